Background: an optimization exercise with open tools, aiming at small area and a short achievable clock period. Do not read the settings as production practice. Where RTL was checked, it was by simulation tests only, not by an equivalence proof against the original. Order is by start time. A run may have started before the one above it ended, and the first run may already hold edits. Some runs may be left out. An edit can pass the tests and still lose a function that they never use. Only the layout flow was run in runs 4 and 6 to 9; the RTL was not checked for function there. No activity file was given, so power comes from the tool's default toggle rates.

$ cat flow/config.mk
export PLATFORM = sky130hd
export DESIGN_NAME = ALU
export DESIGN_NICKNAME = ALU
export VERILOG_FILES = /design/flow/design.v
export SDC_FILE = /design/flow/constraint.sdc
export NUM_CORES = 4
export LEC_CHECK = 0
export CAP_MARGIN = 20
export CORE_MARGIN = 2
export CORE_UTILIZATION = 40
export SLEW_MARGIN = 20
$ cat flow/constraint.sdc
create_clock -name core_clock -period 5.5 [get_ports {clk}]
set_input_delay 1.1000 -clock core_clock [delete_from_list [all_inputs] [get_ports {clk}]]
set_output_delay 1.1000 -clock core_clock [all_outputs]
set_load 0.01 [all_outputs]
$ cat flow/design.v
`timescale 1ns / 1ps
module ALU(
    input clk,
    input reset,
    input [31:0] A, 
    input [31:0] B, 
    input [3:0] ALU_control, 
    output reg [31:0] result,
    output reg Z, 
    output reg N, 
    output reg C,
    output reg V
    );
    wire Cout;
    wire Z_wire, C_wire, V_wire, N_wire;
    wire [31:0] sum, mux1;
    reg [31:0] result_wire;
    assign mux1 = ALU_control[0] ? ~B : B;
    assign {Cout, sum} = A + mux1 + ALU_control[0];
    always @(*) begin
        case(ALU_control)
            4'b0000:  result_wire = sum;                                 
            4'b0001:  result_wire = sum;                                 
            4'b0010:  result_wire = A | B;                               
            4'b0011:  result_wire = A & B;                               
            4'b0100:  result_wire = A ^ B;                               
            4'b0101:  result_wire = A << B[4:0];                         
            4'b0110:  result_wire = A >> B[4:0];                         
            4'b0111:  result_wire = {31'b0, $signed(A) < $signed(B)};    
            4'b1000:  result_wire = {31'b0, A < B};                      
            default:  result_wire = 32'b0;
        endcase
    end 
    assign Z_wire = (result_wire == 32'b0);
    assign N_wire = result_wire[31]; 
    assign C_wire = (ALU_control[3:1] == 3'b000) & Cout;
    assign V_wire = (ALU_control[3:1] == 3'b000) & (A[31] == mux1[31]) & (result_wire[31] != A[31]);
    always @(posedge clk or posedge reset) begin
        if(reset) begin
            result <= 32'b0;
            Z <= 0;
            N <= 0;
            V <= 0;
            C <= 0;
        end
        else begin
            result <= result_wire;
            Z <= Z_wire;
            N <= N_wire;
            V <= V_wire;
            C <= C_wire;
        end
    end
endmodule
$ cat flow/run.sh
#!/bin/bash
# synth_recipe.tcl (not shown) runs the flow's synth.tcl, then flattens the netlist and writes it again
# the make line also repeats each setting of config.mk as NAME=value (left out here)
make -C /OpenROAD-flow-scripts/flow DESIGN_CONFIG=/design/flow/config.mk WORK_HOME=/design/flow/orfs CLKGATE_MAP_FILE= SYNTH_SCRIPT=/design/flow/synth_recipe.tcl finish
==> out/results.ini, run 1 <==
[status]
status = no timing/DRC/antenna violations

[routing]
vias = 11223
drtIter0Drc = 1411
wire_per_inst_um = 28.25
dr.pass1.iters = 6
wl_um = 48840
vias_per_cell = 6.491
drc = 0
drt.antenna.violating_nets = 0

[sta]
whs_ns = 1.217
worst_slew_pin_slew_ns = 0.9197
post-route-period-util = 0.9230
hold_viol_final = 0
period_needed_ns = 5.077
rsz0062_at_grt = false
report.final.setup_viol = 0
max_freq_ghz = 0.1970
finalSetupTns_ns = 0
slew_headroom = 0.3816
maxSlewViolCount = 0

[finish]
seqCellArea_um2 = 875.8
drive_gt1_frac = 0.1851
finalInstanceArea_mm2 = 0.01218
fill_cells = 2364
antenna_cells = 0
syn_to_final_growth_pct = 24.57
nets = 1608
multi_input_area_mm2 = 0.008208

[setup_path]
endpoint_kind = flip-flop
cp-start-kind = primary input
arrival_ns = 5.25
criticalPathCategory = in -> reg
crit_fanout = 4
critPathRequiredTime_ns = 5.68

[synth]
synth_top_family_by_area = compound AO/OA/AOI/OAI gates
synth_top_area_cell = ha_1
ys_warn_count = 1
synth-simple-area-share = 0.1708
ys_async_sr_fraction = 1.000
ys.flop_type = dfrtp_1
synth_xor_area_frac = 0.04478
yosysUniqueCellTypes = 83
synth_most_common_cell = ha_1
syn_nets = 1434
synth_fa_ha_area_frac = 0.1709
muxShareOfSynthArea = 0.1937
synth_cells = 1231
synth_compound_area_frac = 0.2550
synth_area_leaders = ha_1 17%, dfrtp_1 9.0%, mux4_2 8.3%
yosys_register_bits = 35
ys_top_cells_by_count = 132 x ha_1, 97 x nand2_1, 92 x nor2_1
synth_top_area_share = 0.1689
yosysSeqAreaShare = 0.08956
synth_edf_count = 0
syn_area_per_cell_um2 = 7.944
synth_area_mm2 = 0.009779

[global_routing]
grt_start_max_net_pins = 63
grt_pass1_vias = 10731
antenna_found_initial = 0
globalRouteOverflowTotal = 0
grt_pass1_wl_um = 71160
grt_usage = 0.3717

[die]
io_pins = 106
die-area_mm2 = 0.02572
dieHeight_um = 160.4
rows = 57
initial_utilization = 0.4045
core_area_mm2 = 0.02418
fp.dieW_um = 160.4

[place]
dpl_cell_area_mm2 = 0.01204
hpwl_um = 40550
port_buffers = 105
routabilityCongestion = 1.042

[cts]
cts_setup_buffers = 0
clock_path_buffers = 2
root_buffer = clkbuf_16
cts_hold_buf = 0
cts.clk_slew.worst_paths_ns = 0.05
cts.repair.resized = 0
cts_htree_levels = 2
cts_tree = built
clock_sinks = 35
cts_buffers = 5

[run]
max-cap-violations = 0

[power_and_ir_drop]
ir_worst_vdd_v = 0.0001499
p_leak_uw = 0.005440
power.density_mw_per_mm2 = 152.2

[hold_path]
hold_class = in -> async

## cell type report
| class | instances | area share |
|---|---|---|
| multi-input combinational | 1020 | 0.6738 |
| timing repair buffer | 252 | 0.1812 |
| sequential | 35 | 0.07190 |
| tap | 324 | 0.03328 |
| inverter | 91 | 0.02804 |
| clock buffer | 6 | 0.01140 |
| clock inverter | 1 | 0.0004108 |
## registers in the layout, indices dropped and copies added (netlist names)
name / cells
result: 31
C: 1
N: 1
V: 1
Z: 1
## worst max-delay path: stages
cell and delay, ns:
clkdlybuf4s50_1 0.49, mux2i_1 0.15, fa_1 0.44, nand3b_1 0.22, nand2_1 0.15, a31oi_1 0.17
o41ai_2 0.67, xor2_1 0.15, a2111o_1 0.49, or4_1 0.51, nor4_1 0.31, buf_4 0.16
nand4b_1 0.10, nor4_2 0.14
## how the worst max path moves through the flow
stage / from / end / slack, ns / cells after the start
floorplan: B[1] / Z$_DFF_PP0_ / 0.006 / 20
global placement: B[5] / Z$_DFF_PP0_ / 0.23 / 15
detailed placement: A[0] / Z$_DFF_PP0_ / 0.20 / 14
CTS: A[0] / Z$_DFF_PP0_ / 0.46 / 14
global route: B[5] / Z$_DFF_PP0_ / 0.28 / 15
finish: A[0] / Z$_DFF_PP0_ / 0.42 / 14
## stage by stage
stage | setup WS [ns] | std cells | utilization | total power (uW)
3_3_place_gp | 0.2284 | 1722 | 0.4979 | 1553
5_1_grt | 0.2772 | 1729 | 0.5039 | 1955
6_report | 0.4233 | 1729 | 0.5039 | 1854
3_5_place_dp | 0.1959 | 1722 | 0.4979 | 1554
2_1_floorplan | 0.006074 | 1231 | - | 1003
4_1_cts | 0.4582 | 1729 | 0.5039 | 1824
## cell families after synthesis
kind of cell,after synthesis
simple gates,341
mux,135
fa+ha+maj,133
buf+inv,176
compound gates,361
xor+xnor,50
flops,35
## layout by cell type, fill, tap and decap left out, types with 20 or more instances in the layout
cell and count:
nor2_1 92, clkdlybuf4s50_1 100, a21oi_1 74, nand3_1 23, buf_4 142, a211oi_1 20
ha_1 132, mux2i_1 50, a22oi_1 23, nand2_1 97, nor3_1 21, o21ai_0 70
mux4_2 36, xor2_1 42, inv_1 89, dfrtp_1 35, mux2_2 43
## routing by layer
layer / vias to the layer above / global-route usage / routed length [um]
li1: 4982 / - / -
met3: 97 / 0.07800 / 5452
met1: 5440 / 0.5156 / 20360
met2: 704 / 0.5740 / 21180
met5: - / 0 / 0
met4: 0 / 0.1274 / 1859
## report_power, final
| part | total [uW] | internal [uW] | switching (uW) |
|---|---|---|---|
| clock network | 262 | 176 | 86.8 |
| registers | 293 | 286 | 6.33 |
| logic | 1300 | 530 | 769 |
==> inputs of run 2 (changes only) <==
==> flow/design.v (replaced) <==
`timescale 1ns / 1ps
module ALU(
    input clk,
    input reset,
    input [31:0] A,
    input [31:0] B,
    input [3:0] ALU_control,
    output reg [31:0] result,
    output reg Z,
    output reg N,
    output reg C,
    output reg V
    );
    wire [3:0] op = ALU_control;
    wire op_add  = (op == 4'b0000);
    wire op_sub  = (op == 4'b0001);
    wire op_or   = (op == 4'b0010);
    wire op_and  = (op == 4'b0011);
    wire op_xor  = (op == 4'b0100);
    wire op_sll  = (op == 4'b0101);
    wire op_srl  = (op == 4'b0110);
    wire op_slt  = (op == 4'b0111);
    wire op_sltu = (op == 4'b1000);
    wire op_arith = (op[3:1] == 3'b000);
    wire inv = op[3] | (op[0] & ~(op[1] & ~op[2]));
    wire [31:0] bx = B ^ {32{inv}};
    wire [31:0] p = A ^ bx;
    wire [31:0] g = A & bx;
    wire [32:0] s = {1'b0, A} + {1'b0, bx} + {32'b0, inv};
    wire [31:0] sum = s[31:0];
    wire cout = s[32];
    wire ltu = ~cout;
    wire lts = (A[31] ^ B[31]) ? A[31] : ~cout;
    function [31:0] rev(input [31:0] x);
        integer k;
        for (k = 0; k < 32; k = k + 1) rev[k] = x[31 - k];
    endfunction
    wire [31:0] sh_in = op_sll ? rev(A) : A;
    wire [31:0] sh_out = sh_in >> B[4:0];
    wire [31:0] sh_rev = rev(sh_out);
    wire [31:0] r =
          ({32{op_add | op_sub}} & sum)
        | ({32{op_xor | op_or}} & p)
        | ({32{op_and | op_or}} & g)
        | ({32{op_srl}} & sh_out)
        | ({32{op_sll}} & sh_rev)
        | {31'b0, (op_slt & lts) | (op_sltu & ltu)};
    wire z_w = ~|r;
    wire c_w = op_arith & cout;
    wire v_w = op_arith & (A[31] == bx[31]) & (sum[31] != A[31]);
    always @(posedge clk or posedge reset) begin
        if (reset) begin
            result <= 32'b0;
            Z <= 1'b0;
            N <= 1'b0;
            C <= 1'b0;
            V <= 1'b0;
        end else begin
            result <= r;
            Z <= z_w;
            N <= r[31];
            C <= c_w;
            V <= v_w;
        end
    end
endmodule
==> out/results.ini, run 2 <==
[setup_path]
critPathRequiredTime_ns = 5.68
critical_path.top_delay_family = simple AND/OR/NAND/NOR gates
crit_fanout = 8
cp-start-kind = primary input
criticalPathCategory = in -> reg
critPathMaxStageDelay_ns = 0.60
critical_path.cell_chain = clkdlybuf4s50_1 -> nand2b_1 -> nor2_2 -> nor2_4 -> buf_6 -> buf_4 -> xor2_1 -> ha_1 -> nand4_1 -> or2_2 -> o221ai_2 -> o211ai_1 -> a41o_1 -> a211o_1 -> or4_1 -> nor4_1 -> nand2_1 -> nor4_2
endpoint_kind = flip-flop
path_buf_inv = 3
slowest_stage = or4_1
arrival_ns = 5.42

[routing]
drtIter0Drc = 1086
wl_um = 31230
drc = 0
dr.pass1.iters = 6
wire_per_inst_um = 25.43
drt.antenna.violating_nets = 0
vias_per_cell = 6.559
vias = 8054

[power_and_ir_drop]
ir_worst_vdd_v = 0.0001572
power.density_mw_per_mm2 = 204.9
p_total_uw = 1767
p_leak_uw = 0.003666

[synth]
yosysUniqueCellTypes = 75
syn_nets = 957
synth_area_leaders = dfrtp_1 13%, ha_1 7.7%, mux4_2 7.6%
synth_cells = 846
yosysSeqAreaShare = 0.1345
ys.flop_type = dfrtp_1
synth_edf_count = 0
ys_warn_count = 1
ys_async_sr_fraction = 1.000
synth_area_mm2 = 0.006510
ys_top_cells_by_count = 99 x nand2_1, 81 x a21oi_1, 56 x o21ai_0
synth_most_common_cell = nand2_1
yosys_register_bits = 35
synth_top_area_share = 0.1345
synth_top_area_cell = dfrtp_1
syn_area_per_cell_um2 = 7.695

[cts]
clock_sinks = 35
cts_buffers = 5
cts_htree_levels = 2
clock_path_buffers = 2
cts_setup_buffers = 0
root_buffer = clkbuf_16
cts.clk_slew.worst_paths_ns = 0.05
cts_tree = built

[global_routing]
grt-busiest-layer = met2
grt_pass1_wl_um = 47960
antenna_found_initial = 0
globalRouteOverflowTotal = 0
grt_usage = 0.3581
met1_usage = 0.4945
grt_start_max_net_pins = 55
use_met2 = 0.5259
grt_pass1_vias = 7627
use_met3 = 0.07677

[place]
hpwl_um = 25840
port_buffers = 105
preCtsSetupSlack_ns = -0.1816
place_inst = 1220
routabilityCongestion = 1.010

[die]
dieHeight_um = 131.6
core_area_mm2 = 0.01589
rows = 46
io_pins = 106
initial_utilization = 0.4098
die-area_mm2 = 0.01731
fp.dieW_um = 131.6

[sta]
worst_slew_pin_slew_ns = 1.116
finalWorstSetupSlack_ns = 0.2589
hold_viol_final = 0
maxSlewViolCount = 0
slew_headroom = 0.2534
period_needed_ns = 5.241
whs_ns = 1.219
report.final.setup_viol = 0
max_freq_ghz = 0.1908
post-route-period-util = 0.9529

[finish]
layout_common_cells = 106 x buf_4, 104 x clkdlybuf4s50_1, 99 x nand2_1, 81 x a21oi_1, 55 x o21ai_0
largest_reg_flops = 31
drive_gt1_frac = 0.1621
stdcell_count = 1228
final_common_cell = buf_4
utilization = 0.5431
regMostFlops = result
nets = 1122
syn_to_final_growth_pct = 32.52
antenna_cells = 0

[run]
max-cap-violations = 0

[hold_path]
hold_class = in -> async

[status]
status = no timing/DRC/antenna violations

run 2: cell count changes after synthesis, sizes merged, moves of 16 or more:
cell    change
nor2       -37
mux2       -44
ha         -92
inv        -72
mux2i      -26
nand2b     +18
buf        -16
run 2: final cells by class:
cell class,count,area (um2)
Inverter,18,67.56
Timing Repair Buffer,214,1893
Sequential cell,35,875.8
Tap cell,216,270.3
Multi-Input combinational cell,737,5364
Clock buffer,8,156.4
Fill cell,1546,7258
run 2: repair_timing:
item / CTS / global route
gates resized for setup: 0 / 10
setup endpoints to repair: 0 / 3
hold buffers: 0 / 0
run 2: report_power, final:
part / internal [uW] / switching (uW) / leakage (uW)
Sequential: 293 / 9.26 / 0.000462
Combinational: 519 / 663 / 0.00313
Clock: 192 / 90.7 / 0.0000772
run 2: cell families (layout without fill, tap and decap cells):
group / Yosys count / in the layout / synth area share
buffers and inverters: 74 / 240 / 0.05074
muxes: 50 / 50 / 0.1195
AOI/OAI and AO/OA: 325 / 325 / 0.3415
DFF: 35 / 35 / 0.1345
and+or+nand+nor: 266 / 266 / 0.1997
xor gates and xnor gates: 55 / 55 / 0.07400
adders and majority gates: 41 / 41 / 0.07995
run 2: worst max path at each step:
stage	startpoint	end	slack, ns	cells after the start
2_1_floorplan	ALU_control[2]	Z$_DFF_PP0_	0.02	19
3_3_place_gp	ALU_control[3]	Z$_DFF_PP0_	0.05	18
3_5_place_dp	ALU_control[3]	Z$_DFF_PP0_	-0.18	19
4_1_cts	ALU_control[3]	Z$_DFF_PP0_	0.11	19
5_1_grt	ALU_control[3]	Z$_DFF_PP0_	-0.005	20
6_report	ALU_control[3]	Z$_DFF_PP0_	0.26	18
run 2: tightest hold or removal path, cell delays in order:
cell	delay, ns
clkdlybuf4s50_1	0.40
inv_1	0.05
buf_4	0.36
run 2: per-stage QoR:
stage | setup TNS, ns | area [um2]
after floorplan | 0 | 6515
after global placement | 0 | 8427
after detailed placement | -0.1921 | 8427
after CTS | 0 | 8583
after global routing | -0.005301 | 8627
final | 0 | 8627
run 2: per-layer routing:
metal  up-vias  wire (um)  part of all wire
li1       3611          -                 -
met1      3853      13040              0.42
met2       504      13110              0.42
met3        86       3279              0.10
met4         0       1813             0.058
met5         -          0                 0
==> inputs of run 3 (changes only) <==
--- a/flow/config.mk
+++ b/flow/config.mk
@@ -10,2 +10,3 @@
 export CORE_UTILIZATION = 40
+export GPL_TIMING_DRIVEN = 0
 export SLEW_MARGIN = 20
==> out/results.ini, run 3 <==
[die]
dieHeight_um = 131.6
core_area_mm2 = 0.01589
io_pins = 106
initial_utilization = 0.4098
rows = 46
fp.dieW_um = 131.6
die-area_mm2 = 0.01731

[setup_path]
critPathRequiredTime_ns = 5.68
crit_fanout = 10
cp-start-kind = primary input
arrival_ns = 5.53
endpoint_kind = flip-flop
criticalPathCategory = in -> reg

[synth]
synth_edf_count = 0
synth_top_area_cell = dfrtp_1
ys.flop_type = dfrtp_1
synth_cells = 846
syn_nets = 957
syn_area_per_cell_um2 = 7.695
yosysSeqAreaShare = 0.1345
ys_warn_count = 1
ys_top_cells_by_count = 99 x nand2_1, 81 x a21oi_1, 56 x o21ai_0
ys_async_sr_fraction = 1.000
synth_top_area_share = 0.1345
synth_most_common_cell = nand2_1
yosys_register_bits = 35
synth_area_mm2 = 0.006510
yosysUniqueCellTypes = 75
synth_area_leaders = dfrtp_1 13%, ha_1 7.7%, mux4_2 7.6%

[global_routing]
grt_start_max_net_pins = 36
grt_usage = 0.3554
grt_pass1_wl_um = 47200
grt_pass1_vias = 7446
antenna_found_initial = 0
globalRouteOverflowTotal = 0

[run]
max-cap-violations = 0

[place]
dpl_cell_area_mm2 = 0.007816
routabilityCongestion = 1.029
port_buffers = 103
preCtsSetupSlack_ns = -2.121
hpwl_um = 25810

[sta]
slew_headroom = 0.2901
finalWorstSetupSlack_ns = 0.1485
report.final.setup_viol = 0
finalSetupTns_ns = 0
maxSlewViolCount = 0
hold_viol_final = 0
period_needed_ns = 5.351
post-route-period-util = 0.9730
worst_slew_pin_slew_ns = 1.065
max_freq_ghz = 0.1869

[finish]
antenna_cells = 0
utilization = 0.5195
finalInstanceArea_mm2 = 0.008252
final_common_cell = clkdlybuf4s50_1
drive_gt1_frac = 0.09613
syn_to_final_growth_pct = 26.75
layout_common_cells = 100 x clkdlybuf4s50_1, 99 x nand2_1, 78 x a21oi_1, 56 x o21ai_0, 50 x nor2_1
fill_cells = 1655
regMostFlops = result
nets = 1067
largest_reg_flops = 31

[hold_path]
hold_class = in -> async

[cts]
clock_sinks = 35
cts_hold_buf = 0
cts.clk_slew.worst_paths_ns = 0.05
cts_buffers = 5
cts_htree_levels = 2
cts_tree = built
root_buffer = clkbuf_16
clock_path_buffers = 2

[routing]
dr.pass1.iters = 8
vias = 8071
drc = 0
drt.antenna.violating_nets = 0
wl_um = 31570
wire_per_inst_um = 26.92
drtIter0Drc = 1211
vias_per_cell = 6.881

[power_and_ir_drop]
ir_worst_vdd_v = 0.0001604
p_leak_uw = 0.003340
p_total_uw = 1730
power.density_mw_per_mm2 = 209.6

[status]
status = no timing/DRC/antenna violations

==> run 3: cell counts after synthesis <==
No cell type changed its count.
==> run 3: timing repair <==
| action | 4_1_cts | 5_1_grt |
|---|---|---|
| buffers inserted | 8 | 0 |
| endpoints found under the setup margin | 28 | 2 |
| resized for setup | 35 | 20 |
| pin swaps | 6 | 6 |
==> run 3: logic make-up after synthesis <==
group           share of synthesized area
compound gates                     0.3415
xor+xnor                          0.07400
fa+ha+maj                         0.07995
buf+inv                           0.05074
flops                              0.1345
mux                                0.1195
simple gates                       0.1997
==> run 3: per-layer routing <==
layer	share of wire	track usage	up-vias
met5	0	0	-
met4	0.052	0.1534	0
met3	0.12	0.07253	94
met2	0.41	0.5218	659
met1	0.41	0.5027	3824
li1	-	-	3494
==> run 3: layout make-up <==
type                            instances  area, um2  area share
Multi-Input combinational cell        737       5433      0.6584
Timing Repair Buffer                  111       1112      0.1348
Sequential cell                        35      875.8      0.1061
Buffer                                 48      321.6     0.03897
Tap cell                              216      270.3     0.03275
Clock buffer                            5      125.1     0.01516
Inverter                               18      70.07    0.008491
Clock inverter                          3      43.79    0.005307
==> run 3: worst paths after layout <==
kind / from / cells after the start / to
min: reset / 2 / N$_DFF_PP0_
max in group asynchronous: reset / 2 / result[8]$_DFF_PP0_
min in group core_clock: ALU_control[1] / 3 / result[4]$_DFF_PP0_
max: ALU_control[2] / 20 / Z$_DFF_PP0_
==> run 3: critical path, stage by stage <==
cell           delay, ns
dlygate4sd2_1       0.29
clkbuf_8            0.19
nor2_4              0.16
clkbuf_8            0.16
nor2_4              0.06
buf_12              0.14
clkbuf_16           0.16
xor2_1              0.16
ha_1                0.26
a21o_1              0.23
o21bai_1            0.18
a311oi_2            0.38
o221ai_4            0.17
o211ai_1            0.34
nand2_1             0.18
a211o_1             0.34
or4_1               0.53
nor4_1              0.23
nand2_1             0.12
nor4_2              0.14
==> run 3: report_power, final <==
group | internal (uW) | switching, uW | total (uW) | leakage (uW)
sequential | 293 | 9.13 | 302 | 0.000462
combinational | 442 | 673 | 1110 | 0.00279
clock | 213 | 99.6 | 313 | 0.0000838
==> run 3: per-stage QoR <==
stage	hold WS, ns	cells
after floorplan	1.254	846
after global placement	1.667	1165
after detailed placement	1.557	1165
after CTS	1.266	1175
after global routing	1.319	1173
final	1.244	1173
==> inputs of run 4 (changes only) <==
--- a/flow/design.v
+++ b/flow/design.v
@@ -33,9 +33,8 @@
     wire lts = (A[31] ^ B[31]) ? A[31] : ~cout;
-    function [31:0] rev(input [31:0] x);
-        integer k;
-        for (k = 0; k < 32; k = k + 1) rev[k] = x[31 - k];
-    endfunction
-    wire [31:0] sh_in = op_sll ? rev(A) : A;
-    wire [31:0] sh_out = sh_in >> B[4:0];
-    wire [31:0] sh_rev = rev(sh_out);
+    wire [31:0] sh_out, sh_rev;
+    alu_shr u_shr (.a(A), .s(B[4:0]), .left(op_sll), .y(sh_out));
+    genvar k;
+    generate for (k = 0; k < 32; k = k + 1) begin : g_rev
+        assign sh_rev[k] = sh_out[31 - k];
+    end endgenerate
     wire [31:0] r =
@@ -66 +65,32 @@
 endmodule
+module alu_shr(
+    input [31:0] a,
+    input [4:0] s,
+    input left,
+    output [31:0] y
+    );
+    wire nleft = ~left;
+    wire [4:0] ns = ~s;
+    wire [31:0] t [0:5];
+    genvar i, k;
+    generate
+        for (i = 0; i < 32; i = i + 1) begin : g_in
+            alu_aoi22 u (.a(left), .b(a[31 - i]), .c(nleft), .d(a[i]), .y(t[0][i]));
+        end
+        for (k = 0; k < 5; k = k + 1) begin : g_st
+            for (i = 0; i < 32; i = i + 1) begin : g_b
+                if (i + (1 << k) < 32) begin : g_m
+                    alu_aoi22 u (.a(s[k]), .b(t[k][i + (1 << k)]), .c(ns[k]), .d(t[k][i]), .y(t[k + 1][i]));
+                end else if (k % 2 == 0) begin : g_f0
+                    assign t[k + 1][i] = ~(s[k] | t[k][i]);
+                end else begin : g_f1
+                    assign t[k + 1][i] = ~(ns[k] & t[k][i]);
+                end
+            end
+        end
+    endgenerate
+    assign y = t[5];
+endmodule
+module alu_aoi22(input a, input b, input c, input d, output y);
+    assign y = ~((a & b) | (c & d));
+endmodule
--- a/flow/config.mk
+++ b/flow/config.mk
@@ -12 +12,3 @@
 export SLEW_MARGIN = 20
+export SYNTH_HIERARCHICAL = 1
+export SYNTH_MINIMUM_KEEP_SIZE = 0
==> out/results.ini, run 4 <==
[sta]
hold_viol_final = 0
worst_slew_pin_slew_ns = 1.089
slew_headroom = 0.2714
finalWorstSetupSlack_ns = -0.1795
post-route-period-util = 1.033
maxSlewViolCount = 0
report.final.setup_viol = 1
max_freq_ghz = 0.1761
period_needed_ns = 5.680
rsz0062_at_grt = true

[synth]
synth_area_leaders = a22oi_2 30%, dfrtp_1 13%, ha_1 7.3%
syn_nets = 893
synth_area_mm2 = 0.006818
ys_async_sr_fraction = 1.000
ys.flop_type = dfrtp_1
ys_warn_count = 8
syn_area_per_cell_um2 = 8.718
synth_most_common_cell = a22oi_2
yosysSeqAreaShare = 0.1285
ys_top_cells_by_count = 161 x a22oi_2, 58 x nand2_1, 50 x a21oi_1
synth_edf_count = 0
yosysUniqueCellTypes = 79
synth_top_area_cell = a22oi_2
yosys_register_bits = 35
synth_top_area_share = 0.2955
synth_cells = 782

[status]
check-failures = negative setup slack
status = failed layout checks

[setup_path]
arrival_ns = 5.86
path_buf_inv = 7
critical_path.cell_chain = buf_8 -> buf_4 -> buf_4 -> nor3b_4 -> clkbuf_8 -> buf_6 -> nor2_4 -> clkbuf_8 -> xor2_1 -> ha_1 -> buf_4 -> nand4_1 -> or4_1 -> o21ba_4 -> or4b_4 -> a21oi_1 -> nand3b_1 -> or4_1 -> nor4_4 -> nand4b_1 -> nor4_2
criticalPathCategory = in -> reg
critPathRequiredTime_ns = 5.68
critPathMaxStageDelay_ns = 0.59
cp-start-kind = primary input
critical_path.top_delay_family = simple AND/OR/NAND/NOR gates
endpoint_kind = flip-flop
crit_top_cell = buf_4
slowest_stage = or4_1
crit_fanout = 10

[cts]
cts.clk_slew.worst_paths_ns = 0.05
cts_buffers = 5
clock_sinks = 35
cts_tree = built
cts_hold_buf = 0
clock_path_buffers = 2
root_buffer = clkbuf_16
cts_htree_levels = 2

[routing]
drt.antenna.violating_nets = 0
vias_per_cell = 6.411
wl_um = 27590
dr.pass1.iters = 5
wire_per_inst_um = 23.74
drc = 0
drtIter0Drc = 788
vias = 7450

[finish]
antenna_cells = 0
fill_cells = 1553
syn_to_final_growth_pct = 32.43
finalInstanceArea_mm2 = 0.009029
regMostFlops = result
utilization = 0.5425
seqCellArea_um2 = 875.8
final_common_cell = a22oi_2
multi_input_area_mm2 = 0.005743
nets = 1053
largest_reg_flops = 31
drive_gt1_frac = 0.3163
layout_common_cells = 161 x a22oi_2, 97 x clkdlybuf4s50_1, 58 x nand2_1, 47 x a21oi_1, 42 x nor2_1

[die]
dieHeight_um = 134.6
initial_utilization = 0.4097
core_area_mm2 = 0.01664
die-area_mm2 = 0.01811
fp.dieW_um = 134.6
rows = 47
io_pins = 106

[run]
max-cap-violations = 0

[global_routing]
grt_pass1_vias = 7063
grt_start_max_net_pins = 36
globalRouteOverflowTotal = 0
antenna_found_initial = 0
grt_pass1_wl_um = 42480
grt_usage = 0.3037

[power_and_ir_drop]
p_leak_uw = 0.003503
power.density_mw_per_mm2 = 191.9
ir_worst_vdd_v = 0.0001690

[place]
hpwl_um = 21350
routabilityCongestion = 1.004
port_buffers = 103
dpl_cell_area_mm2 = 0.008262

[hold_path]
hold_class = in -> async

-- run 4: path summary, 6_finish.rpt --
check | start | to | cells past startpoint
max | ALU_control[3] | Z$_DFF_PP0_ | 21
min | reset | result[1]$_DFF_PP0_ | 2
max in group asynchronous | reset | result[12]$_DFF_PP0_ | 2
min in group core_clock | ALU_control[3] | result[2]$_DFF_PP0_ | 4
-- run 4: repair_timing --
action                                  4_1_cts  5_1_grt
setup buffers                                39        9
pin swaps                                    28       29
gates resized for setup                      48       21
endpoints found under the setup margin       33        6
cloned                                        4        0
-- run 4: cells by family (layout without fill, tap and decap cells) --
kind of cell	count (synthesis)	after routing	share of synthesized area
AOI/OAI and AO/OA	375	375	0.5197
muxes	5	5	0.008441
and+or+nand+nor	210	210	0.1606
adders and majority gates	41	41	0.07634
xor gates and xnor gates	45	45	0.05891
buffers and inverters	71	231	0.04753
DFF	35	35	0.1285
-- run 4: final cells by class --
cell class	count	share of cell area
Buffer	40	0.03201
Clock buffer	6	0.01538
Clock inverter	1	0.0005543
Inverter	30	0.01289
Multi-Input combinational cell	676	0.6361
Sequential cell	35	0.09701
Tap cell	220	0.03049
Timing Repair Buffer	153	0.1748
Timing Repair inverter	1	0.0008315
-- run 4: where the power goes --
part | internal [uW] | switching [uW] | total, uW
Combinational | 495 | 668 | 1160
Sequential | 293 | 7.79 | 301
Clock | 176 | 92.9 | 269
Total | 964 | 769 | 1730
-- run 4: modules after synthesis, one instance, submodules excluded --
module     flops+latches  copies in the design  area [um2]  cells inside
alu_aoi22              0                   161       12.51             1
alu_shr                0                     1       197.7            41
ALU                   35                     1        4606           580
-- run 4: layer usage --
layer / vias to the layer above / routed length, um / GRT usage / share of wire
li1: 3475 / - / - / -
met1: 3598 / 12180 / 0.4228 / 0.44
met2: 323 / 12940 / 0.5054 / 0.47
met3: 54 / 1642 / 0.02440 / 0.060
met4: 0 / 824 / 0.08421 / 0.030
met5: - / 0 / 0 / 0
-- run 4: per-stage QoR --
step	worst slack, ns	cells	setup TNS [ns]	hold slack, ns	total power [uW]
3_3_place_gp	-2.538	1105	-43.57	1.588	1356
5_1_grt	-0.3483	1162	-0.3483	1.311	1850
6_report	-0.1795	1162	-0.1795	1.249	1733
3_5_place_dp	-2.457	1109	-39.89	1.562	1361
4_1_cts	-0.1856	1157	-0.1856	1.273	1702
2_1_floorplan	-0.4123	782	-0.4123	1.254	990.0
==> inputs of run 5 (changes only) <==
--- a/flow/design.v
+++ b/flow/design.v
@@ -33,8 +33,9 @@
     wire lts = (A[31] ^ B[31]) ? A[31] : ~cout;
-    wire [31:0] sh_out, sh_rev;
-    alu_shr u_shr (.a(A), .s(B[4:0]), .left(op_sll), .y(sh_out));
-    genvar k;
-    generate for (k = 0; k < 32; k = k + 1) begin : g_rev
-        assign sh_rev[k] = sh_out[31 - k];
-    end endgenerate
+    function [31:0] rev(input [31:0] x);
+        integer k;
+        for (k = 0; k < 32; k = k + 1) rev[k] = x[31 - k];
+    endfunction
+    wire [31:0] sh_in = op_sll ? rev(A) : A;
+    wire [31:0] sh_out = sh_in >> B[4:0];
+    wire [31:0] sh_rev = rev(sh_out);
     wire [31:0] r =
@@ -65,32 +66 @@
 endmodule
-module alu_shr(
-    input [31:0] a,
-    input [4:0] s,
-    input left,
-    output [31:0] y
-    );
-    wire nleft = ~left;
-    wire [4:0] ns = ~s;
-    wire [31:0] t [0:5];
-    genvar i, k;
-    generate
-        for (i = 0; i < 32; i = i + 1) begin : g_in
-            alu_aoi22 u (.a(left), .b(a[31 - i]), .c(nleft), .d(a[i]), .y(t[0][i]));
-        end
-        for (k = 0; k < 5; k = k + 1) begin : g_st
-            for (i = 0; i < 32; i = i + 1) begin : g_b
-                if (i + (1 << k) < 32) begin : g_m
-                    alu_aoi22 u (.a(s[k]), .b(t[k][i + (1 << k)]), .c(ns[k]), .d(t[k][i]), .y(t[k + 1][i]));
-                end else if (k % 2 == 0) begin : g_f0
-                    assign t[k + 1][i] = ~(s[k] | t[k][i]);
-                end else begin : g_f1
-                    assign t[k + 1][i] = ~(ns[k] & t[k][i]);
-                end
-            end
-        end
-    endgenerate
-    assign y = t[5];
-endmodule
-module alu_aoi22(input a, input b, input c, input d, output y);
-    assign y = ~((a & b) | (c & d));
-endmodule
==> flow/flow/run.sh (new file) <==
#!/bin/bash
# The standard ORFS layout, with three changes: port buffers use the
# smallest buffer, and after global routing gates that are not timing
# critical are sized down (ORFS's power recovery).
set -euo pipefail
bash standard.sh \
  "BUFFER_PORTS_ARGS=-buffer_cell sky130_fd_sc_hd__buf_1" \
  RECOVER_POWER=100 \
  finish > flow_make.log 2>&1
==> flow/standard.sh (new file) <==
#!/bin/bash
# synth_recipe.tcl (not shown) runs the flow's synth.tcl, then flattens the netlist and writes it again
# the make line also repeats each setting of config.mk as NAME=value (left out here)
make -C /OpenROAD-flow-scripts/flow DESIGN_CONFIG=/design/flow/config.mk WORK_HOME=/design/flow/orfs CLKGATE_MAP_FILE= SYNTH_SCRIPT=/design/flow/synth_recipe.tcl "${@:-finish}"
--- a/flow/config.mk
+++ b/flow/config.mk
@@ -12,3 +12 @@
 export SLEW_MARGIN = 20
-export SYNTH_HIERARCHICAL = 1
-export SYNTH_MINIMUM_KEEP_SIZE = 0
removed: flow/run.sh
==> out/results.ini, run 5 <==
[sta]
period_needed_ns = 5.364
slew_headroom = 0.2082
maxSlewViolCount = 0
hold_viol_final = 0
worst_slew_pin_slew_ns = 1.186
post-route-period-util = 0.9752
max_freq_ghz = 0.1864
finalSetupTns_ns = 0
report.final.setup_viol = 0
whs_ns = 1.118

[setup_path]
arrival_ns = 5.54
endpoint_kind = flip-flop
criticalPathCategory = in -> reg
critPathRequiredTime_ns = 5.68
crit_fanout = 10
cp-start-kind = primary input
critPathLaunch = ALU_control[3]

[die]
io_pins = 106
die-area_mm2 = 0.01731
initial_utilization = 0.4098
core_area_mm2 = 0.01589
dieHeight_um = 131.6
fp.dieW_um = 131.6
rows = 46

[synth]
yosys_register_bits = 35
synth_edf_count = 0
ys_warn_count = 1
synth_top_area_share = 0.1345
synth_top_family_by_area = compound AO/OA/AOI/OAI gates
syn_area_per_cell_um2 = 7.695
synth_area_mm2 = 0.006510
ys_top_cells_by_count = 99 x nand2_1, 81 x a21oi_1, 56 x o21ai_0
synth_xor_area_frac = 0.07400
yosysSeqAreaShare = 0.1345
synth_compound_area_frac = 0.3415
yosysUniqueCellTypes = 75
synth_most_common_cell = nand2_1
synth_cells = 846
synth_area_leaders = dfrtp_1 13%, ha_1 7.7%, mux4_2 7.6%
synth_fa_ha_area_frac = 0.07995
synth_top_area_cell = dfrtp_1
ys_async_sr_fraction = 1.000
synth-simple-area-share = 0.1997
muxShareOfSynthArea = 0.1195
syn_nets = 957
ys.flop_type = dfrtp_1

[routing]
dr.pass1.iters = 7
vias_per_cell = 6.801
drtIter0Drc = 1174
drc = 0
wire_per_inst_um = 26.30
vias = 7978
wl_um = 30850
drt.antenna.violating_nets = 0

[finish]
regMostFlops = result
fill_cells = 1691
drive_gt1_frac = 0.09195
syn_to_final_growth_pct = 15.68
final_common_cell = buf_1
largest_reg_flops = 31
nets = 1067
utilization = 0.4741
antenna_cells = 0
finalInstanceArea_mm2 = 0.007531
layout_common_cells = 104 x buf_1, 98 x nand2_1, 79 x a21oi_1, 56 x o21ai_0, 51 x nor2_1

[place]
dpl_cell_area_mm2 = 0.007177
hpwl_um = 25290
routabilityCongestion = 1.077
port_buffers = 103

[cts]
cts.clk_slew.worst_paths_ns = 0.05
cts_hold_buf = 0
root_buffer = clkbuf_16
clock_sinks = 35
cts_htree_levels = 2
cts_buffers = 5
cts_tree = built
clock_path_buffers = 2

[status]
status = no timing/DRC/antenna violations

[power_and_ir_drop]
power.density_mw_per_mm2 = 210.3
ir_worst_vdd_v = 0.0001923
p_leak_uw = 0.003022

[global_routing]
grt_usage = 0.3490
antenna_found_initial = 0
globalRouteOverflowTotal = 0
grt_pass1_vias = 7333
grt_pass1_wl_um = 46470
grt_start_max_net_pins = 36

[hold_path]
hold_class = in -> async

[run]
max-cap-violations = 0

run 5: cell types whose count changed after synthesis, sizes merged, moves of 13 or more:
cell / change
mux2i: +24
inv: -13
o21ai: +19
clkbuf: +14
a22oi: -134
nand2b: +15
nand2: +41
a21oi: +25
mux4: +22
run 5: per-layer routing:
layer  vias to the layer above  routed length [um]  global-route usage
met4                         0                1969              0.1624
met3                        95                3674             0.05671
li1                       3509                   -                   -
met2                       585               12570              0.5160
met5                         -                   0                   0
met1                      3789               12640              0.4948
run 5: what timing repair did:
item / 4_1_cts / 5_1_grt
buffers inserted: 1 / 5
gates cloned: 0 / 0
pin swaps: 2 / 5
gates resized for setup: 29 / 22
setup endpoints to repair: 19 / 3
run 5: final cells by class:
type                       instances  area, um2  share of cell area
inverter                          18      67.56            0.008972
timing repair buffer             110      441.7             0.05865
clock buffer                       7      132.6             0.01761
multi-input combinational        737       5429              0.7209
buffer                            49      309.0             0.04104
tap                              216      270.3             0.03589
sequential                        35      875.8              0.1163
clock inverter                     1      5.005           0.0006646
run 5: cell families (layout without fill, tap and decap cells):
kind of cell / Yosys count / after routing
AND/OR/NAND/NOR: 266 / 266
XOR/XNOR: 55 / 55
buffers and inverters: 74 / 185
AO/OA/AOI/OAI: 325 / 325
adder cells (fa/ha/maj): 41 / 41
flip-flops: 35 / 35
multiplexers: 50 / 50
run 5: critical path: stages:
cell	delay, ns
clkbuf_4	0.17
nand2b_4	0.17
nor2_4	0.15
buf_8	0.16
buf_6	0.17
nor2_4	0.09
clkbuf_16	0.19
xor2_1	0.16
ha_2	0.42
a21o_1	0.18
o21bai_1	0.14
a311oi_2	0.11
buf_4	0.17
o221ai_4	0.22
o211ai_1	0.19
buf_4	0.17
a41o_1	0.25
a211o_1	0.33
or4_1	0.53
nor4_1	0.23
nand2_1	0.11
nor4_2	0.12
run 5: final timing paths:
| path | to | slack [ns] | depth (start not counted) |
|---|---|---|---|
| hold / removal | Z$_DFF_PP0_ | 1.12 | 2 |
| max in group asynchronous | result[7]$_DFF_PP0_ | 3.67 | 2 |
| min in group core_clock | result[4]$_DFF_PP0_ | 1.42 | 3 |
| setup / recovery | Z$_DFF_PP0_ | 0.14 | 22 |
run 5: report_power, final:
part,total (uW),internal [uW],switching (uW)
sequential,302,294,8.92
combinational,1030,360,668
clock,253,166,87.0
run 5: metrics by stage:
stage / worst slack, ns / std cells / power (uW)
5_1_grt: -0.03288 / 1173 / 1673
6_report: 0.1363 / 1173 / 1584
2_1_floorplan: 0.01645 / 846 / 931.4
3_5_place_dp: -1.679 / 1166 / 1253
3_3_place_gp: -1.755 / 1165 / 1258
4_1_cts: 0.003209 / 1173 / 1533
==> inputs of run 6 (changes only) <==
--- a/flow/design.v
+++ b/flow/design.v
@@ -8,3 +8,3 @@
     output reg [31:0] result,
-    output reg Z,
+    output Z,
     output reg N,
@@ -33,9 +33,8 @@
     wire lts = (A[31] ^ B[31]) ? A[31] : ~cout;
-    function [31:0] rev(input [31:0] x);
-        integer k;
-        for (k = 0; k < 32; k = k + 1) rev[k] = x[31 - k];
-    endfunction
-    wire [31:0] sh_in = op_sll ? rev(A) : A;
-    wire [31:0] sh_out = sh_in >> B[4:0];
-    wire [31:0] sh_rev = rev(sh_out);
+    wire [31:0] sh_out, sh_rev;
+    alu_shr u_shr (.a(A), .s(B[4:0]), .left(op_sll), .y(sh_out));
+    genvar k;
+    generate for (k = 0; k < 32; k = k + 1) begin : g_rev
+        assign sh_rev[k] = sh_out[31 - k];
+    end endgenerate
     wire [31:0] r =
@@ -47,5 +46,6 @@
         | {31'b0, (op_slt & lts) | (op_sltu & ltu)};
-    wire z_w = ~|r;
     wire c_w = op_arith & cout;
     wire v_w = op_arith & (A[31] == bx[31]) & (sum[31] != A[31]);
+    reg zero_ok;
+    assign Z = zero_ok & ~|result;
     always @(posedge clk or posedge reset) begin
@@ -53,3 +53,3 @@
             result <= 32'b0;
-            Z <= 1'b0;
+            zero_ok <= 1'b0;
             N <= 1'b0;
@@ -59,3 +59,3 @@
             result <= r;
-            Z <= z_w;
+            zero_ok <= 1'b1;
             N <= r[31];
@@ -66 +66,32 @@
 endmodule
+module alu_shr(
+    input [31:0] a,
+    input [4:0] s,
+    input left,
+    output [31:0] y
+    );
+    wire nleft = ~left;
+    wire [4:0] ns = ~s;
+    wire [31:0] t [0:5];
+    genvar i, k;
+    generate
+        for (i = 0; i < 32; i = i + 1) begin : g_in
+            alu_aoi22 u (.a(left), .b(a[31 - i]), .c(nleft), .d(a[i]), .y(t[0][i]));
+        end
+        for (k = 0; k < 5; k = k + 1) begin : g_st
+            for (i = 0; i < 32; i = i + 1) begin : g_b
+                if (i + (1 << k) < 32) begin : g_m
+                    alu_aoi22 u (.a(s[k]), .b(t[k][i + (1 << k)]), .c(ns[k]), .d(t[k][i]), .y(t[k + 1][i]));
+                end else if (k % 2 == 0) begin : g_f0
+                    assign t[k + 1][i] = ~(s[k] | t[k][i]);
+                end else begin : g_f1
+                    assign t[k + 1][i] = ~(ns[k] & t[k][i]);
+                end
+            end
+        end
+    endgenerate
+    assign y = t[5];
+endmodule
+module alu_aoi22(input a, input b, input c, input d, output y);
+    assign y = ~((a & b) | (c & d));
+endmodule
==> flow/flow/run.sh (replaced) <==
#!/bin/bash
# The standard ORFS layout, with these changes: before the floorplan repair
# every gate gets its smallest size (flow/pre_fp.tcl), and port buffers use
# the smallest buffer.
set -euo pipefail
bash standard.sh \
  "PRE_FLOORPLAN_TCL=$PWD/flow/pre_fp.tcl" \
  "BUFFER_PORTS_ARGS=-buffer_cell sky130_fd_sc_hd__buf_1" \
  finish > flow_make.log 2>&1
==> flow/flow/pre_fp.tcl (new file) <==
# Run before ORFS's floorplan repair: remove the synthesis buffers and give
# every cell the smallest drive strength of its kind; the repair steps that
# follow size up only what timing needs.
remove_buffers
set n 0
foreach inst [get_cells *] {
  set cell [get_property $inst ref_name]
  if {![regexp {^(sky130_fd_sc_hd__[a-z0-9]+)_([0-9]+)$} $cell -> base drive]} { continue }
  if {[string match "*dfr*" $base] || [string match "*df*" $base]} { continue }
  set best $cell
  set best_area [get_property [get_lib_cells */$cell] area]
  foreach lc [get_lib_cells */${base}_*] {
    set name [get_property $lc name]
    if {![regexp "^${base}_\[0-9\]+\$" $name]} { continue }
    if {[get_property $lc dont_use]} { continue }
    set a [get_property $lc area]
    if {$a < $best_area} { set best $name; set best_area $a }
  }
  if {$best ne $cell} {
    replace_cell $inst $best
    incr n
  }
}
puts "pre_fp: downsized $n cells"
--- a/flow/config.mk
+++ b/flow/config.mk
@@ -12 +12,3 @@
 export SLEW_MARGIN = 20
+export SYNTH_HIERARCHICAL = 1
+export SYNTH_MINIMUM_KEEP_SIZE = 0
==> out/results.ini, run 6 <==
[die]
initial_utilization = 0.4053
fp.dieW_um = 119.4
dieHeight_um = 119.4
die-area_mm2 = 0.01425
rows = 42
core_area_mm2 = 0.01314
io_pins = 106

[routing]
drc = 0
vias = 6770
vias_per_cell = 6.951
wire_per_inst_um = 22.82
drt.antenna.violating_nets = 0
wl_um = 22220
dr.pass1.iters = 10
drtIter0Drc = 1136

[cts]
cts_buffers = 5
clock_sinks = 35
cts_tree = built
root_buffer = clkbuf_16
cts_hold_buf = 0
cts.repair.resized = 0
cts_htree_levels = 2
cts.clk_slew.worst_paths_ns = 0.05
clock_path_buffers = 2
cts_setup_buffers = 0

[power_and_ir_drop]
ir_worst_vdd_v = 0.0001128
power.density_mw_per_mm2 = 223.3
p_leak_uw = 0.002649

[setup_path]
endpoint_kind = flip-flop
critPathRequiredTime_ns = 5.65
crit_fanout = 18
cp-start-kind = primary input
arrival_ns = 5.48
critPathLaunch = ALU_control[3]
criticalPathCategory = in -> reg

[sta]
hold_viol_final = 0
maxSlewViolCount = 0
worst_slew_pin_slew_ns = 0.9082
max_freq_ghz = 0.1876
period_needed_ns = 5.329
post-route-period-util = 0.9690
finalSetupTns_ns = 0
report.final.setup_viol = 0
whs_ns = 0.8996
finalWorstSetupSlack_ns = 0.1707
slew_headroom = 0.3938
rsz0062_at_grt = true

[global_routing]
grt_pass1_vias = 6172
globalRouteOverflowTotal = 0
grt_usage = 0.3000
grt_pass1_wl_um = 33610
antenna_found_initial = 0
grt_start_max_net_pins = 66

[finish]
fill_cells = 1349
syn_to_final_growth_pct = 17.18
antenna_cells = 0
seqCellArea_um2 = 875.8
largest_reg_flops = 31
layout_common_cells = 167 x a22oi_1, 100 x buf_1, 49 x nand2_1, 46 x a21oi_1, 41 x nor2_1
final_common_cell = a22oi_1
stdcell_count = 974
multi_input_area_mm2 = 0.004409
regMostFlops = result
drive_gt1_frac = 0.03885
nets = 909

[place]
routabilityCongestion = 0.9690
port_buffers = 105
hpwl_um = 17030
place_inst = 965
preCtsSetupSlack_ns = -0.2863

[synth]
syn_area_per_cell_um2 = 7.866
syn_nets = 788
synth_cells = 677
synth_area_mm2 = 0.005325
ys_warn_count = 8

[status]
status = no timing/DRC/antenna violations

[run]
max-cap-violations = 0

[hold_path]
hold_class = in -> async

run 6: worst max-delay path, stage by stage:
cell and delay, ns:
buf_1 0.50, nor2_1 0.20, nor2_4 0.63, buf_16 0.24
xor2_1 0.19, ha_1 0.34, a21o_1 0.20, a211oi_1 0.24
a21oi_1 0.11, a31oi_1 0.64, o21ai_0 0.34, a21oi_1 0.33
xor2_1 0.11, o211ai_1 0.31
run 6: final timing paths:
check	endpoint	slack, ns
worst max-delay path	result[15]$_DFF_PP0_	0.17
worst min-delay path	N$_DFF_PP0_	0.90
max in group asynchronous	result[15]$_DFF_PP0_	4.15
min in group core_clock	V$_DFF_PP0_	1.27
run 6: final cells by class:
type                       count  area share
clock buffer                   6     0.02226
clock inverter                 1   0.0008021
inverter                      23     0.01384
multi-input combinational    620      0.7066
sequential                    35      0.1404
tap                          176     0.03529
timing repair buffer         113     0.08081
run 6: where the power goes:
group	switching [uW]	leakage (uW)	internal [uW]
clock	98.8	0.0000727	176
combinational	518	0.00212	280
sequential	20.9	0.000453	299
run 6: metrics by stage:
| stage | util | power (uW) | cell area, um2 |
|---|---|---|---|
| 5_1_grt | 0.4750 | 1487 | 6240 |
| 3_5_place_dp | 0.4624 | 1097 | 6075 |
| 3_3_place_gp | 0.4527 | 1080 | 5947 |
| 6_report | 0.4750 | 1393 | 6240 |
| 2_1_floorplan | - | 830.3 | 5333 |
| 4_1_cts | 0.4733 | 1375 | 6218 |
run 6: per-layer routing:
metal | vias to the layer above | wire length, um | GRT usage
met5 | - | 0 | 0
met4 | 0 | 501 | 0.08676
met3 | 38 | 2328 | 0.05220
met2 | 396 | 10170 | 0.4756
met1 | 3259 | 9222 | 0.4183
li1 | 3077 | - | -
==> inputs of run 7 (changes only) <==
--- a/flow/config.mk
+++ b/flow/config.mk
@@ -11,2 +11,3 @@
 export GPL_TIMING_DRIVEN = 0
+export SETUP_SLACK_MARGIN = 2
 export SLEW_MARGIN = 20
==> out/results.ini, run 7 <==
[die]
core_area_mm2 = 0.01314
die-area_mm2 = 0.01425
rows = 42
io_pins = 106
initial_utilization = 0.4053
dieHeight_um = 119.4
fp.dieW_um = 119.4

[sta]
maxSlewViolCount = 0
period_needed_ns = 4.089
worst_slew_pin_slew_ns = 0.9739
post-route-period-util = 0.7435
slew_headroom = 0.3500
hold_viol_final = 0
report.final.setup_viol = 0
finalWorstSetupSlack_ns = 1.411
max_freq_ghz = 0.2445
rsz0062_at_grt = true
finalSetupTns_ns = 0

[finish]
drive_gt1_frac = 0.2345
final_common_cell = a22oi_1
regMostFlops = result
syn_to_final_growth_pct = 38.53
nets = 967
finalInstanceArea_mm2 = 0.007377
stdcell_count = 1033
antenna_cells = 0
fill_cells = 1249
largest_reg_flops = 31
layout_common_cells = 110 x a22oi_1, 96 x buf_1, 57 x a22oi_2, 53 x buf_4, 47 x nand2_1

[power_and_ir_drop]
switchingPower_uw = 710.1
pwr-share-comb = 0.626
p_clk_frac = 0.169
ir_worst_vdd_v = 0.0001069
swShare = 0.4534
power_frac_seq = 0.204
power.density_mw_per_mm2 = 212.3
p_int_uw = 856.0
p_leak_uw = 0.003021

[routing]
drc = 0
dr.pass1.iters = 9
wl_um = 24220
drtIter0Drc = 953
vias_per_cell = 6.911
vias = 7139
drt.antenna.violating_nets = 0
wire_per_inst_um = 23.44

[place]
port_buffers = 105
dpl_cell_area_mm2 = 0.006188
hpwl_um = 17280
routabilityCongestion = 0.9262
preCtsSetupSlack_ns = -0.2700
place_inst = 967

[global_routing]
antenna_found_initial = 1
grt_pass1_vias = 6468
globalRouteOverflowTotal = 0
grt_usage = 0.3315
grt_pass1_wl_um = 37000
grt_start_max_net_pins = 42

[status]
status = no timing/DRC/antenna violations

[synth]
ys_warn_count = 8
synth_cells = 677
syn_nets = 788
syn_area_per_cell_um2 = 7.866
synth_area_mm2 = 0.005325

[setup_path]
cp-start-kind = primary input
critPathMaxStageDelay_ns = 0.55
crit_top_cell = a22oi_2
slowest_stage = a222oi_1
critical_path.cell_chain = buf_12 -> and4bb_4 -> clkinvlp_4 -> buf_6 -> a22oi_2 -> a22oi_2 -> buf_4 -> a22oi_2 -> a22oi_1 -> a22oi_2 -> a22oi_1 -> a222oi_1 -> a21boi_1 -> a21bo_1
criticalPathCategory = in -> reg
critPathRequiredTime_ns = 5.67
arrival_ns = 4.26
crit_fanout = 8
endpoint_kind = flip-flop

[cts]
clock_sinks = 35
cts.clk_slew.worst_paths_ns = 0.05
cts_htree_levels = 2
root_buffer = clkbuf_16
cts_buffers = 5
cts_tree = built
clock_path_buffers = 2
cts_hold_buf = 0

[run]
max-cap-violations = 0

[hold_path]
hold_class = in -> async

run 7: what timing repair did:
action / 4_1_cts / 5_1_grt
endpoints found under the setup margin: 34 / 33
buffers inserted: 44 / 7
cloned: 7 / 0
resized for setup: 123 / 14
endpoints found under the hold margin: 0 / 0
pin swaps: 55 / 26
run 7: path summary, 6_finish.rpt:
kind	startpoint	endpoint	depth (start not counted)
max in group asynchronous	reset	result[20]$_DFF_PP0_	2
max	ALU_control[1]	N$_DFF_PP0_	14
min in group core_clock	ALU_control[2]	result[3]$_DFF_PP0_	4
min	reset	result[28]$_DFF_PP0_	2
run 7: power groups by stage:
stage / logic, uW / registers (uW) / clock network [uW]
6_report: 981 / 320 / 265
5_1_grt: 1050 / 325 / 280
4_1_cts: 937 / 321 / 271
3_5_place_dp: 797 / 325 / 0
3_3_place_gp: 781 / 323 / 0
2_1_floorplan: 509 / 343 / 0
run 7: final cells by class:
class	count	area [um2]	share of cell area
Clock inverter	1	5.005	0.0006784
Multi-Input combinational cell	621	4952	0.6713
Inverter	23	97.59	0.01323
Timing Repair inverter	3	22.52	0.003053
Clock buffer	7	132.6	0.01798
Timing Repair Buffer	167	1071	0.1452
Tap cell	176	220.2	0.02985
Sequential cell	35	875.8	0.1187
run 7: per-stage QoR:
step	hold slack, ns	util	power (uW)
after floorplan	1.254	-	852.5
after global placement	1.471	0.4595	1104
after detailed placement	1.232	0.4710	1123
after CTS	0.9304	0.5534	1528
after global routing	0.9838	0.5615	1656
final	0.9028	0.5615	1566
run 7: worst max-delay path: cells and delay by family:
family | cells | cell delay (ns)
AND/OR/NAND/NOR | 1 | 0.44
buffers and inverters | 4 | 0.61
AO/OA/AOI/OAI | 9 | 2.10
run 7: per-layer routing:
metal	vias to the layer above	GRT usage	routed length (um)
li1	3194	-	-
met1	3481	0.4639	10400
met2	409	0.5417	11130
met3	55	0.02730	1924
met4	0	0.1059	767
met5	-	0	0
==> inputs of run 8 (changes only) <==
--- a/flow/config.mk
+++ b/flow/config.mk
@@ -11,3 +11,3 @@
 export GPL_TIMING_DRIVEN = 0
-export SETUP_SLACK_MARGIN = 2
+export SETUP_SLACK_MARGIN = 1
 export SLEW_MARGIN = 20
==> out/results.ini, run 8 <==
[routing]
drt.antenna.violating_nets = 0
wl_um = 23230
drtIter0Drc = 1191
vias = 6982
wire_per_inst_um = 23.41
dr.pass1.iters = 10
vias_per_cell = 7.038
drc = 0

[sta]
period_needed_ns = 4.387
finalSetupTns_ns = 0
finalWorstSetupSlack_ns = 1.113
slew_headroom = 0.3777
post-route-period-util = 0.7977
maxSlewViolCount = 0
hold_viol_final = 0
max_freq_ghz = 0.2279
rsz0062_at_grt = true
worst_slew_pin_slew_ns = 0.9324
report.final.setup_viol = 0

[power_and_ir_drop]
ir_worst_vdd_v = 0.0001053
p_total_uw = 1438
p_leak_uw = 0.002737
power.density_mw_per_mm2 = 221.9

[finish]
nets = 925
drive_gt1_frac = 0.07485
final_common_cell = a22oi_1
layout_common_cells = 162 x a22oi_1, 96 x buf_1, 49 x nand2_1, 46 x a21oi_1, 41 x nor2_1
largest_reg_flops = 31
regMostFlops = result
stdcell_count = 992
syn_to_final_growth_pct = 21.66

[die]
die-area_mm2 = 0.01425
core_area_mm2 = 0.01314
rows = 42
io_pins = 106
initial_utilization = 0.4053
fp.dieW_um = 119.4
dieHeight_um = 119.4

[cts]
root_buffer = clkbuf_16
clock_path_buffers = 2
cts_tree = built
cts_buffers = 5
cts_htree_levels = 2
cts.clk_slew.worst_paths_ns = 0.05
clock_sinks = 35

[global_routing]
globalRouteOverflowTotal = 0
grt_pass1_vias = 6089
grt_usage = 0.3136
grt_pass1_wl_um = 35210
grt_start_max_net_pins = 39
antenna_found_initial = 1

[place]
port_buffers = 105
preCtsSetupSlack_ns = -0.2213
hpwl_um = 17070
routabilityCongestion = 0.9689
place_inst = 966

[status]
status = no timing/DRC/antenna violations

[setup_path]
cp-start-kind = primary input
critPathRequiredTime_ns = 5.64
arrival_ns = 4.53
criticalPathCategory = in -> reg
endpoint_kind = flip-flop
critPathLaunch = ALU_control[1]
crit_fanout = 12

[synth]
synth_cells = 677
syn_area_per_cell_um2 = 7.866
synth_area_mm2 = 0.005325
ys_warn_count = 8
syn_nets = 788

[hold_path]
hold_class = in -> async

[run]
max-cap-violations = 0

## run 8: routing by layer
metal | vias up | global-route usage | routed length (um)
met5 | - | 0 | 8
met1 | 3304 | 0.4549 | 9688
met2 | 500 | 0.4878 | 10320
met4 | 2 | 0.08162 | 650
met3 | 49 | 0.04406 | 2555
li1 | 3127 | - | -
## run 8: how the worst max path moves through the flow
| stage | endpoint | slack (ns) |
|---|---|---|
| floorplan | result[15]$_DFF_PP0_ | 1.03 |
| global placement | result[15]$_DFF_PP0_ | -0.55 |
| detailed placement | result[29]$_DFF_PP0_ | -0.22 |
| CTS | result[29]$_DFF_PP0_ | 1.01 |
| global route | result[29]$_DFF_PP0_ | 0.92 |
| finish | result[29]$_DFF_PP0_ | 1.11 |
## run 8: what timing repair did
| action | in CTS | in global routing |
|---|---|---|
| resized for setup | 8 | 12 |
| endpoints found under the setup margin | 34 | 8 |
| hold buffers | 0 | 0 |
| gates cloned | 4 | 2 |
| setup buffers | 6 | 5 |
| pin swaps | 2 | 1 |
## run 8: worst max-delay path, stage by stage
cell and delay (ns):
buf_2 0.19, and4bb_4 0.51, clkinvlp_4 0.23, buf_4 0.19, a22oi_1 0.22, a22oi_1 0.16, a22oi_1 0.26, a22oi_1 0.15
a22oi_1 0.27, a22oi_2 0.14, a22o_1 0.22, a21oi_1 0.22, nand3_1 0.11, a31oi_1 0.19, nand4b_1 0.14, o31a_1 0.14
o21ai_0 0.10
## run 8: stage by stage
step                      utilization  hold WS [ns]  cell area, um2
after floorplan                     -         1.254            5348
after global placement         0.4538         1.462            5962
after detailed placement       0.4630         1.227            6082
after CTS                      0.4838        0.9339            6356
after global routing           0.4930        0.9855            6476
final                          0.4931        0.9099            6479
## run 8: area by class of cell
cell class                      instances  area (um2)
Antenna cell                            1       2.502
Clock buffer                            8       156.4
Fill cell                            1338        6659
Inverter                               23       93.84
Multi-Input combinational cell        622        4488
Sequential cell                        35       875.8
Tap cell                              176       220.2
Timing Repair Buffer                  124       621.8
Timing Repair inverter                  3       20.02
## run 8: where the power goes
part,switching (uW),internal (uW),total [uW]
registers,22.5,299,321
logic,535,293,828
clock network,96.3,192,289
==> inputs of run 9 (changes only) <==
--- a/flow/design.v
+++ b/flow/design.v
@@ -14,4 +14,3 @@
     wire [3:0] op = ALU_control;
-    wire op_add  = (op == 4'b0000);
-    wire op_sub  = (op == 4'b0001);
+    wire op_addsub = (op[3:1] == 3'b000);
     wire op_or   = (op == 4'b0010);
@@ -23,27 +22,35 @@
     wire op_sltu = (op == 4'b1000);
-    wire op_arith = (op[3:1] == 3'b000);
     wire inv = op[3] | (op[0] & ~(op[1] & ~op[2]));
     wire [31:0] bx = B ^ {32{inv}};
-    wire [31:0] p = A ^ bx;
-    wire [31:0] g = A & bx;
-    wire [32:0] s = {1'b0, A} + {1'b0, bx} + {32'b0, inv};
-    wire [31:0] sum = s[31:0];
-    wire cout = s[32];
+    wire [31:0] p, gn, tn;
+    genvar k;
+    generate for (k = 0; k < 32; k = k + 1) begin : g_pg
+        alu_pg u (.a(A[k]), .b(bx[k]), .p(p[k]), .gn(gn[k]), .tn(tn[k]));
+    end endgenerate
+    wire [31:0] sum;
+    wire cout;
+    alu_add u_add (.p(p), .gn(gn), .tn(tn), .cin(inv), .sum(sum), .cout(cout));
     wire ltu = ~cout;
     wire lts = (A[31] ^ B[31]) ? A[31] : ~cout;
-    wire [31:0] sh_out, sh_rev;
-    alu_shr u_shr (.a(A), .s(B[4:0]), .left(op_sll), .y(sh_out));
-    genvar k;
-    generate for (k = 0; k < 32; k = k + 1) begin : g_rev
-        assign sh_rev[k] = sh_out[31 - k];
+    wire lt = (op_slt & lts) | (op_sltu & ltu);
+    wire [31:0] y;
+    alu_shr u_shr (.a(A), .s(B[4:0]), .left(op[0]), .y(y));
+    wire sel_s = op_addsub;
+    wire sel_p = op_xor | op_or;
+    wire nsel_g = ~(op_and | op_or);
+    wire [31:0] r;
+    generate for (k = 0; k < 32; k = k + 1) begin : g_r
+        wire n1, n2, n3, n4;
+        alu_a2bb2oi u1 (.an(gn[k]), .bn(nsel_g), .c(sel_p), .d(p[k]), .y(n1));
+        alu_aoi22 u2 (.a(sel_s), .b(sum[k]), .c(op_srl), .d(y[k]), .y(n2));
+        alu_nand2 u3 (.a(op_sll), .b(y[31 - k]), .y(n3));
+        if (k == 0) begin : g_b0
+            alu_and2b u4 (.a(n1), .bn(lt), .y(n4));
+            alu_nand3 u5 (.a(n4), .b(n2), .c(n3), .y(r[k]));
+        end else begin : g_bn
+            alu_nand3 u5 (.a(n1), .b(n2), .c(n3), .y(r[k]));
+        end
     end endgenerate
-    wire [31:0] r =
-          ({32{op_add | op_sub}} & sum)
-        | ({32{op_xor | op_or}} & p)
-        | ({32{op_and | op_or}} & g)
-        | ({32{op_srl}} & sh_out)
-        | ({32{op_sll}} & sh_rev)
-        | {31'b0, (op_slt & lts) | (op_sltu & ltu)};
-    wire c_w = op_arith & cout;
-    wire v_w = op_arith & (A[31] == bx[31]) & (sum[31] != A[31]);
+    wire c_w = op_addsub & cout;
+    wire v_w = op_addsub & (A[31] == bx[31]) & (sum[31] != A[31]);
     reg zero_ok;
@@ -66,2 +73,103 @@
 endmodule
+module alu_pg(input a, input b, output p, output gn, output tn);
+    alu_nand2 u1 (.a(a), .b(b), .y(gn));
+    alu_nor2 u2 (.a(a), .b(b), .y(tn));
+    alu_and2b u3 (.a(gn), .bn(tn), .y(p));
+endmodule
+module alu_add(
+    input [31:0] p,
+    input [31:0] gn,
+    input [31:0] tn,
+    input cin,
+    output [31:0] sum,
+    output cout
+    );
+    function integer pc(input integer x);
+        integer t;
+        begin
+            pc = 0;
+            for (t = 0; t < 6; t = t + 1) pc = pc + ((x >> t) & 1);
+        end
+    endfunction
+    wire [31:0] gg [0:5];
+    wire [31:0] tt [0:5];
+    wire [31:0] ggx [0:4];
+    wire [31:0] ttx [0:4];
+    wire g0n;
+    alu_g0 u_g0 (.gn(gn[0]), .tn(tn[0]), .cin(cin), .y(g0n));
+    assign gg[0] = {gn[31:1], g0n};
+    assign tt[0] = tn;
+    genvar k, i;
+    generate
+        for (k = 0; k < 5; k = k + 1) begin : g_lvl
+            for (i = 0; i < 32; i = i + 1) begin : g_inv
+                alu_inv ug (.a(gg[k][i]), .y(ggx[k][i]));
+                alu_inv ut (.a(tt[k][i]), .y(ttx[k][i]));
+            end
+            for (i = 0; i < 32; i = i + 1) begin : g_bit
+                if ((i >> k) & 1) begin : g_node
+                    localparam integer J = ((i >> k) << k) - 1;
+                    localparam integer PI = (1 + pc(i % (1 << k))) & 1;
+                    localparam integer PJ = (1 + k) & 1;
+                    wire gl = (PI == PJ) ? gg[k][J] : ggx[k][J];
+                    wire tl = (PI == PJ) ? tt[k][J] : ttx[k][J];
+                    if (PI == 0) begin : g_t
+                        alu_gt u (.gh(gg[k][i]), .th(tt[k][i]), .gl(gl), .y(gg[k + 1][i]));
+                    end else begin : g_i
+                        alu_gi u (.gh(gg[k][i]), .th(tt[k][i]), .gl(gl), .y(gg[k + 1][i]));
+                    end
+                    if (i < (1 << (k + 1))) begin : g_go
+                        assign tt[k + 1][i] = 1'b0;
+                    end else if (PI == 0) begin : g_tt
+                        alu_nand2 v (.a(tt[k][i]), .b(tl), .y(tt[k + 1][i]));
+                    end else begin : g_ti
+                        alu_nor2 v (.a(tt[k][i]), .b(tl), .y(tt[k + 1][i]));
+                    end
+                end else begin : g_pass
+                    assign gg[k + 1][i] = gg[k][i];
+                    assign tt[k + 1][i] = tt[k][i];
+                end
+            end
+        end
+        assign sum[0] = p[0] ^ cin;
+        for (i = 1; i < 32; i = i + 1) begin : g_sum
+            if ((1 + pc(i - 1)) & 1) begin : g_n
+                assign sum[i] = ~(p[i] ^ gg[5][i - 1]);
+            end else begin : g_p
+                assign sum[i] = p[i] ^ gg[5][i - 1];
+            end
+        end
+    endgenerate
+    assign cout = (1 + pc(31)) & 1 ? ~gg[5][31] : gg[5][31];
+endmodule
+module alu_g0(input gn, input tn, input cin, output y);
+    assign y = gn & (tn | ~cin);
+endmodule
+module alu_gt(input gh, input th, input gl, output y);
+    assign y = ~(gh | (th & gl));
+endmodule
+module alu_gi(input gh, input th, input gl, output y);
+    assign y = ~(gh & (th | gl));
+endmodule
+module alu_inv(input a, output y);
+    assign y = ~a;
+endmodule
+module alu_nand2(input a, input b, output y);
+    assign y = ~(a & b);
+endmodule
+module alu_nor2(input a, input b, output y);
+    assign y = ~(a | b);
+endmodule
+module alu_and2b(input a, input bn, output y);
+    assign y = a & ~bn;
+endmodule
+module alu_nand3(input a, input b, input c, output y);
+    assign y = ~(a & b & c);
+endmodule
+module alu_aoi22(input a, input b, input c, input d, output y);
+    assign y = ~((a & b) | (c & d));
+endmodule
+module alu_a2bb2oi(input an, input bn, input c, input d, output y);
+    assign y = ~((~an & ~bn) | (c & d));
+endmodule
 module alu_shr(
@@ -85,5 +193,5 @@
                 end else if (k % 2 == 0) begin : g_f0
-                    assign t[k + 1][i] = ~(s[k] | t[k][i]);
+                    alu_nor2 u (.a(s[k]), .b(t[k][i]), .y(t[k + 1][i]));
                 end else begin : g_f1
-                    assign t[k + 1][i] = ~(ns[k] & t[k][i]);
+                    alu_nand2 u (.a(ns[k]), .b(t[k][i]), .y(t[k + 1][i]));
                 end
@@ -94,4 +202 @@
 endmodule
-module alu_aoi22(input a, input b, input c, input d, output y);
-    assign y = ~((a & b) | (c & d));
-endmodule
--- a/flow/config.mk
+++ b/flow/config.mk
@@ -11,3 +11,3 @@
 export GPL_TIMING_DRIVEN = 0
-export SETUP_SLACK_MARGIN = 1
+export SETUP_SLACK_MARGIN = 2
 export SLEW_MARGIN = 20
==> out/results.ini, run 9 <==
[sta]
report.final.setup_viol = 0
rsz0062_at_grt = true
maxSlewViolCount = 0
worst_slew_pin_slew_ns = 0.9685
post-route-period-util = 0.6702
period_needed_ns = 3.686
slew_headroom = 0.3536
hold_viol_final = 0
max_freq_ghz = 0.2713

[setup_path]
slowest_stage = a21oi_4
critPathLaunch = ALU_control[1]
cp-start-kind = primary input
criticalPathCategory = in -> reg
critical_path.cell_chain = buf_12 -> nor2b_4 -> nor2_4 -> nor2_4 -> buf_6 -> buf_4 -> xnor2_1 -> nor2_1 -> o21ai_2 -> a21oi_4 -> o21ai_4 -> a21oi_4 -> buf_4 -> buf_4 -> o21ai_2 -> xor2_1 -> a22oi_1 -> nand3_1
arrival_ns = 3.81
endpoint_kind = flip-flop
endpoint = result[29]$_DFF_PP0_
crit_fanout = 6
crit_top_cell = buf_4
critPathMaxStageDelay_ns = 0.26
critPathRequiredTime_ns = 5.62

[power_and_ir_drop]
ir_worst_vdd_v = 0.0001081
p_leak_uw = 0.002704
power.density_mw_per_mm2 = 223.0
p_total_uw = 1516

[die]
die-area_mm2 = 0.01327
rows = 40
core_area_mm2 = 0.01206
io_pins = 106
initial_utilization = 0.4102
dieHeight_um = 115.2
fp.dieW_um = 115.2

[cts]
clock_sinks = 35
cts_tree = built
root_buffer = clkbuf_16
cts_htree_levels = 2
cts_buffers = 5
clock_path_buffers = 2
cts.clk_slew.worst_paths_ns = 0.05

[finish]
nets = 953
syn_to_final_growth_pct = 37.43
utilization = 0.5637
final_common_cell = a22oi_1
antenna_cells = 0
fill_cells = 1173
stdcell_count = 1052
regMostFlops = result
layout_common_cells = 193 x a22oi_1, 96 x buf_1, 88 x nand2_1, 56 x nor2_1, 42 x buf_4
largest_reg_flops = 31
drive_gt1_frac = 0.1912

[synth]
synth_area_mm2 = 0.004947
syn_area_per_cell_um2 = 6.929
synth_cells = 714
ys_warn_count = 9
syn_nets = 784

[place]
place_inst = 998
routabilityCongestion = 0.9360
hpwl_um = 15470
port_buffers = 105

[global_routing]
grt_pass1_wl_um = 30530
grt_pass1_vias = 5593
grt_start_max_net_pins = 36
globalRouteOverflowTotal = 0
grt_usage = 0.2971
antenna_found_initial = 0

[routing]
drc = 0
dr.pass1.iters = 9
wl_um = 21470
drt.antenna.violating_nets = 0
drtIter0Drc = 807
wire_per_inst_um = 20.41
vias = 6646
vias_per_cell = 6.317

[status]
status = no timing/DRC/antenna violations

[hold_path]
hold_class = in -> async

[run]
max-cap-violations = 0

[run 9: critical path: cells and delay by family]
kind	cells	cell delay, ns
AOI/OAI and AO/OA	6	1.00
xor gates and xnor gates	2	0.29
buffers and inverters	5	0.71
and+or+nand+nor	5	0.67
[run 9: worst min path at each step]
stage	startpoint	end	slack, ns	cells after the start
2_1_floorplan	reset	C$_DFF_PP0_	1.25	1
3_3_place_gp	reset	C$_DFF_PP0_	1.43	2
3_5_place_dp	reset	result[0]$_DFF_PP0_	1.22	2
4_1_cts	reset	result[0]$_DFF_PP0_	0.92	2
5_1_grt	reset	result[0]$_DFF_PP0_	0.99	2
6_report	reset	result[0]$_DFF_PP0_	0.90	2
[run 9: per-stage QoR]
| stage | setup TNS, ns | worst slack, ns | cell area, um2 | hold WS [ns] |
|---|---|---|---|---|
| CTS | 0 | 1.822 | 6327 | 0.9205 |
| global route | 0 | 1.727 | 6799 | 0.9927 |
| finish | 0 | 1.814 | 6799 | 0.9016 |
| floorplan | 0 | 1.412 | 5034 | 1.254 |
| detailed placement | 0 | 0.4030 | 5788 | 1.215 |
| global placement | -1.979 | -0.2638 | 5638 | 1.431 |
[run 9: cell type report]
type                    instances  area, um2  area share
clock buffers                   6      138.9     0.02043
multi-input cells             642       4394      0.6463
inverters                      37      155.1     0.02282
clock inverters                 2      35.03    0.005153
flip-flops and latches         35      875.8      0.1288
well taps                     168      210.2     0.03092
repair inverters                3      20.02    0.002944
repair buffers                159      969.7      0.1426
[run 9: layer usage]
layer	track usage	vias up	part of all wire
li1	-	3062	-
met1	0.4332	3164	0.43
met2	0.4757	379	0.46
met3	0.01950	41	0.087
met4	0.07871	0	0.025
met5	0	-	0
[run 9: repair_timing]
action                                  in CTS  in global routing
setup buffers                               22                 18
gates resized for setup                     42                 69
gates cloned                                 2                  4
endpoints found under the setup margin      34                 33
hold buffers                                 0                  0
pin swaps                                   19                 36
endpoints found under the hold margin        0                  0
[run 9: power breakdown]
part | total, uW | internal (uW) | switching, uW
Combinational | 892 | 356 | 536
Sequential | 306 | 290 | 16.0
Clock | 319 | 225 | 94.4
Total | 1520 | 870 | 647
==> inputs of run 10 (changes only) <==
==> flow/design.v (replaced) <==
`timescale 1ns / 1ps
module ALU(
    input clk,
    input reset,
    input [31:0] A,
    input [31:0] B,
    input [3:0] ALU_control,
    output reg [31:0] result,
    output Z,
    output reg N,
    output reg C,
    output reg V
    );
    wire [3:0] op = ALU_control;
    wire op_addsub = (op[3:1] == 3'b000);
    wire op_or   = (op == 4'b0010);
    wire op_and  = (op == 4'b0011);
    wire op_xor  = (op == 4'b0100);
    wire op_sll  = (op == 4'b0101);
    wire op_srl  = (op == 4'b0110);
    wire op_slt  = (op == 4'b0111);
    wire op_sltu = (op == 4'b1000);
    wire inv = op[3] | (op[0] & ~(op[1] & ~op[2]));
    wire [31:0] bx = B ^ {32{inv}};
    wire [31:0] p = A ^ bx;
    wire [31:0] g = A & bx;
    wire [31:0] sum;
    wire cout;
    alu_add u_add (.p(p), .g(g), .cin(inv), .sum(sum), .cout(cout));
    wire ltu = ~cout;
    wire lts = (A[31] ^ B[31]) ? A[31] : ~cout;
    wire lt = (op_slt & lts) | (op_sltu & ltu);
    wire [31:0] y;
    alu_shr u_shr (.a(A), .s(B[4:0]), .left(op[0]), .y(y));
    wire sel_s = op_addsub;
    wire sel_p = op_xor | op_or;
    wire sel_g = op_and | op_or;
    wire [31:0] r;
    genvar k;
    generate for (k = 0; k < 32; k = k + 1) begin : g_r
        if (k == 0) begin : g_b0
            alu_rbit0 u (.sel_s(sel_s), .sum(sum[k]), .sel_p(sel_p), .p(p[k]), .sel_g(sel_g), .g(g[k]),
                         .srl(op_srl), .y(y[k]), .sll(op_sll), .yr(y[31 - k]), .lt(lt), .r(r[k]));
        end else begin : g_bn
            alu_rbit u (.sel_s(sel_s), .sum(sum[k]), .sel_p(sel_p), .p(p[k]), .sel_g(sel_g), .g(g[k]),
                        .srl(op_srl), .y(y[k]), .sll(op_sll), .yr(y[31 - k]), .r(r[k]));
        end
    end endgenerate
    wire c_w = op_addsub & cout;
    wire v_w = op_addsub & (A[31] == bx[31]) & (sum[31] != A[31]);
    reg zero_ok;
    assign Z = zero_ok & ~|result;
    always @(posedge clk or posedge reset) begin
        if (reset) begin
            result <= 32'b0;
            zero_ok <= 1'b0;
            N <= 1'b0;
            C <= 1'b0;
            V <= 1'b0;
        end else begin
            result <= r;
            zero_ok <= 1'b1;
            N <= r[31];
            C <= c_w;
            V <= v_w;
        end
    end
endmodule
module alu_rbit(
    input sel_s, input sum, input sel_p, input p, input sel_g, input g,
    input srl, input y, input sll, input yr,
    output r
    );
    wire n1 = ~((sel_s & sum) | (sel_p & p) | (sel_g & g));
    wire n2 = ~((srl & y) | (sll & yr));
    assign r = ~(n1 & n2);
endmodule
module alu_rbit0(
    input sel_s, input sum, input sel_p, input p, input sel_g, input g,
    input srl, input y, input sll, input yr, input lt,
    output r
    );
    wire n1 = ~((sel_s & sum) | (sel_p & p) | (sel_g & g));
    wire n2 = ~((srl & y) | (sll & yr));
    assign r = ~(n1 & n2) | lt;
endmodule
module alu_shr(
    input [31:0] a,
    input [4:0] s,
    input left,
    output [31:0] y
    );
    wire nleft = ~left;
    wire [4:0] ns = ~s;
    wire [31:0] t [0:5];
    genvar i, k;
    generate
        for (i = 0; i < 32; i = i + 1) begin : g_in
            alu_aoi22 u (.a(left), .b(a[31 - i]), .c(nleft), .d(a[i]), .y(t[0][i]));
        end
        for (k = 0; k < 5; k = k + 1) begin : g_st
            for (i = 0; i < 32; i = i + 1) begin : g_b
                if (i + (1 << k) < 32) begin : g_m
                    alu_aoi22 u (.a(s[k]), .b(t[k][i + (1 << k)]), .c(ns[k]), .d(t[k][i]), .y(t[k + 1][i]));
                end else if (k % 2 == 0) begin : g_f0
                    assign t[k + 1][i] = ~(s[k] | t[k][i]);
                end else begin : g_f1
                    assign t[k + 1][i] = ~(ns[k] & t[k][i]);
                end
            end
        end
    endgenerate
    assign y = t[5];
endmodule
module alu_aoi22(input a, input b, input c, input d, output y);
    assign y = ~((a & b) | (c & d));
endmodule
module alu_add(
    input [31:0] p,
    input [31:0] g,
    input cin,
    output [31:0] sum,
    output cout
    );
    function integer pc(input integer x);
        integer t;
        begin
            pc = 0;
            for (t = 0; t < 6; t = t + 1) pc = pc + ((x >> t) & 1);
        end
    endfunction
    wire [31:0] gg [0:5];
    wire [31:0] pp [0:5];
    wire [31:0] ggx [0:4];
    wire [31:0] ppx [0:4];
    assign gg[0] = {g[31:1], g[0] | (p[0] & cin)};
    assign pp[0] = p;
    genvar k, i;
    generate
        for (k = 0; k < 5; k = k + 1) begin : g_lvl
            assign ggx[k] = ~gg[k];
            assign ppx[k] = ~pp[k];
            for (i = 0; i < 32; i = i + 1) begin : g_bit
                if ((i >> k) & 1) begin : g_node
                    localparam integer J = ((i >> k) << k) - 1;
                    localparam integer PI = pc(i % (1 << k)) & 1;
                    localparam integer PJ = k & 1;
                    wire gl = (PI == PJ) ? gg[k][J] : ggx[k][J];
                    wire pl = (PI == PJ) ? pp[k][J] : ppx[k][J];
                    if (i < (1 << (k + 1))) begin : g_go
                        if (PI == 0) begin : g_t
                            alu_gt u (.gh(gg[k][i]), .ph(pp[k][i]), .gl(gl), .y(gg[k + 1][i]));
                        end else begin : g_i
                            alu_gi u (.gh(gg[k][i]), .ph(pp[k][i]), .gl(gl), .y(gg[k + 1][i]));
                        end
                        assign pp[k + 1][i] = 1'b0;
                    end else begin : g_gp
                        if (PI == 0) begin : g_t
                            alu_gt u (.gh(gg[k][i]), .ph(pp[k][i]), .gl(gl), .y(gg[k + 1][i]));
                            alu_pt v (.ph(pp[k][i]), .pl(pl), .y(pp[k + 1][i]));
                        end else begin : g_i
                            alu_gi u (.gh(gg[k][i]), .ph(pp[k][i]), .gl(gl), .y(gg[k + 1][i]));
                            alu_pi v (.ph(pp[k][i]), .pl(pl), .y(pp[k + 1][i]));
                        end
                    end
                end else begin : g_pass
                    assign gg[k + 1][i] = gg[k][i];
                    assign pp[k + 1][i] = pp[k][i];
                end
            end
        end
        assign sum[0] = p[0] ^ cin;
        for (i = 1; i < 32; i = i + 1) begin : g_sum
            if (pc(i - 1) & 1) begin : g_n
                assign sum[i] = ~(p[i] ^ gg[5][i - 1]);
            end else begin : g_p
                assign sum[i] = p[i] ^ gg[5][i - 1];
            end
        end
    endgenerate
    assign cout = ~gg[5][31];
endmodule
module alu_gt(input gh, input ph, input gl, output y);
    assign y = ~(gh | (ph & gl));
endmodule
module alu_gi(input gh, input ph, input gl, output y);
    assign y = ~(gh & (ph | gl));
endmodule
module alu_pt(input ph, input pl, output y);
    assign y = ~(ph & pl);
endmodule
module alu_pi(input ph, input pl, output y);
    assign y = ~(ph | pl);
endmodule
--- a/flow/config.mk
+++ b/flow/config.mk
@@ -11,3 +11,3 @@
 export GPL_TIMING_DRIVEN = 0
-export SETUP_SLACK_MARGIN = 2
+export SETUP_SLACK_MARGIN = 1.5
 export SLEW_MARGIN = 20
==> out/results.ini, run 10 <==
[setup_path]
crit_fanout = 8
cp-start-kind = primary input
endpoint_kind = flip-flop
critPathRequiredTime_ns = 5.64
arrival_ns = 4.14
criticalPathCategory = in -> reg

[finish]
regMostFlops = result
fill_cells = 1126
utilization = 0.5381
layout_common_cells = 194 x a22oi_1, 97 x buf_1, 70 x nand2_1, 48 x xor2_1, 35 x dfrtp_1
final_common_cell = a22oi_1
drive_gt1_frac = 0.1334
syn_to_final_growth_pct = 29.84
antenna_cells = 0
nets = 874
largest_reg_flops = 31

[power_and_ir_drop]
power.density_mw_per_mm2 = 231.4
ir_worst_vdd_v = 0.0001201
p_leak_uw = 0.002649
p_total_uw = 1440

[global_routing]
grt_usage = 0.2878
grt_pass1_wl_um = 29130
globalRouteOverflowTotal = 0
grt_start_max_net_pins = 39
grt_pass1_vias = 5274
antenna_found_initial = 1

[sta]
report.final.setup_viol = 0
whs_ns = 0.9028
rsz0062_at_grt = true
slew_headroom = 0.3856
post-route-period-util = 0.7271
max_freq_ghz = 0.2501
period_needed_ns = 3.999
finalWorstSetupSlack_ns = 1.501
maxSlewViolCount = 0
finalSetupTns_ns = 0
worst_slew_pin_slew_ns = 0.9206
hold_viol_final = 0

[cts]
clock_sinks = 35
cts_buffers = 5
cts_htree_levels = 2
cts.clk_slew.worst_paths_ns = 0.05
root_buffer = clkbuf_16
clock_path_buffers = 2
cts_tree = built

[routing]
wl_um = 19370
vias_per_cell = 6.614
vias = 6052
drc = 0
drt.antenna.violating_nets = 0
wire_per_inst_um = 21.17
drtIter0Drc = 758
dr.pass1.iters = 8

[die]
die-area_mm2 = 0.01288
io_pins = 106
initial_utilization = 0.4145
dieHeight_um = 113.5
rows = 39
core_area_mm2 = 0.01156
fp.dieW_um = 113.5

[synth]
synth_area_mm2 = 0.004793
ys_warn_count = 9
synth_cells = 619
syn_area_per_cell_um2 = 7.744
syn_nets = 722

[run]
max-cap-violations = 0

[place]
port_buffers = 105
preCtsSetupSlack_ns = 0.1192
hpwl_um = 14560
routabilityCongestion = 0.8959

[hold_path]
hold_class = in -> async

[status]
status = no timing/DRC/antenna violations

==> run 10: per-layer routing <==
layer | vias to the layer above | track usage | share of wire
met5 | - | 0 | 0.00067
met3 | 26 | 0.04357 | 0.090
met2 | 321 | 0.4379 | 0.45
li1 | 2821 | - | -
met4 | 2 | 0.07236 | 0.019
met1 | 2882 | 0.4269 | 0.45
==> run 10: layout make-up <==
cell class                 count  area [um2]  area share
sequential                    35       875.8      0.1407
tap                          143       178.9     0.02875
timing repair buffer         145       854.6      0.1373
clock inverter                 1       5.005   0.0008042
inverter                      34       132.6     0.02131
clock buffer                   7       132.6     0.02131
multi-input combinational    550        4044      0.6498
==> run 10: how the worst max path moves through the flow <==
stage	from	endpoint	slack [ns]	depth (start not counted)
2_1_floorplan	ALU_control[2]	N$_DFF_PP0_	0.75	15
3_3_place_gp	ALU_control[0]	result[28]$_DFF_PP0_	-0.79	16
3_5_place_dp	ALU_control[0]	N$_DFF_PP0_	0.12	15
4_1_cts	ALU_control[0]	result[28]$_DFF_PP0_	1.50	15
5_1_grt	ALU_control[1]	result[25]$_DFF_PP0_	1.41	16
6_report	ALU_control[3]	result[25]$_DFF_PP0_	1.50	17
==> run 10: power breakdown <==
part / switching [uW] / leakage (uW) / total [uW] / internal (uW)
Combinational: 527 / 0.00212 / 870 / 343
Clock: 94.7 / 0.0000679 / 262 / 167
Sequential: 16.7 / 0.000462 / 309 / 292
==> run 10: what timing repair did <==
action,CTS,global route
resized for setup,13,53
setup endpoints to repair,34,26
hold buffers,0,0
pin swaps,9,37
hold endpoints to repair,0,0
gates cloned,0,2
buffers inserted,15,12
==> run 10: metrics by stage <==
step	instance area [um2]	std cells
after floorplan	4866	619
after global placement	5439	867
after detailed placement	5574	878
after CTS	5869	901
after global routing	6223	915
final	6223	915
==> run 10: critical path: stages <==
cell      delay [ns]
buf_8           0.12
nor3b_4         0.24
nor2_4          0.11
xor2_1          0.17
ha_1            0.33
ha_2            0.17
or2_4           0.26
a21oi_4         0.21
o21ai_4         0.09
a21oi_4         0.23
o21ai_4         0.13
clkinv_4        0.13
buf_4           0.12
o21ai_1         0.07
xor2_1          0.16
a222oi_1        0.39
nand2_1         0.09
==> inputs of run 11 (changes only) <==
==> flow/design.v (replaced) <==
`timescale 1ns / 1ps
module ALU(
    input clk,
    input reset,
    input [31:0] A,
    input [31:0] B,
    input [3:0] ALU_control,
    output reg [31:0] result,
    output Z,
    output reg N,
    output reg C,
    output reg V
    );
    wire [3:0] op = ALU_control;
    wire op_addsub = (op[3:1] == 3'b000);
    wire op_or   = (op == 4'b0010);
    wire op_and  = (op == 4'b0011);
    wire op_xor  = (op == 4'b0100);
    wire op_sll  = (op == 4'b0101);
    wire op_srl  = (op == 4'b0110);
    wire op_slt  = (op == 4'b0111);
    wire op_sltu = (op == 4'b1000);
    wire inv = op[3] | (op[0] & ~(op[1] & ~op[2]));
    wire [31:0] bx = B ^ {32{inv}};
    wire [31:0] p, gn, tn;
    genvar k;
    generate for (k = 0; k < 32; k = k + 1) begin : g_pg
        alu_pg u (.a(A[k]), .b(bx[k]), .p(p[k]), .gn(gn[k]), .tn(tn[k]));
    end endgenerate
    wire [31:0] sum;
    wire c31, cout;
    alu_add u_add (.p(p), .gn(gn), .tn(tn), .cin(inv), .sum(sum), .c31(c31), .cout(cout));
    wire lt_c0 = op_sltu | (op_slt & (~(A[31] ^ B[31]) | A[31]));
    wire lt_c1 = op_slt & A[31] & ~B[31];
    wire lt;
    alu_mux2 u_lt (.s(cout), .a0(lt_c0), .a1(lt_c1), .y(lt));
    wire [31:0] y;
    alu_shr u_shr (.a(A), .s(B[4:0]), .left(op[0]), .y(y));
    wire sel_s = op_addsub;
    wire sel_p = op_xor | op_or;
    wire nsel_g = ~(op_and | op_or);
    wire [31:0] r;
    generate for (k = 0; k < 32; k = k + 1) begin : g_r
        wire n1, n2, n3, n4;
        alu_a2bb2oi u1 (.an(gn[k]), .bn(nsel_g), .c(sel_p), .d(p[k]), .y(n1));
        alu_aoi22 u2 (.a(sel_s), .b(sum[k]), .c(op_srl), .d(y[k]), .y(n2));
        if (k != 0) begin : g_n3
            alu_nand2 u3 (.a(op_sll), .b(y[31 - k]), .y(n3));
        end
        if (k == 0) begin : g_b0
            alu_a21oi u4 (.a(op_sll), .b(y[31 - k]), .c(lt), .y(n4));
            alu_nand3 u5 (.a(n1), .b(n2), .c(n4), .y(r[k]));
        end else begin : g_bn
            alu_nand3 u5 (.a(n1), .b(n2), .c(n3), .y(r[k]));
        end
    end endgenerate
    wire c_w = op_addsub & cout;
    wire v_w = op_addsub & ~p[31] & (c31 ^ A[31]);
    reg zero_ok;
    assign Z = zero_ok & ~|result;
    always @(posedge clk or posedge reset) begin
        if (reset) begin
            result <= 32'b0;
            zero_ok <= 1'b0;
            N <= 1'b0;
            C <= 1'b0;
            V <= 1'b0;
        end else begin
            result <= r;
            zero_ok <= 1'b1;
            N <= r[31];
            C <= c_w;
            V <= v_w;
        end
    end
endmodule
module alu_pg(input a, input b, output p, output gn, output tn);
    alu_nand2 u1 (.a(a), .b(b), .y(gn));
    alu_nor2 u2 (.a(a), .b(b), .y(tn));
    alu_and2b u3 (.a(gn), .bn(tn), .y(p));
endmodule
module alu_g0(input gn, input tn, input cin, output y);
    assign y = gn & (tn | ~cin);
endmodule
module alu_gt(input gh, input th, input gl, output y);
    assign y = ~(gh | (th & gl));
endmodule
module alu_gi(input gh, input th, input gl, output y);
    assign y = ~(gh & (th | gl));
endmodule
module alu_inv(input a, output y);
    assign y = ~a;
endmodule
module alu_nand2(input a, input b, output y);
    assign y = ~(a & b);
endmodule
module alu_nor2(input a, input b, output y);
    assign y = ~(a | b);
endmodule
module alu_mux2(input s, input a0, input a1, output y);
    assign y = s ? a1 : a0;
endmodule
module alu_a21oi(input a, input b, input c, output y);
    assign y = ~((a & b) | c);
endmodule
module alu_and2b(input a, input bn, output y);
    assign y = a & ~bn;
endmodule
module alu_nand4(input a, input b, input c, input d, output y);
    assign y = ~(a & b & c & d);
endmodule
module alu_nand3(input a, input b, input c, output y);
    assign y = ~(a & b & c);
endmodule
module alu_oai22(input a, input b, input c, input d, output y);
    assign y = ~((a | b) & (c | d));
endmodule
module alu_aoi22(input a, input b, input c, input d, output y);
    assign y = ~((a & b) | (c & d));
endmodule
module alu_a2bb2oi(input an, input bn, input c, input d, output y);
    assign y = ~((~an & ~bn) | (c & d));
endmodule
module alu_shr(
    input [31:0] a,
    input [4:0] s,
    input left,
    output [31:0] y
    );
    wire nleft = ~left;
    wire [4:0] ns = ~s;
    wire [31:0] t [0:5];
    genvar i, k;
    generate
        for (i = 0; i < 32; i = i + 1) begin : g_in
            alu_oai22 u (.a(nleft), .b(a[31 - i]), .c(left), .d(a[i]), .y(t[0][i]));
        end
        for (k = 0; k < 5; k = k + 1) begin : g_st
            for (i = 0; i < 32; i = i + 1) begin : g_b
                if (i + (1 << k) < 32) begin : g_m
                    alu_oai22 u (.a(ns[k]), .b(t[k][i + (1 << k)]), .c(s[k]), .d(t[k][i]), .y(t[k + 1][i]));
                end else if (k % 2 == 0) begin : g_f0
                    alu_nor2 u (.a(s[k]), .b(t[k][i]), .y(t[k + 1][i]));
                end else begin : g_f1
                    alu_nand2 u (.a(ns[k]), .b(t[k][i]), .y(t[k + 1][i]));
                end
            end
        end
    endgenerate
    assign y = t[5];
endmodule
module alu_add(
    input [31:0] p,
    input [31:0] gn,
    input [31:0] tn,
    input cin,
    output [31:0] sum,
    output c31,
    output cout
    );
    wire g0n;
    alu_g0 u_g0 (.gn(gn[0]), .tn(tn[0]), .cin(cin), .y(g0n));
    wire g0_1;
    alu_gi ug0 (.gh(gn[1]), .th(tn[1]), .gl(g0n), .y(g0_1));
    wire g0_3;
    alu_gi ug1 (.gh(gn[3]), .th(tn[3]), .gl(gn[2]), .y(g0_3));
    wire t0_3;
    alu_nor2 ut1 (.a(tn[3]), .b(tn[2]), .y(t0_3));
    wire g0_5;
    alu_gi ug2 (.gh(gn[5]), .th(tn[5]), .gl(gn[4]), .y(g0_5));
    wire t0_5;
    alu_nor2 ut2 (.a(tn[5]), .b(tn[4]), .y(t0_5));
    wire g0_7;
    alu_gi ug3 (.gh(gn[7]), .th(tn[7]), .gl(gn[6]), .y(g0_7));
    wire t0_7;
    alu_nor2 ut3 (.a(tn[7]), .b(tn[6]), .y(t0_7));
    wire g0_9;
    alu_gi ug4 (.gh(gn[9]), .th(tn[9]), .gl(gn[8]), .y(g0_9));
    wire t0_9;
    alu_nor2 ut4 (.a(tn[9]), .b(tn[8]), .y(t0_9));
    wire g0_11;
    alu_gi ug5 (.gh(gn[11]), .th(tn[11]), .gl(gn[10]), .y(g0_11));
    wire t0_11;
    alu_nor2 ut5 (.a(tn[11]), .b(tn[10]), .y(t0_11));
    wire g0_13;
    alu_gi ug6 (.gh(gn[13]), .th(tn[13]), .gl(gn[12]), .y(g0_13));
    wire t0_13;
    alu_nor2 ut6 (.a(tn[13]), .b(tn[12]), .y(t0_13));
    wire g0_15;
    alu_gi ug7 (.gh(gn[15]), .th(tn[15]), .gl(gn[14]), .y(g0_15));
    wire t0_15;
    alu_nor2 ut7 (.a(tn[15]), .b(tn[14]), .y(t0_15));
    wire g0_17;
    alu_gi ug8 (.gh(gn[17]), .th(tn[17]), .gl(gn[16]), .y(g0_17));
    wire t0_17;
    alu_nor2 ut8 (.a(tn[17]), .b(tn[16]), .y(t0_17));
    wire g0_19;
    alu_gi ug9 (.gh(gn[19]), .th(tn[19]), .gl(gn[18]), .y(g0_19));
    wire t0_19;
    alu_nor2 ut9 (.a(tn[19]), .b(tn[18]), .y(t0_19));
    wire g0_21;
    alu_gi ug10 (.gh(gn[21]), .th(tn[21]), .gl(gn[20]), .y(g0_21));
    wire t0_21;
    alu_nor2 ut10 (.a(tn[21]), .b(tn[20]), .y(t0_21));
    wire g0_23;
    alu_gi ug11 (.gh(gn[23]), .th(tn[23]), .gl(gn[22]), .y(g0_23));
    wire t0_23;
    alu_nor2 ut11 (.a(tn[23]), .b(tn[22]), .y(t0_23));
    wire g0_25;
    alu_gi ug12 (.gh(gn[25]), .th(tn[25]), .gl(gn[24]), .y(g0_25));
    wire t0_25;
    alu_nor2 ut12 (.a(tn[25]), .b(tn[24]), .y(t0_25));
    wire g0_27;
    alu_gi ug13 (.gh(gn[27]), .th(tn[27]), .gl(gn[26]), .y(g0_27));
    wire t0_27;
    alu_nor2 ut13 (.a(tn[27]), .b(tn[26]), .y(t0_27));
    wire g0_29;
    alu_gi ug14 (.gh(gn[29]), .th(tn[29]), .gl(gn[28]), .y(g0_29));
    wire t0_29;
    alu_nor2 ut14 (.a(tn[29]), .b(tn[28]), .y(t0_29));
    wire g0_31;
    alu_gi ug15 (.gh(gn[31]), .th(tn[31]), .gl(gn[30]), .y(g0_31));
    wire t0_31;
    alu_nor2 ut15 (.a(tn[31]), .b(tn[30]), .y(t0_31));
    wire g1_3;
    alu_gt ug16 (.gh(g0_3), .th(t0_3), .gl(g0_1), .y(g1_3));
    wire g1_7;
    alu_gt ug17 (.gh(g0_7), .th(t0_7), .gl(g0_5), .y(g1_7));
    wire t1_7;
    alu_nand2 ut17 (.a(t0_7), .b(t0_5), .y(t1_7));
    wire g1_11;
    alu_gt ug18 (.gh(g0_11), .th(t0_11), .gl(g0_9), .y(g1_11));
    wire t1_11;
    alu_nand2 ut18 (.a(t0_11), .b(t0_9), .y(t1_11));
    wire g1_15;
    alu_gt ug19 (.gh(g0_15), .th(t0_15), .gl(g0_13), .y(g1_15));
    wire t1_15;
    alu_nand2 ut19 (.a(t0_15), .b(t0_13), .y(t1_15));
    wire g1_19;
    alu_gt ug20 (.gh(g0_19), .th(t0_19), .gl(g0_17), .y(g1_19));
    wire t1_19;
    alu_nand2 ut20 (.a(t0_19), .b(t0_17), .y(t1_19));
    wire g1_23;
    alu_gt ug21 (.gh(g0_23), .th(t0_23), .gl(g0_21), .y(g1_23));
    wire t1_23;
    alu_nand2 ut21 (.a(t0_23), .b(t0_21), .y(t1_23));
    wire g1_27;
    alu_gt ug22 (.gh(g0_27), .th(t0_27), .gl(g0_25), .y(g1_27));
    wire t1_27;
    alu_nand2 ut22 (.a(t0_27), .b(t0_25), .y(t1_27));
    wire g1_31;
    alu_gt ug23 (.gh(g0_31), .th(t0_31), .gl(g0_29), .y(g1_31));
    wire t1_31;
    alu_nand2 ut23 (.a(t0_31), .b(t0_29), .y(t1_31));
    wire g2_7;
    alu_gi ug24 (.gh(g1_7), .th(t1_7), .gl(g1_3), .y(g2_7));
    wire g2_15;
    alu_gi ug25 (.gh(g1_15), .th(t1_15), .gl(g1_11), .y(g2_15));
    wire t2_15;
    alu_nor2 ut25 (.a(t1_15), .b(t1_11), .y(t2_15));
    wire g2_23;
    alu_gi ug26 (.gh(g1_23), .th(t1_23), .gl(g1_19), .y(g2_23));
    wire t2_23;
    alu_nor2 ut26 (.a(t1_23), .b(t1_19), .y(t2_23));
    wire g2_31;
    alu_gi ug27 (.gh(g1_31), .th(t1_31), .gl(g1_27), .y(g2_31));
    wire t2_31;
    alu_nor2 ut27 (.a(t1_31), .b(t1_27), .y(t2_31));
    wire g3_15;
    alu_gt ug28 (.gh(g2_15), .th(t2_15), .gl(g2_7), .y(g3_15));
    wire g3_31;
    alu_gt ug29 (.gh(g2_31), .th(t2_31), .gl(g2_23), .y(g3_31));
    wire t3_31;
    alu_nand2 ut29 (.a(t2_31), .b(t2_23), .y(t3_31));
    wire g4_31;
    alu_gi ug30 (.gh(g3_31), .th(t3_31), .gl(g3_15), .y(g4_31));
    wire x0;
    alu_inv ui0 (.a(g3_15), .y(x0));
    wire g5_23;
    alu_gt ug31 (.gh(g2_23), .th(t2_23), .gl(x0), .y(g5_23));
    wire x1;
    alu_inv ui1 (.a(g2_7), .y(x1));
    wire g6_11;
    alu_gi ug32 (.gh(g1_11), .th(t1_11), .gl(x1), .y(g6_11));
    wire g6_19;
    alu_gi ug33 (.gh(g1_19), .th(t1_19), .gl(g3_15), .y(g6_19));
    wire g6_27;
    alu_gi ug34 (.gh(g1_27), .th(t1_27), .gl(g5_23), .y(g6_27));
    wire x2;
    alu_inv ui2 (.a(g1_3), .y(x2));
    wire g7_5;
    alu_gt ug35 (.gh(g0_5), .th(t0_5), .gl(x2), .y(g7_5));
    wire g7_9;
    alu_gt ug36 (.gh(g0_9), .th(t0_9), .gl(g2_7), .y(g7_9));
    wire g7_13;
    alu_gt ug37 (.gh(g0_13), .th(t0_13), .gl(g6_11), .y(g7_13));
    wire g7_17;
    alu_gt ug38 (.gh(g0_17), .th(t0_17), .gl(x0), .y(g7_17));
    wire g7_21;
    alu_gt ug39 (.gh(g0_21), .th(t0_21), .gl(g6_19), .y(g7_21));
    wire x3;
    alu_inv ui3 (.a(g5_23), .y(x3));
    wire g7_25;
    alu_gt ug40 (.gh(g0_25), .th(t0_25), .gl(x3), .y(g7_25));
    wire g7_29;
    alu_gt ug41 (.gh(g0_29), .th(t0_29), .gl(g6_27), .y(g7_29));
    wire x4;
    alu_inv ui4 (.a(g0_1), .y(x4));
    wire g8_2;
    alu_gi ug42 (.gh(gn[2]), .th(tn[2]), .gl(x4), .y(g8_2));
    wire g8_4;
    alu_gi ug43 (.gh(gn[4]), .th(tn[4]), .gl(g1_3), .y(g8_4));
    wire g8_6;
    alu_gi ug44 (.gh(gn[6]), .th(tn[6]), .gl(g7_5), .y(g8_6));
    wire g8_8;
    alu_gi ug45 (.gh(gn[8]), .th(tn[8]), .gl(x1), .y(g8_8));
    wire g8_10;
    alu_gi ug46 (.gh(gn[10]), .th(tn[10]), .gl(g7_9), .y(g8_10));
    wire x5;
    alu_inv ui5 (.a(g6_11), .y(x5));
    wire g8_12;
    alu_gi ug47 (.gh(gn[12]), .th(tn[12]), .gl(x5), .y(g8_12));
    wire g8_14;
    alu_gi ug48 (.gh(gn[14]), .th(tn[14]), .gl(g7_13), .y(g8_14));
    wire g8_16;
    alu_gi ug49 (.gh(gn[16]), .th(tn[16]), .gl(g3_15), .y(g8_16));
    wire g8_18;
    alu_gi ug50 (.gh(gn[18]), .th(tn[18]), .gl(g7_17), .y(g8_18));
    wire x6;
    alu_inv ui6 (.a(g6_19), .y(x6));
    wire g8_20;
    alu_gi ug51 (.gh(gn[20]), .th(tn[20]), .gl(x6), .y(g8_20));
    wire g8_22;
    alu_gi ug52 (.gh(gn[22]), .th(tn[22]), .gl(g7_21), .y(g8_22));
    wire g8_24;
    alu_gi ug53 (.gh(gn[24]), .th(tn[24]), .gl(g5_23), .y(g8_24));
    wire g8_26;
    alu_gi ug54 (.gh(gn[26]), .th(tn[26]), .gl(g7_25), .y(g8_26));
    wire x7;
    alu_inv ui7 (.a(g6_27), .y(x7));
    wire g8_28;
    alu_gi ug55 (.gh(gn[28]), .th(tn[28]), .gl(x7), .y(g8_28));
    wire g8_30;
    alu_gi ug56 (.gh(gn[30]), .th(tn[30]), .gl(g7_29), .y(g8_30));
    assign sum[0] = p[0] ^ cin;
    assign sum[1] = ~(p[1] ^ g0n);
    assign sum[2] = p[2] ^ g0_1;
    assign sum[3] = p[3] ^ g8_2;
    assign sum[4] = ~(p[4] ^ g1_3);
    assign sum[5] = p[5] ^ g8_4;
    assign sum[6] = ~(p[6] ^ g7_5);
    assign sum[7] = p[7] ^ g8_6;
    assign sum[8] = p[8] ^ g2_7;
    assign sum[9] = p[9] ^ g8_8;
    assign sum[10] = ~(p[10] ^ g7_9);
    assign sum[11] = p[11] ^ g8_10;
    assign sum[12] = p[12] ^ g6_11;
    assign sum[13] = p[13] ^ g8_12;
    assign sum[14] = ~(p[14] ^ g7_13);
    assign sum[15] = p[15] ^ g8_14;
    assign sum[16] = ~(p[16] ^ g3_15);
    assign sum[17] = p[17] ^ g8_16;
    assign sum[18] = ~(p[18] ^ g7_17);
    assign sum[19] = p[19] ^ g8_18;
    assign sum[20] = p[20] ^ g6_19;
    assign sum[21] = p[21] ^ g8_20;
    assign sum[22] = ~(p[22] ^ g7_21);
    assign sum[23] = p[23] ^ g8_22;
    assign sum[24] = ~(p[24] ^ g5_23);
    assign sum[25] = p[25] ^ g8_24;
    assign sum[26] = ~(p[26] ^ g7_25);
    assign sum[27] = p[27] ^ g8_26;
    assign sum[28] = p[28] ^ g6_27;
    assign sum[29] = p[29] ^ g8_28;
    assign sum[30] = ~(p[30] ^ g7_29);
    assign sum[31] = p[31] ^ g8_30;
    assign c31 = g8_30;
    assign cout = g4_31;
endmodule
==> out/results.ini, run 11 <==
[status]
status = no timing/DRC/antenna violations

[setup_path]
cp.depth = 19
crit_top_cell = a21oi_2
slowest_stage = a21oi_4
path_buf_inv = 4
arrival_ns = 4.04
endpoint_kind = flip-flop
crit_fanout = 16
criticalPathCategory = in -> reg
endpoint = N$_DFF_PP0_
critical_path.top_delay_family = compound AO/OA/AOI/OAI gates
critical_path.cell_chain = clkbuf_2 -> nand2b_4 -> a21oi_4 -> buf_16 -> buf_16 -> xnor2_1 -> nor2_2 -> o21ai_1 -> a21oi_2 -> o21ai_1 -> a21oi_2 -> inv_2 -> a21oi_4 -> o21ai_2 -> a21oi_2 -> o21ai_2 -> xor2_1 -> a22oi_1 -> nand3_1
critPathMaxStageDelay_ns = 0.23
critPathRequiredTime_ns = 5.67
critPathLaunch = ALU_control[2]
cp-start-kind = primary input

[die]
dieHeight_um = 109.6
rows = 38
fp.dieW_um = 109.6
core_area_mm2 = 0.01084
initial_utilization = 0.4117
die-area_mm2 = 0.01202
io_pins = 106

[power_and_ir_drop]
ir_worst_vdd_v = 0.0001899
p_clk_frac = 0.217
switchingPower_uw = 534.6
power.density_mw_per_mm2 = 230.8
pwr-share-comb = 0.540
power_frac_seq = 0.242
swShare = 0.4255
p_leak_uw = 0.001954
p_int_uw = 721.9

[global_routing]
antenna_found_initial = 1
grt_pass1_wl_um = 26740
grt_usage = 0.2904
globalRouteOverflowTotal = 0
grt_start_max_net_pins = 40
grt_pass1_vias = 5137

[synth]
syn_nets = 718
synth_area_mm2 = 0.004463
synth_cells = 648
ys_warn_count = 8
syn_area_per_cell_um2 = 6.887

[routing]
wl_um = 17850
drt.antenna.violating_nets = 0
vias = 5740
wire_per_inst_um = 19.57
dr.pass1.iters = 8
vias_per_cell = 6.294
drtIter0Drc = 370
drc = 0

[finish]
layout_common_cells = 161 x o22ai_1, 97 x buf_1, 83 x nand2_1, 66 x nor2_1, 44 x xnor2_1
drive_gt1_frac = 0.08161
nets = 841
antenna_cells = 0
final_common_cell = o22ai_1
regMostFlops = result
syn_to_final_growth_pct = 22.01
largest_reg_flops = 31
utilization = 0.5023
finalInstanceArea_mm2 = 0.005445

[cts]
cts_buffers = 5
cts.clk_slew.worst_paths_ns = 0.07
cts_tree = built
root_buffer = clkbuf_8
cts_htree_levels = 2
clock_path_buffers = 2
clock_sinks = 35

[run]
max-cap-violations = 0

[sta]
max_freq_ghz = 0.2583
period_needed_ns = 3.871
post-route-period-util = 0.7038
worst_slew_pin_slew_ns = 0.9139
rsz0062_at_grt = false
report.final.setup_viol = 0
hold_viol_final = 0
maxSlewViolCount = 0
slew_headroom = 0.3900

[hold_path]
hold_class = in -> async

[place]
dpl_cell_area_mm2 = 0.005240
routabilityCongestion = 0.9484
port_buffers = 105
hpwl_um = 14370

run 11: power groups by stage:
stage | clock [uW] | sequential [uW] | combinational, uW
after floorplan | 0 | 325 | 429
after global placement | 0 | 308 | 635
after detailed placement | 0 | 310 | 650
after CTS | 277 | 305 | 658
after global routing | 290 | 308 | 737
final | 273 | 304 | 679
run 11: worst min path at each step:
stage	startpoint	to	slack [ns]	depth (start not counted)
final	reset	zero_ok$_DFF_PP0_	0.89	2
after floorplan	reset	C$_DFF_PP0_	1.25	1
after CTS	reset	result[24]$_DFF_PP0_	0.91	2
after global placement	reset	N$_DFF_PP0_	1.43	2
after global routing	reset	result[24]$_DFF_PP0_	0.97	2
after detailed placement	reset	zero_ok$_DFF_PP0_	1.21	2
run 11: area by class of cell:
class | instances | area, um2
Tap cell | 140 | 175.2
Inverter | 17 | 63.81
Clock buffer | 5 | 68.82
Fill cell | 1151 | 5395
Timing Repair Buffer | 116 | 533.0
Multi-Input combinational cell | 596 | 3661
Sequential cell | 35 | 875.8
Clock inverter | 3 | 67.56
run 11: metrics by stage:
| stage | total power, uW | TNS (ns) | cells | hold WS (ns) | setup WS (ns) |
|---|---|---|---|---|---|
| after global routing | 1335 | 0 | 912 | 0.9656 | 1.502 |
| after global placement | 943.7 | -1.903 | 893 | 1.434 | -0.3579 |
| after CTS | 1240 | 0 | 912 | 0.9101 | 1.504 |
| after floorplan | 753.2 | 0 | 648 | 1.254 | 1.094 |
| final | 1257 | 0 | 912 | 0.8904 | 1.629 |
| after detailed placement | 960.3 | 0 | 902 | 1.215 | 0.8640 |
run 11: metal layers:
layer	wire length, um	GRT usage
met1	8116	0.4098
met2	8173	0.4709
met3	1195	0.02727
met4	348	0.08137
met5	11	0
run 11: repair_timing:
action                                  CTS  global route
endpoints found under the setup margin   11             9
pin swaps                                 1             3
hold buffers                              0             0
resized for setup                         3            16
setup buffers                             2             0
==> inputs of run 12 (changes only) <==
--- a/flow/design.v
+++ b/flow/design.v
@@ -45,8 +45,8 @@
         alu_a2bb2oi u1 (.an(gn[k]), .bn(nsel_g), .c(sel_p), .d(p[k]), .y(n1));
-        alu_aoi22 u2 (.a(sel_s), .b(sum[k]), .c(op_srl), .d(y[k]), .y(n2));
+        alu_nand2 u2 (.a(sel_s), .b(sum[k]), .y(n2));
         if (k != 0) begin : g_n3
-            alu_nand2 u3 (.a(op_sll), .b(y[31 - k]), .y(n3));
+            alu_aoi22 u3 (.a(op_srl), .b(y[k]), .c(op_sll), .d(y[31 - k]), .y(n3));
         end
         if (k == 0) begin : g_b0
-            alu_a21oi u4 (.a(op_sll), .b(y[31 - k]), .c(lt), .y(n4));
+            alu_a221oi u4 (.a(op_srl), .b(y[k]), .c(op_sll), .d(y[31 - k]), .e(lt), .y(n4));
             alu_nand3 u5 (.a(n1), .b(n2), .c(n4), .y(r[k]));
@@ -99,2 +99,5 @@
 endmodule
+module alu_a221oi(input a, input b, input c, input d, input e, output y);
+    assign y = ~((a & b) | (c & d) | e);
+endmodule
 module alu_mux2(input s, input a0, input a1, output y);
--- a/flow/config.mk
+++ b/flow/config.mk
@@ -10,4 +10,4 @@
 export CORE_UTILIZATION = 40
-export GPL_TIMING_DRIVEN = 0
-export SETUP_SLACK_MARGIN = 1.5
+export GPL_TIMING_DRIVEN = 1
+export SETUP_SLACK_MARGIN = 1.75
 export SLEW_MARGIN = 20
==> out/results.ini, run 12 <==
[status]
status = no timing/DRC/antenna violations

[place]
dpl_cell_area_mm2 = 0.005216
routabilityCongestion = 0.9115
hpwl_um = 13750
port_buffers = 105

[die]
initial_utilization = 0.4117
io_pins = 106
fp.dieW_um = 109.6
core_area_mm2 = 0.01084
rows = 38
die-area_mm2 = 0.01202
dieHeight_um = 109.6

[sta]
period_needed_ns = 3.647
finalSetupTns_ns = 0
maxSlewViolCount = 0
worst_slew_pin_slew_ns = 0.9378
whs_ns = 0.8597
slew_headroom = 0.3741
report.final.setup_viol = 0
hold_viol_final = 0
max_freq_ghz = 0.2742
rsz0062_at_grt = true
post-route-period-util = 0.6631

[power_and_ir_drop]
p_int_uw = 667.2
p_clk_frac = 0.165
pwr-share-comb = 0.579
power_frac_seq = 0.256
ir_worst_vdd_v = 0.0001749
swShare = 0.4399
p_leak_uw = 0.002006
switchingPower_uw = 524.1
power.density_mw_per_mm2 = 214.8
p_total_uw = 1191

[cts]
cts_hold_buf = 0
root_buffer = clkbuf_8
cts_tree = built
cts_htree_levels = 2
clock_sinks = 35
cts_buffers = 5
cts.clk_slew.worst_paths_ns = 0.07
clock_path_buffers = 2

[hold_path]
hold_class = in -> async

[synth]
synth_area_mm2 = 0.004463
synth_cells = 648
syn_nets = 718
syn_area_per_cell_um2 = 6.887
ys_warn_count = 8

[global_routing]
globalRouteOverflowTotal = 0
grt_usage = 0.2838
grt_pass1_wl_um = 26300
antenna_found_initial = 0
grt_pass1_vias = 5153
grt_start_max_net_pins = 40

[setup_path]
path_buf_inv = 3
critical_path.top_delay_family = compound AO/OA/AOI/OAI gates
criticalPathCategory = in -> reg
crit_top_cell = a21oi_4
endpoint_kind = flip-flop
arrival_ns = 3.81
critPathRequiredTime_ns = 5.66
critPathMaxStageDelay_ns = 0.24
critical_path.cell_chain = clkbuf_2 -> nand2b_4 -> a21oi_4 -> xnor2_1 -> nor2_1 -> inv_1 -> a21boi_4 -> o21ai_2 -> a21oi_4 -> o21ai_4 -> a21oi_4 -> inv_2 -> a21oi_4 -> o21ai_2 -> a21oi_2 -> o21ai_2 -> xor2_1 -> nand2_1 -> nand3_1
cp-start-kind = primary input
crit_fanout = 7
slowest_stage = a21oi_4

[routing]
drt.antenna.violating_nets = 0
vias_per_cell = 6.354
drtIter0Drc = 521
wl_um = 17970
wire_per_inst_um = 19.41
dr.pass1.iters = 5
drc = 0
vias = 5884

[finish]
largest_reg_flops = 31
antenna_cells = 0
syn_to_final_growth_pct = 24.25
finalInstanceArea_mm2 = 0.005545
fill_cells = 1158
seqCellArea_um2 = 875.8
drive_gt1_frac = 0.09160
utilization = 0.5115
layout_common_cells = 161 x o22ai_1, 101 x buf_1, 84 x nand2_1, 67 x nor2_1, 44 x xnor2_1
nets = 855
multi_input_area_mm2 = 0.003685
final_common_cell = o22ai_1
regMostFlops = result

[run]
max-cap-violations = 0

[run 12: metrics by stage]
| step | setup WS [ns] | std cells |
|---|---|---|
| after CTS | 1.720 | 916 |
| final | 1.853 | 926 |
| after floorplan | 1.204 | 648 |
| after global routing | 1.733 | 926 |
| after detailed placement | 0.8529 | 904 |
| after global placement | 1.002 | 904 |
[run 12: repair_timing]
item	4_1_cts	5_1_grt
pin swaps	2	8
setup endpoints to repair	29	33
gates resized for setup	9	19
buffers inserted	3	9
gates cloned	1	1
[run 12: how the worst max path moves through the flow]
stage	slack [ns]	to	depth (start not counted)	startpoint
after floorplan	1.20	V$_DFF_PP0_	18	ALU_control[2]
after global placement	1.00	N$_DFF_PP0_	18	ALU_control[1]
after detailed placement	0.85	N$_DFF_PP0_	18	ALU_control[1]
after CTS	1.72	N$_DFF_PP0_	19	ALU_control[2]
after global routing	1.73	result[27]$_DFF_PP0_	19	ALU_control[2]
final	1.85	N$_DFF_PP0_	19	ALU_control[2]
[run 12: worst min-delay path, delay by kind of cell]
family | cells | cell delay, ns
buffers and inverters | 3 | 0.47
[run 12: final cells by class]
type                       count  share of cell area
inverter                      17             0.01218
clock buffer                   8             0.01805
multi-input combinational    596              0.6645
sequential                    35              0.1579
tap                          140             0.03159
timing repair inverter         1            0.001354
timing repair buffer         129              0.1144
[run 12: routing by layer]
| metal | up-vias | global-route usage | part of all wire |
|---|---|---|---|
| li1 | 2800 | - | - |
| met1 | 2827 | 0.3954 | 0.46 |
| met2 | 226 | 0.4727 | 0.46 |
| met3 | 31 | 0.02075 | 0.060 |
| met4 | 0 | 0.07595 | 0.021 |
| met5 | - | 0 | 0 |
[run 12: power groups by stage]
stage | combinational, uW | sequential, uW | clock [uW]
2_1_floorplan | 426 | 325 | 0
3_3_place_gp | 623 | 309 | 0
3_5_place_dp | 632 | 310 | 0
4_1_cts | 644 | 306 | 200
5_1_grt | 747 | 309 | 209
6_report | 690 | 305 | 196
==> inputs of run 13 (changes only) <==
--- a/flow/design.v
+++ b/flow/design.v
@@ -31,7 +31,9 @@
     wire c31, cout;
-    alu_add u_add (.p(p), .gn(gn), .tn(tn), .cin(inv), .sum(sum), .c31(c31), .cout(cout));
+    wire g0n;
+    alu_mux2i u_g0 (.s(inv), .a0(A[0] & B[0]), .a1(A[0] | ~B[0]), .y(g0n));
+    alu_add u_add (.p(p), .gn(gn), .tn(tn), .cin(inv), .g0n(g0n), .sum(sum), .c31(c31), .cout(cout));
     wire lt_c0 = op_sltu | (op_slt & (~(A[31] ^ B[31]) | A[31]));
     wire lt_c1 = op_slt & A[31] & ~B[31];
-    wire lt;
-    alu_mux2 u_lt (.s(cout), .a0(lt_c0), .a1(lt_c1), .y(lt));
+    wire ltn;
+    alu_mux2i u_lt (.s(cout), .a0(lt_c0), .a1(lt_c1), .y(ltn));
     wire [31:0] y;
@@ -50,4 +52,4 @@
         if (k == 0) begin : g_b0
-            alu_a221oi u4 (.a(op_srl), .b(y[k]), .c(op_sll), .d(y[31 - k]), .e(lt), .y(n4));
-            alu_nand3 u5 (.a(n1), .b(n2), .c(n4), .y(r[k]));
+            alu_aoi22 u4 (.a(op_srl), .b(y[k]), .c(op_sll), .d(y[31 - k]), .y(n4));
+            alu_nand4 u5 (.a(n1), .b(n2), .c(n4), .d(ltn), .y(r[k]));
         end else begin : g_bn
@@ -81,5 +83,2 @@
 endmodule
-module alu_g0(input gn, input tn, input cin, output y);
-    assign y = gn & (tn | ~cin);
-endmodule
 module alu_gt(input gh, input th, input gl, output y);
@@ -102,2 +101,5 @@
 endmodule
+module alu_mux2i(input s, input a0, input a1, output y);
+    assign y = ~(s ? a1 : a0);
+endmodule
 module alu_mux2(input s, input a0, input a1, output y);
@@ -159,2 +161,3 @@
     input cin,
+    input g0n,
     output [31:0] sum,
@@ -163,4 +166,2 @@
     );
-    wire g0n;
-    alu_g0 u_g0 (.gn(gn[0]), .tn(tn[0]), .cin(cin), .y(g0n));
     wire g0_1;
--- a/flow/config.mk
+++ b/flow/config.mk
@@ -11,3 +11,3 @@
 export GPL_TIMING_DRIVEN = 1
-export SETUP_SLACK_MARGIN = 1.75
+export SETUP_SLACK_MARGIN = 1.7
 export SLEW_MARGIN = 20
==> out/results.ini, run 13 <==
[cts]
clock_path_buffers = 2
cts_htree_levels = 2
clock_sinks = 35
cts_buffers = 5
cts_tree = built
cts.clk_slew.worst_paths_ns = 0.07
root_buffer = clkbuf_8

[finish]
antenna_cells = 0
drive_gt1_frac = 0.08524
finalInstanceArea_mm2 = 0.005499
final_common_cell = o22ai_1
layout_common_cells = 161 x o22ai_1, 103 x buf_1, 84 x nand2_1, 68 x nor2_1, 44 x xnor2_1
regMostFlops = result
syn_to_final_growth_pct = 22.94
utilization = 0.5051
nets = 855
largest_reg_flops = 31

[synth]
synth_area_mm2 = 0.004473
syn_area_per_cell_um2 = 6.892
synth_cells = 649
ys_warn_count = 8
syn_nets = 719

[place]
routabilityCongestion = 0.9438
dpl_cell_area_mm2 = 0.005211
hpwl_um = 13890
port_buffers = 105

[die]
die-area_mm2 = 0.01204
fp.dieW_um = 109.7
io_pins = 106
rows = 38
dieHeight_um = 109.7
initial_utilization = 0.4108
core_area_mm2 = 0.01089

[run]
max-cap-violations = 0

[power_and_ir_drop]
p_leak_uw = 0.001980
pwr-share-comb = 0.569
switchingPower_uw = 516.3
power.density_mw_per_mm2 = 213.5
ir_worst_vdd_v = 0.0001595
power_frac_seq = 0.260
swShare = 0.4398
p_clk_frac = 0.170
p_int_uw = 657.5

[setup_path]
endpoint_kind = flip-flop
cp-start-kind = primary input
critPathRequiredTime_ns = 5.61
criticalPathCategory = in -> reg
crit_fanout = 36
arrival_ns = 3.81

[sta]
slew_headroom = 0.3757
worst_slew_pin_slew_ns = 0.9353
rsz0062_at_grt = false
max_freq_ghz = 0.2706
hold_viol_final = 0
period_needed_ns = 3.695
report.final.setup_viol = 0
post-route-period-util = 0.6718
maxSlewViolCount = 0
finalSetupTns_ns = 0

[global_routing]
grt_usage = 0.2880
grt_start_max_net_pins = 40
antenna_found_initial = 0
globalRouteOverflowTotal = 0
grt_pass1_wl_um = 26680
grt_pass1_vias = 5196

[routing]
drc = 0
drt.antenna.violating_nets = 0
drtIter0Drc = 544
wire_per_inst_um = 19.09
vias = 5822
vias_per_cell = 6.287
dr.pass1.iters = 5
wl_um = 17680

[status]
status = no timing/DRC/antenna violations

[hold_path]
hold_class = in -> async

## run 13: final timing paths
path | to | start | slack (ns) | cells past startpoint
worst max-delay path | result[0]$_DFF_PP0_ | B[0] | 1.80 | 10
min in group core_clock | V$_DFF_PP0_ | A[31] | 1.32 | 4
worst min-delay path | result[0]$_DFF_PP0_ | reset | 0.86 | 3
max in group asynchronous | result[11]$_DFF_PP0_ | reset | 4.34 | 3
## run 13: timing repair
action / CTS / global route
pin swaps: 1 / 2
setup endpoints to repair: 19 / 33
endpoints found under the hold margin: 0 / 0
gates resized for setup: 10 / 13
buffers inserted: 2 / 9
cloned: 1 / 0
hold buffers: 0 / 0
## run 13: power by group through the flow
stage                     combinational, uW  sequential, uW  clock, uW
after floorplan                         421             324          0
after global placement                  622             309          0
after detailed placement                628             311          0
after CTS                               641             306        206
after global routing                    731             310        218
final                                   668             306        200
## run 13: area by class of cell
class / instances / area, um2
clock buffer: 7 / 96.34
clock inverter: 1 / 7.507
fill: 1146 / 5389
inverter: 16 / 63.81
multi-input combinational: 598 / 3662
sequential: 35 / 875.8
tap: 140 / 175.2
timing repair buffer: 128 / 610.6
timing repair inverter: 1 / 7.507
## run 13: metrics by stage
stage	hold slack (ns)	worst slack, ns	power [uW]	std cells
final	0.8550	1.805	1174	926
after global routing	0.9231	1.709	1258	926
after CTS	0.8668	1.751	1153	917
after detailed placement	1.182	0.9019	938.7	906
after global placement	1.177	1.097	930.8	906
after floorplan	1.254	1.353	745.2	649
## run 13: critical path: stages
cell and delay (ns):
buf_1 0.07, buf_4 0.23, inv_1 0.71, o22ai_1 0.25, o22ai_1 0.37, o22ai_1 0.17
o22ai_1 0.28, o22ai_1 0.17, a22oi_1 0.21, nand4_1 0.22
## run 13: per-layer routing
layer,vias to the layer above,track usage,share of wire
li1,2798,-,-
met1,2742,0.4029,0.44
met2,251,0.4594,0.45
met3,31,0.03201,0.075
met4,0,0.09584,0.029
met5,-,0,0

==> afterwards: timing with drivers on the ports <==
In the flow no input, the clock included, has a driving cell. The finished layouts below were timed again as built, in two steps.
Step 1 sets driving cells, clkbuf_16 on the clock port and buf_2 on the other inputs (assumed; they add their load-dependent delay and slew).
Step 2 adds t to the input delays and takes it off the output delays; t is the mean of the earliest and latest rising clock arrival at the registers after step 1. Input paths then give back, and output paths get back, about the clock's delay inside the block.
a / b / c = no drivers / after step 1 / after step 2; a / b = the first two.
run | t (ns) | slack for setup (ns) | clock arrival spread, ns | worst data-port slew with drivers (ns) | pins driven straight from the clock port
run 1 | 0.301 | 0.423 / 0.430 / 0.129 | 0.002 / 0.002 | 0.06 | 1
run 2 | 0.303 | 0.259 / 0.257 / -0.046 | 0.002 / 0.002 | 0.06 | 1
run 3 | 0.305 | 0.149 / 0.161 / -0.144 | 0.004 / 0.004 | 0.05 | 1
run 4 | 0.307 | -0.180 / -0.186 / -0.493 | 0.008 / 0.008 | 0.06 | 1
run 5 | 0.299 | 0.136 / 0.147 / -0.152 | 0.002 / 0.002 | 0.04 | 1
run 6 | 0.316 | 0.171 / 0.183 / -0.133 | 0.004 / 0.005 | 0.04 | 1
run 7 | 0.316 | 1.411 / 1.400 / 1.084 | 0.007 / 0.007 | 0.07 | 1
run 8 | 0.311 | 1.113 / 1.131 / 0.820 | 0.007 / 0.007 | 0.05 | 1
run 9 | 0.305 | 1.814 / 1.650 / 1.345 | 0.003 / 0.003 | 0.20 | 1
run 10 | 0.309 | 1.501 / 1.448 / 1.139 | 0.003 / 0.004 | 0.15 | 1
run 11 | 0.312 | 1.629 / 1.635 / 1.322 | 0.006 / 0.007 | 0.04 | 1
run 12 | 0.311 | 1.853 / 1.863 / 1.552 | 0.008 / 0.009 | 0.04 | 1
run 13 | 0.312 | 1.805 / 1.814 / 1.502 | 0.010 / 0.009 | 0.04 | 1
With both steps, setup timing fails in run 2, run 3, run 5 and run 6, where it was met with ideal ports. For run 9, which loses most, drivers alone change the setup slack by -0.164 ns; drivers and shift together by -0.469 ns.
